Background: an optimization exercise with open tools, aiming at small area, a short achievable clock period and few clock cycles. Do not read the settings as production practice. Only simulation tests tie the RTL to the original design; equivalence was not proved. The runs stand in the order in which they began. Some may have run side by side, so a run need not build on the results above it, and the first need not be the original design. Not every run is shown, and edits may drop behaviour that the tests do not exercise.

[flow/config.mk]
export PLATFORM = sky130hd
export DESIGN_NAME = core_top
export DESIGN_NICKNAME = core_top
export VERILOG_FILES = /design/flow/design.v
export SDC_FILE = /design/flow/constraint.sdc
export NUM_CORES = 4
export LEC_CHECK = 0
export CAP_MARGIN = 20
export CORE_MARGIN = 2
export CORE_UTILIZATION = 40
export SLEW_MARGIN = 20
[flow/constraint.sdc]
create_clock -name core_clock -period 22.0 [get_ports {clk}]
set_input_delay 4.4000 -clock core_clock [delete_from_list [all_inputs] [get_ports {clk}]]
set_output_delay 4.4000 -clock core_clock [all_outputs]
set_load 0.01 [all_outputs]
[flow/design.v]
typedef enum bit [3:0] {
  ALU_OP_SUM = 4'b0000,   
  ALU_OP_DIF = 4'b0001,   
  ALU_OP_AND = 4'b0010,   
  ALU_OP_ORR = 4'b0011,   
  ALU_OP_XOR = 4'b0100,   
  ALU_OP_SLL = 4'b0101,   
  ALU_OP_SLR = 4'b0110,   
  ALU_OP_SAR = 4'b0111,   
  ALU_OP_MUL = 4'b1000,   
  ALU_OP_DIV = 4'b1100    
} alu_op;
module alu #(
    parameter WIDTH = 32
) (
    input [WIDTH-1:0] op1,
    input [WIDTH-1:0] op2,
    input bit [3:0] alu_control,
    output logic [3:0] flags,
    output logic [WIDTH-1:0] result
);
  logic overflow, carry, negative, zero;
  wire carry_in;
  wire [WIDTH:0] sum_res;
  wire [WIDTH-1:0] sum_op2;
  assign carry_in = alu_control[0];
  assign sum_op2 = (alu_control[0] == 0) ? op2 : ~op2;
  assign sum_res = op1 + sum_op2 + carry_in;
  assign negative = (result[WIDTH-1] == 1);
  assign zero = (result == 0);
  always @(*) begin
    overflow = 0;
    carry = 0;
    case (alu_control)
      ALU_OP_SUM, ALU_OP_DIF: begin
        {carry, result} = sum_res;
        overflow = ~(alu_control[0]^op1[WIDTH-1]^op2[WIDTH-1]) & (op1[WIDTH-1]^result[WIDTH-1]);
      end
      ALU_OP_AND: result = op1 & op2;
      ALU_OP_ORR: result = op1 | op2;
      ALU_OP_XOR: result = op1 ^ op2;
      ALU_OP_SLL: result = op1 << op2;   
      ALU_OP_SLR: result = op1 >> op2;   
      ALU_OP_SAR: result = $signed(op1) >>> op2;
      ALU_OP_MUL: result = op1 * op2;
      default: result = 0;   
    endcase
  end
  assign flags = {negative, zero, carry, overflow};
endmodule
module control_unit (
    input [2:0] op,   
    input [2:0] func3,   
    input [10:0] func11,   
    output reg_write,   
    output mem_write,   
    output jump,   
    output jump_cond,   
    output [2:0] jump_cond_type,   
    output logic [3:0] alu_control,   
    output alu_src_op1,   
    output alu_src_op2,   
    output pc_target_src,   
    output logic [3:0] imm_src,
    output logic [1:0] result_src   
);
  typedef enum bit [2:0] {
    OP_A = 3'b000,   
    OP_B = 3'b001,   
    OP_C = 3'b010,   
    OP_D = 3'b011,   
    OP_E = 3'b100,   
    OP_F = 3'b101,   
    OP_G = 3'b110,   
    OP_H = 3'b111    
  } op_type;
  typedef enum bit [2:0] {
    CLIR = 3'b000,
    CUIR = 3'b001,
    JLL  = 3'b010
  } func3_d;
  typedef enum bit [2:0] {
    LDM  = 3'b000,
    JLRL = 3'b010
  } func3_f;
  typedef enum bit [1:0] {
    RESULT_SRC_ALURES = 2'b00,
    RESULT_SRC_MEMRD = 2'b01,
    RESULT_SRC_PCPLUS4 = 2'b10,
    RESULT_SRC_IMM = 2'b11   
  } result_src_t;
  assign reg_write = ~(op[1:0] == 2'b10);   
  assign mem_write = (op == OP_C);
  assign jump = (((op == OP_D) && (func3 == JLL)) || ((op == OP_F) && (func3 == JLRL)));
  assign jump_cond = (op == OP_G);
  assign jump_cond_type = func3;   
  assign alu_src_op1 = (op != OP_D);   
  assign alu_src_op2 = (op != OP_A) && (op != OP_G);   
  assign pc_target_src = (op == OP_F);  
  always @(*) begin
    case (op)
      OP_A: begin
        alu_control = {func11[0],func3};
        imm_src = 4'b0;   
        result_src = RESULT_SRC_ALURES;
      end
      OP_B: begin
        alu_control = {1'b0,func3};
        imm_src = ((func3 == 3'b101) || (func3 == 3'b110)) ? 4'b0001 : 4'b0000;   
        result_src = RESULT_SRC_ALURES;
      end
      OP_C: begin   
        alu_control = 4'b0;   
        imm_src = 4'b100;   
        result_src = RESULT_SRC_ALURES;   
      end
      OP_D: begin   
        alu_control = 4'b0;   
        case (func3)
          CLIR: begin
            imm_src = 4'b1100;
            result_src = RESULT_SRC_ALURES;
          end
          CUIR: begin
            imm_src = 4'b1110;
            result_src = RESULT_SRC_ALURES;
          end
          default: begin
            imm_src = 4'b1100;
            result_src = RESULT_SRC_PCPLUS4;
          end
        endcase
      end
      OP_F: begin
        alu_control = 4'b0;   
        imm_src = 4'b0000;   
        result_src = (func3 == LDM) ? RESULT_SRC_MEMRD : RESULT_SRC_ALURES;
      end
      OP_G: begin
        alu_control = 4'b1;   
        imm_src = 4'b1000;   
        result_src = RESULT_SRC_ALURES;   
      end
      default: begin
        alu_control = 4'b00;
        imm_src = 4'b000;
        result_src = RESULT_SRC_ALURES;
      end
    endcase
  end
endmodule
module hazard_unit (
    input reset,
    input [4:0] de_rs1,
    input [4:0] de_rs2,
    input [4:0] ex_rs1,
    input [4:0] ex_rs2,
    input [4:0] ex_rd,
    input ex_pc_src,
    input [1:0] ex_result_src,
    input [4:0] mem_rd,
    input mem_reg_write,
    input [4:0] wb_rd,
    input wb_reg_write,
    output if_stall,
    output de_stall,
    output de_flush,
    output ex_flush,
    output logic [1:0] ex_op1_forward,
    output logic [1:0] ex_op2_forward
);
  wire ldm_hazard_stall = (ex_result_src == 2'b01) & ((de_rs1 == ex_rd) | (de_rs2 == ex_rd));
  assign if_stall = ldm_hazard_stall | reset;
  assign de_stall = ldm_hazard_stall | reset;
  assign de_flush = ex_pc_src | reset;
  assign ex_flush = ldm_hazard_stall | ex_pc_src | reset;
  always @(*) begin
    if (((ex_rs1 == mem_rd) & mem_reg_write) & (ex_rs1 != 0)) begin
      ex_op1_forward = 2'b10;
    end else if (((ex_rs1 == wb_rd) & wb_reg_write) & (ex_rs1 != 0)) begin
      ex_op1_forward = 2'b01;
    end else begin
      ex_op1_forward = 2'b00;
    end
    if (((ex_rs2 == mem_rd) & mem_reg_write) & (ex_rs2 != 0)) begin
      ex_op2_forward = 2'b10;
    end else if (((ex_rs2 == wb_rd) & wb_reg_write) & (ex_rs2 != 0)) begin
      ex_op2_forward = 2'b01;
    end else begin
      ex_op2_forward = 2'b00;
    end
  end
endmodule
module imm_extend (
    input [25:0] imm_in,   
    input [3:0] imm_src,   
    output logic [31:0] imm_out   
);
  wire sign;   
  assign sign = (imm_src[0] == 1'b0) ? imm_in[25] : 1'b0;
  wire [15:0] imm_type_bf;
  wire [15:0] imm_type_c;
  wire [20:0] imm_type_d;
  wire [17:0] imm_type_g;
  assign imm_type_bf = imm_in[25-:16];
  assign imm_type_c  = {imm_in[25-:11], imm_in[4-:5]};
  assign imm_type_d  = imm_in[25-:21];
  assign imm_type_g  = {imm_type_c, 2'b00};   
  always @(*) begin
    case (imm_src)
      4'b0000, 4'b0001: imm_out = {{16{sign}}, imm_type_bf};   
      4'b0100, 4'b0101: imm_out = {{16{sign}}, imm_type_c};   
      4'b1000, 4'b1001: imm_out = {{14{sign}}, imm_type_g};   
      4'b1100, 4'b1101:
      imm_out = {{11{sign}}, imm_type_d};   
      default: imm_out = {imm_type_d, {11{1'b0}}};   
    endcase
  end
endmodule
module jump_cond_ctrl (
    input jump_cond,
    input [2:0] jump_cond_type,
    input [3:0] alu_flags,
    output logic jump_cond_true
);
  typedef enum bit [2:0] {
    COND_EQ = 3'b000,   
    COND_NE = 3'b001,   
    COND_GT = 3'b010,   
    COND_LT = 3'b011,   
    COND_GE = 3'b100,   
    COND_LE = 3'b101    
  } jump_cond_t;
  wire negative, zero, carry, overflow, ge, gt;
  assign {negative, zero, carry, overflow} = alu_flags;
  assign ge = (negative == overflow);
  assign gt = (~zero & ge);
  always @(*) begin
    if (jump_cond) begin
      case (jump_cond_type)
        COND_EQ: jump_cond_true = zero;
        COND_NE: jump_cond_true = ~zero;
        COND_GT: jump_cond_true = gt;
        COND_LT: jump_cond_true = ~ge;
        COND_GE: jump_cond_true = ge;
        COND_LE: jump_cond_true = ~gt;
        default: jump_cond_true = 1'b0;
      endcase
    end else begin
      jump_cond_true = 1'b0;
    end
  end
endmodule
module register_file #(
    parameter REGISTERS = 32,
    WIDTH = 32
) (
    input clk,
    we3,
    input [($clog2(REGISTERS))-1:0] a1,
    input [($clog2(REGISTERS))-1:0] a2,
    input [($clog2(REGISTERS))-1:0] a3,
    input [WIDTH-1:0] wd3,
    output [WIDTH-1:0] rd1,
    output [WIDTH-1:0] rd2
);
  reg [WIDTH-1:0] registers[REGISTERS-1:0];
  assign rd1 = (a1 == 0) ? 0 : (we3 && (a3 == a1)) ? wd3 : registers[a1];
  assign rd2 = (a2 == 0) ? 0 : (we3 && (a3 == a2)) ? wd3 : registers[a2];
  always @(posedge clk) begin
    if (we3) registers[a3] <= wd3;
  end
endmodule
module stage_instruction_fetch (
    input clk,
    input reset,
    input de_clear,
    input if_stall,
    input de_stall,
    input ex_pc_src,   
    input [31:0] ex_pc_target,
    input [31:0] if_instr_rd,   
    output [31:0] if_pc_next_instr_mem,   
    output reg [31:0] de_instr,   
    output reg [31:0] de_pc,
    output reg [31:0] de_pc_plus4
);
  logic [31:0] if_pc_plus4;
  logic [31:0] if_pc_next;
  logic [31:0] if_pc;
  assign if_pc_plus4 = if_pc + 4;
  assign if_pc_next = (ex_pc_src == 0) ? if_pc_plus4 : ex_pc_target;
  assign if_pc_next_instr_mem = (reset) ? 32'b0 : if_pc_next;
  always @(posedge clk) begin
    if (reset) if_pc <= -4;
    else if (~if_stall) if_pc <= if_pc_next;
  end
  always @(posedge clk) begin
    if (de_clear) begin
      de_instr <= 0;
      de_pc <= 0;
      de_pc_plus4 <= 0;
    end else if (~de_stall) begin
      de_instr <= if_instr_rd;
      de_pc <= if_pc;
      de_pc_plus4 <= if_pc_plus4;
    end
  end
endmodule
module stage_decode (
    input clk,
    input ex_clear,
    input [31:0] de_instr,
    input [31:0] de_pc,
    input [31:0] de_pc_plus4,
    input [31:0] wb_result,
    input wb_reg_write,
    input [4:0] wb_rd,
    output reg ex_reg_write,
    output reg ex_mem_write,
    output reg ex_jump,
    output reg ex_jump_cond,
    output reg [2:0] ex_jump_cond_type,
    output reg [3:0] ex_alu_control,
    output reg ex_alu_src_op1,
    output reg ex_alu_src_op2,
    output reg ex_pc_target_src,
    output reg [1:0] ex_result_src,
    output reg [31:0] ex_pc,
    output reg [31:0] ex_pc_plus_4,
    output reg [31:0] ex_imm_ext,
    output reg [31:0] ex_rd1,
    output reg [31:0] ex_rd2,
    output reg [4:0] ex_rd,
    output reg [4:0] ex_rs1,
    output reg [4:0] ex_rs2,
    output [4:0] de_rs1,
    output [4:0] de_rs2
);
  logic [3:0] imm_src;
  logic [31:0] rd1;
  logic [31:0] rd2;
  logic [31:0] imm_out;
  logic reg_write;
  logic mem_write;
  logic jump;
  logic jump_cond;
  logic alu_src_op1;
  logic alu_src_op2;
  logic pc_target_src;
  logic [1:0] result_src;
  logic [2:0] jump_cond_type;
  logic [3:0] alu_control;
  logic [4:0] rs1;
  logic [4:0] rs2;
  logic [4:0] rd;
  assign rs1 = de_instr[15:11];
  assign rs2 = de_instr[20:16];
  assign rd  = de_instr[10:6];
  register_file reg_file (
      .clk(clk),   
      .we3(wb_reg_write),
      .a1(rs1),
      .a2(rs2),
      .a3(wb_rd),
      .wd3(wb_result),
      .rd1(rd1),
      .rd2(rd2)
  );
  control_unit ctrl_unit (
      .op(de_instr[2:0]),
      .func3(de_instr[5:3]),
      .func11(de_instr[31:21]),
      .reg_write(reg_write),
      .mem_write(mem_write),
      .jump(jump),
      .jump_cond(jump_cond),
      .jump_cond_type(jump_cond_type),
      .alu_control(alu_control),
      .alu_src_op1(alu_src_op1),
      .alu_src_op2(alu_src_op2),
      .pc_target_src(pc_target_src),
      .imm_src(imm_src),
      .result_src(result_src)
  );
  imm_extend imm_ext (
      .imm_in (de_instr[31:6]),
      .imm_src(imm_src),
      .imm_out(imm_out)
  );
  assign de_rs1 = rs1;
  assign de_rs2 = rs2;
  always @(posedge clk) begin
    if (ex_clear) begin
      ex_reg_write      <= 0;
      ex_mem_write      <= 0;
      ex_jump           <= 0;
      ex_jump_cond      <= 0;
      ex_jump_cond_type <= 0;
      ex_alu_control    <= 0;
      ex_alu_src_op1    <= 0;
      ex_alu_src_op2    <= 0;
      ex_pc_target_src  <= 0;
      ex_result_src     <= 0;
      ex_pc             <= 0;
      ex_pc_plus_4      <= 0;
      ex_imm_ext        <= 0;
      ex_rd1            <= 0;
      ex_rd2            <= 0;
      ex_rd             <= 0;
      ex_rs1            <= 0;
      ex_rs2            <= 0;
    end else begin
      ex_reg_write      <= reg_write;
      ex_mem_write      <= mem_write;
      ex_jump           <= jump;
      ex_jump_cond      <= jump_cond;
      ex_jump_cond_type <= jump_cond_type;
      ex_alu_control    <= alu_control;
      ex_alu_src_op1    <= alu_src_op1;
      ex_alu_src_op2    <= alu_src_op2;
      ex_pc_target_src  <= pc_target_src;
      ex_result_src     <= result_src;
      ex_pc             <= de_pc;
      ex_pc_plus_4      <= de_pc_plus4;
      ex_imm_ext        <= imm_out;
      ex_rd1            <= rd1;
      ex_rd2            <= rd2;
      ex_rd             <= rd;
      ex_rs1            <= rs1;
      ex_rs2            <= rs2;
    end
  end
endmodule
module stage_execute (
    input clk,
    input reset, 
    input mem_clear,
    input ex_reg_write,
    input ex_mem_write,
    input ex_jump,
    input ex_jump_cond,
    input [2:0] ex_jump_cond_type,
    input [3:0] ex_alu_control,
    input ex_alu_src_op1,
    input ex_alu_src_op2,
    input ex_pc_target_src,
    input [1:0] ex_result_src,
    input [31:0] ex_pc,
    input [31:0] ex_pc_plus_4,
    input [31:0] ex_imm_ext,
    input [31:0] ex_rd1,
    input [31:0] ex_rd2,
    input [4:0] ex_rd,
    input [31:0] wb_result,
    input [1:0] ex_op1_forward,
    input [1:0] ex_op2_forward,
    output reg mem_reg_write,
    output reg mem_mem_write,
    output reg [1:0] mem_result_src,
    output reg [31:0] mem_alu_result,
    output reg [31:0] mem_write_data,
    output reg [31:0] mem_pc_plus_4,
    output reg [31:0] mem_imm_ext,
    output reg [ 4:0] mem_rd,
    output ex_pc_src,
    output [31:0] ex_pc_target
);
  logic [31:0] pre_op1;
  logic [31:0] op1;
  logic [31:0] write_data;
  logic [31:0] op2;
  logic [3:0] alu_flags;
  logic jump_cond_true;
  logic [31:0] alu_result;
  reg [31:0] mem_alu_result_proxy;
  always @(*) begin
    case (ex_op1_forward)
      2'b01:   pre_op1 = wb_result;
      2'b10:   pre_op1 = mem_alu_result_proxy;
      default: pre_op1 = ex_rd1;
    endcase
    case (ex_op2_forward)
      2'b01:   write_data = wb_result;
      2'b10:   write_data = mem_alu_result_proxy;
      default: write_data = ex_rd2;
    endcase
  end
  jump_cond_ctrl cond_unit (
      .jump_cond(ex_jump_cond),
      .jump_cond_type(ex_jump_cond_type),
      .alu_flags(alu_flags),
      .jump_cond_true(jump_cond_true)
  );
  alu alu0 (
      .op1(op1),
      .op2(op2),
      .alu_control(ex_alu_control),
      .flags(alu_flags),
      .result(alu_result)
  );
  assign op1 = (ex_alu_src_op1) ? pre_op1 : 32'b0;
  assign op2 = (ex_alu_src_op2) ? ex_imm_ext : write_data;
  assign mem_alu_result = mem_alu_result_proxy;
  assign ex_pc_target = (ex_pc_target_src)? alu_result : ex_pc + ex_imm_ext;
  assign ex_pc_src = ((ex_jump_cond & jump_cond_true) | (ex_jump)) & (~reset);
  always @(posedge clk) begin
    if (mem_clear) begin
      mem_reg_write        <= 0;
      mem_mem_write        <= 0;
      mem_result_src       <= 0;
      mem_alu_result_proxy <= 0;
      mem_write_data       <= 0;
      mem_pc_plus_4        <= 0;
      mem_imm_ext          <= 0;
      mem_rd               <= 0;
    end else begin
      mem_reg_write        <= ex_reg_write;
      mem_mem_write        <= ex_mem_write;
      mem_result_src       <= ex_result_src;
      mem_alu_result_proxy <= alu_result;
      mem_write_data       <= write_data;
      mem_pc_plus_4        <= ex_pc_plus_4;
      mem_imm_ext          <= ex_imm_ext;
      mem_rd               <= ex_rd;
    end
  end
endmodule
module stage_memory (
    input clk,
    input wb_clear,
    input mem_reg_write,
    input mem_mem_write,
    input [1:0] mem_result_src,
    input [31:0] mem_alu_result,
    input [31:0] mem_write_data,
    input [31:0] mem_pc_plus_4,
    input [31:0] mem_imm_ext,
    input [ 4:0] mem_rd,
    input [31:0] mem_read_result,
    output reg wb_reg_write,
    output reg [1:0] wb_result_src,
    output reg [31:0] wb_alu_result,
    output reg [31:0] wb_read_result,
    output reg [31:0] wb_pc_plus_4,
    output reg [31:0] wb_imm_ext,
    output reg [ 4:0] wb_rd
);
  assign wb_read_result = mem_read_result;
  always @(posedge clk) begin
    if (wb_clear) begin
      wb_reg_write <= 0;
      wb_result_src <= 0;
      wb_alu_result <= 0;
      wb_pc_plus_4 <= 0;
      wb_imm_ext <= 0;
      wb_rd <= 0;
    end else begin
      wb_reg_write <= mem_reg_write;
      wb_result_src <= mem_result_src;
      wb_alu_result <= mem_alu_result;
      wb_pc_plus_4 <= mem_pc_plus_4;
      wb_imm_ext <= mem_imm_ext;
      wb_rd <= mem_rd;
    end
  end
endmodule
module stage_writeback(
    input [1:0] wb_result_src,
    input [31:0] wb_alu_result,
    input [31:0] wb_read_result,
    input [31:0] wb_pc_plus_4,
    input [31:0] wb_imm_ext,
    output reg [31:0] wb_result
);
always @(*) begin
    case (wb_result_src)
        2'b01: wb_result =  wb_read_result;
        2'b10: wb_result =  wb_pc_plus_4;
        2'b11: wb_result = wb_imm_ext;
        default: wb_result = wb_alu_result;
    endcase
end
endmodule
module core_top (
    input clk,
    input reset,
    input [31:0] instr_memory_data,
    input [31:0] data_memory_data,
    output [31:0] instr_memory_addr,
    output [31:0] data_memory_addr,
    output [31:0] data_memory_wd,
    output data_memory_we,
    output instr_memory_enable
);
  wire if_stall;
  wire [31:0] if_instr_rd;   
  wire [31:0] if_pc_next_instr_mem;   
  wire de_clear;
  wire de_stall;
  wire [31:0] de_instr;   
  wire [31:0] de_pc;
  wire [31:0] de_pc_plus4;
  wire [4:0] de_rs1;
  wire [4:0] de_rs2;
  wire ex_clear;
  wire ex_reg_write;
  wire ex_mem_write;
  wire ex_jump;
  wire ex_jump_cond;
  wire [2:0] ex_jump_cond_type;
  wire [3:0] ex_alu_control;
  wire ex_alu_src_op1;
  wire ex_alu_src_op2;
  wire ex_pc_target_src;
  wire [1:0] ex_result_src;
  wire [31:0] ex_pc;
  wire [31:0] ex_pc_plus_4;
  wire [31:0] ex_imm_ext;
  wire [31:0] ex_rd1;
  wire [31:0] ex_rd2;
  wire [4:0] ex_rs1;
  wire [4:0] ex_rs2;
  wire [4:0] ex_rd;
  wire ex_pc_src;
  wire [31:0] ex_pc_target;
  wire mem_clear;
  wire mem_reg_write;
  wire mem_mem_write;
  wire [1:0] mem_result_src;
  wire [31:0] mem_alu_result;
  wire [31:0] mem_write_data;
  wire [31:0] mem_pc_plus_4;
  wire [31:0] mem_imm_ext;
  wire [4:0] mem_rd;
  wire [31:0] mem_read_result;
  wire wb_clear;
  wire wb_reg_write;
  wire [1:0] wb_result_src;
  wire [31:0] wb_alu_result;
  wire [31:0] wb_read_result;
  wire [31:0] wb_pc_plus_4;
  wire [31:0] wb_imm_ext;
  wire [4:0] wb_rd;
  wire [31:0] wb_result;
  wire [1:0] ex_op1_forward;
  wire [1:0] ex_op2_forward;
  assign instr_memory_addr = if_pc_next_instr_mem;
  assign if_instr_rd = instr_memory_data;
  assign instr_memory_enable = ~if_stall;
  assign mem_clear = reset;
  assign wb_clear = reset;
  stage_instruction_fetch instf (
      .clk(clk),
      .reset(reset),
      .de_clear(de_clear),
      .if_stall(if_stall),
      .de_stall(de_stall),
      .ex_pc_src(ex_pc_src),
      .ex_pc_target(ex_pc_target),
      .if_instr_rd(if_instr_rd),
      .if_pc_next_instr_mem(if_pc_next_instr_mem),   
      .de_instr(de_instr),
      .de_pc(de_pc),
      .de_pc_plus4(de_pc_plus4)
  );
  stage_decode de (
      .clk(clk),
      .ex_clear(ex_clear),
      .de_instr(de_instr),
      .de_pc(de_pc),
      .de_pc_plus4(de_pc_plus4),
      .wb_result(wb_result),
      .wb_reg_write(wb_reg_write),
      .wb_rd(wb_rd),
      .ex_reg_write(ex_reg_write),
      .ex_mem_write(ex_mem_write),
      .ex_jump(ex_jump),
      .ex_jump_cond(ex_jump_cond),
      .ex_jump_cond_type(ex_jump_cond_type),
      .ex_alu_control(ex_alu_control),
      .ex_alu_src_op1(ex_alu_src_op1),
      .ex_alu_src_op2(ex_alu_src_op2),
      .ex_pc_target_src(ex_pc_target_src),
      .ex_result_src(ex_result_src),
      .ex_pc(ex_pc),
      .ex_pc_plus_4(ex_pc_plus_4),
      .ex_imm_ext(ex_imm_ext),
      .ex_rd1(ex_rd1),
      .ex_rd2(ex_rd2),
      .ex_rd(ex_rd),
      .ex_rs1(ex_rs1),
      .ex_rs2(ex_rs2),
      .de_rs1(de_rs1),
      .de_rs2(de_rs2)
  );
  stage_execute ex (
      .clk(clk),
      .reset(reset),
      .mem_clear(mem_clear),
      .ex_reg_write(ex_reg_write),
      .ex_mem_write(ex_mem_write),
      .ex_jump(ex_jump),
      .ex_jump_cond(ex_jump_cond),
      .ex_jump_cond_type(ex_jump_cond_type),
      .ex_alu_control(ex_alu_control),
      .ex_alu_src_op1(ex_alu_src_op1),
      .ex_alu_src_op2(ex_alu_src_op2),
      .ex_pc_target_src(ex_pc_target_src),
      .ex_result_src(ex_result_src),
      .ex_pc(ex_pc),
      .ex_pc_plus_4(ex_pc_plus_4),
      .ex_imm_ext(ex_imm_ext),
      .ex_rd1(ex_rd1),
      .ex_rd2(ex_rd2),
      .ex_rd(ex_rd),
      .wb_result(wb_result),
      .ex_op1_forward(ex_op1_forward),
      .ex_op2_forward(ex_op2_forward),
      .mem_reg_write(mem_reg_write),
      .mem_mem_write(mem_mem_write),
      .mem_result_src(mem_result_src),
      .mem_alu_result(mem_alu_result),
      .mem_write_data(mem_write_data),
      .mem_pc_plus_4(mem_pc_plus_4),
      .mem_imm_ext(mem_imm_ext),
      .mem_rd(mem_rd),
      .ex_pc_src(ex_pc_src),
      .ex_pc_target(ex_pc_target)
  );
  assign data_memory_addr = mem_alu_result;
  assign data_memory_wd   = mem_write_data;
  assign data_memory_we   = mem_mem_write;
  assign mem_read_result  = data_memory_data;
  stage_memory mem (
      .clk(clk),
      .wb_clear(wb_clear),
      .mem_reg_write(mem_reg_write),
      .mem_mem_write(mem_mem_write),
      .mem_result_src(mem_result_src),
      .mem_alu_result(mem_alu_result),
      .mem_write_data(mem_write_data),
      .mem_pc_plus_4(mem_pc_plus_4),
      .mem_imm_ext(mem_imm_ext),
      .mem_rd(mem_rd),
      .mem_read_result(mem_read_result),
      .wb_reg_write(wb_reg_write),
      .wb_result_src(wb_result_src),
      .wb_alu_result(wb_alu_result),
      .wb_read_result(wb_read_result),
      .wb_pc_plus_4(wb_pc_plus_4),
      .wb_imm_ext(wb_imm_ext),
      .wb_rd(wb_rd)
  );
  stage_writeback wb (
      .wb_result_src(wb_result_src),
      .wb_alu_result(wb_alu_result),
      .wb_read_result(wb_read_result),
      .wb_pc_plus_4(wb_pc_plus_4),
      .wb_imm_ext(wb_imm_ext),
      .wb_result(wb_result)
  );
  hazard_unit hazard_u (
      .reset(reset),
      .de_rs1(de_rs1),
      .de_rs2(de_rs2),
      .ex_rs1(ex_rs1),
      .ex_rs2(ex_rs2),
      .ex_rd(ex_rd),
      .ex_pc_src(ex_pc_src),
      .ex_result_src(ex_result_src),
      .mem_rd(mem_rd),
      .mem_reg_write(mem_reg_write),
      .wb_rd(wb_rd),
      .wb_reg_write(wb_reg_write),
      .if_stall(if_stall),
      .de_stall(de_stall),
      .de_flush(de_clear),
      .ex_flush(ex_clear),
      .ex_op1_forward(ex_op1_forward),
      .ex_op2_forward(ex_op2_forward)
  );
endmodule
[flow/run.sh]
#!/bin/bash
# synth_recipe.tcl (not shown) runs the flow's synth.tcl, then flattens the netlist and writes it again
# the make line also repeats each setting of config.mk as NAME=value (left out here)
make -C /OpenROAD-flow-scripts/flow DESIGN_CONFIG=/design/flow/config.mk WORK_HOME=/design/flow/orfs CLKGATE_MAP_FILE= SYNTH_SCRIPT=/design/flow/synth_recipe.tcl finish
==> impl_metrics.tcl, run 1 <==
set metrics [dict create \
    outcome "finished clean" \
    fmax_ghz 0.04638 \
    first_global_vias 71100 \
    netlist_top_cells_area "edfxtp_1, dfxtp_1, mux4_2" \
    post-route-period-util 0.9801 \
    ys_seq_elements 1580 \
    wl_mm 383.6 \
    ios 164 \
    cts.sinks 1580 \
    fin_setup_tns_ns 0 \
    reg2regPathDepth 37 \
    area_growth_pct 12.52 \
    layout.cells.non_filler 11390 \
    clk_latency_ns 0.86 \
    largest_register "de.reg_file.registers" \
    crit_path_max_fanout 37 \
    grt_max_degree 103 \
    dr.first_iter.drc_count 9707 \
    r2r_end "instf.de_pc_plus4[21]$_SDFFE_PP0P_" \
    critPathBufInv 6 \
    cpMostUsedCell "fa_1" \
    grt_pass1_wl_mm 538.5 \
    chipHeight_um 489.3 \
    root_buffer "clkbuf_16" \
    ys_seq_area_frac 0.4446 \
    cts_made_buffers 166 \
    synth_area_per_cell_um2 11.68 \
    die-area_um2 239400 \
    core_area_um2 234700 \
    rsz0062_at_grt "false" \
    syn-cell-area_um2 94210 \
    syn_inst 8065 \
    wl_per_cell_um 33.67 \
    ys_types 100 \
    cts_max_path_buffers 3 \
    postCtsSetupRepairBufs 0 \
    initial_core_util 0.4013 \
    clock_skew_ns 0.06034 \
    seqCellArea_um2 41920 \
    gp_congestion 1.022 \
    synth-main-ff-cell "edfxtp_1" \
    drt-vias-per-instance 6.355 \
    startpoint_type "primary input" \
    port_buffers 163 \
    synth_edf_count 1024 \
    htree_levels 4 \
    die_x_um 489.3 \
    cp.required_ns 17.60 \
    timing.final.crit_period_ns 21.56 \
    dp.cells 11070 \
    hp-class "reg2reg" \
    cp-endpoint "instr_memory_addr[25]" \
    rr_startpoint "mem.wb_rd[3]$_SDFF_PP0_" \
    via_count 72410 \
    setup_viol 0 \
    synth_warnings 13 \
    nNetsFinal 8817 \
    r2r_slack_ns 8.43 \
    dr.pass1.iters 8 \
    startpoint "data_memory_data[11]" \
    slowest_stage "mux4_2" \
    track_usage 0.3161 \
    async_flop_share 0 \
    num_rows 178 \
    hold_viol_final 0 \
    endpoint_kind "output port" \
    drc 0 \
    drtAntennaViolNets 0 \
    cp.depth 34 \
    tightest_slew_ns 1.279 \
    largest_register_ff_count 1024 \
    worstPathArrival_ns 17.16 \
    cpPeakStageDelay_ns 0.90 \
    synth_top_cell_by_area "edfxtp_1" \
    hpwl_mm 266.8 \
    finalMaxSlewViolations 0 \
    drive_gt1_frac 0.1514 \
    slew_headroom 0.1368 \
    antenna_found_initial 22 \
    grt_overflow_total 0 \
    fillers 21520 \
    cap_violations 0 \
    synth_top_area_frac 0.3264 \
    clk_pin_slew_ns 0.06 \
    multi_input_area_um2 48520 \
    crit_family "adder cells" \
    cts_tree "built" \
    crit_type "in2out" \
]
==> through the flow <==
| step | util | hold slack [ns] | instance area [um2] | setup slack, ns |
|---|---|---|---|---|
| finish | 0.4516 | 0.4265 | 106000 | 0.4386 |
| CTS | 0.4513 | 0.4173 | 105900 | 0.4832 |
| global placement | 0.4268 | 0.4161 | 100200 | 0.7010 |
| floorplan | - | 0.4138 | 94210 | 2.116 |
| detailed placement | 0.4269 | 0.4204 | 100200 | 0.5237 |
| global route | 0.4515 | 0.4456 | 106000 | 0.01026 |
==> synthesized netlist by cell type (60+ instances only) <==
| cell | instances |
|---|---|
| and2_1 | 118 |
| nor2b_1 | 175 |
| dfxtp_1 | 556 |
| and3_1 | 85 |
| edfxtp_1 | 1024 |
| mux2i_1 | 256 |
| mux4_2 | 483 |
| xnor2_1 | 155 |
| o221ai_1 | 60 |
| mux2_2 | 76 |
| fa_1 | 410 |
| xor2_1 | 60 |
| a221oi_1 | 83 |
| nor3_1 | 171 |
| o22ai_1 | 81 |
| clkbuf_1 | 396 |
| nand2_1 | 572 |
| nor2_1 | 716 |
| inv_1 | 517 |
| buf_1 | 122 |
| ha_1 | 249 |
| o21ai_0 | 203 |
| a211oi_1 | 197 |
| o211ai_1 | 73 |
| a21oi_1 | 379 |
| nand3_1 | 104 |
==> final cells by class <==
cell class / instances / share of cell area
Multi-Input combinational cell: 5361 / 0.4577
Timing Repair Buffer: 440 / 0.03603
Clock buffer: 207 / 0.04256
Clock inverter: 103 / 0.01153
Inverter: 543 / 0.01925
Antenna cell: 10 / 0.0002361
Sequential cell: 1580 / 0.3955
Tap cell: 3150 / 0.03718
==> worst min-delay path by stage <==
stage                             startpoint                             to  slack (ns)  depth (start not counted)
2_1_floorplan     de.ex_mem_write$_SDFF_PP0_    ex.mem_mem_write$_SDFF_PP0_        0.41                          1
3_3_place_gp   ex.mem_imm_ext[18]$_SDFF_PP0_  mem.wb_imm_ext[18]$_SDFF_PP0_        0.42                          1
3_5_place_dp   ex.mem_imm_ext[24]$_SDFF_PP0_  mem.wb_imm_ext[24]$_SDFF_PP0_        0.42                          1
4_1_cts        ex.mem_imm_ext[24]$_SDFF_PP0_  mem.wb_imm_ext[24]$_SDFF_PP0_        0.42                          1
5_1_grt        ex.mem_imm_ext[24]$_SDFF_PP0_  mem.wb_imm_ext[24]$_SDFF_PP0_        0.45                          1
6_report       ex.mem_imm_ext[22]$_SDFF_PP0_  mem.wb_imm_ext[22]$_SDFF_PP0_        0.43                          1
==> metal layers <==
layer,track usage,part of all wire,vias to the layer above
met5,0,0.000089,-
met4,0.1831,0.070,4
met3,0.07230,0.11,1113
met2,0.4817,0.44,4685
met1,0.4135,0.38,36840
li1,-,-,29770
==> cell families after synthesis <==
family | after synthesis | share of synthesized area
simple gates | 2159 | 0.1071
flops | 1580 | 0.4446
compound gates | 1508 | 0.1094
buf+inv | 1124 | 0.04579
mux | 815 | 0.1518
fa+ha+maj | 659 | 0.1202
xor+xnor | 220 | 0.02118
==> layout by cell type, fill, tap and decap left out, types with 45 or more instances in the layout <==
cell,n
a211oi_1,188
nor3_1,168
inv_1,515
mux2_2,76
o22ai_1,81
mux2i_1,255
nor2_1,680
dfxtp_1,541
xnor2_1,155
clkinv_1,45
nand3_1,104
and2_1,116
ha_1,249
o211ai_1,73
o21ai_0,202
nand2b_1,58
a221oi_1,79
buf_4,268
mux4_2,483
nor2b_1,173
edfxtp_1,1024
o221ai_1,60
clkdlybuf4s50_1,162
xor2_1,60
and3_1,85
clkbuf_16,169
a21oi_1,378
nand2_1,568
o31a_1,47
fa_1,410
==> worst register-to-register path, delay by kind of cell (launching register included) <==
kind,cells,cell delay (ns)
AOI/OAI and AO/OA,8,2.73
xor gates and xnor gates,2,0.56
DFF,1,0.71
muxes,1,0.25
buffers and inverters,6,2.03
and+or+nand+nor,11,3.48
adders and majority gates,9,3.65
==> timing repair <==
action	in CTS	in global routing
endpoints found under the hold margin	0	0
gates resized for setup	0	1
endpoints found under the setup margin	0	4
hold buffers	0	0
Testbench counts, summed over its fixed seeds: cycles 46,491.
Power of run 1 is not shown: the default activity estimate is doubtful for this run.
==> run 2: changes to the inputs <==
==> flow/design.v (replaced) <==
module ks_add #(
    parameter N = 32
) (
    input [N-1:0] a,
    input [N-1:0] b,
    input cin,
    output [N-1:0] s
);
  localparam L = $clog2(N);
  wire [N-1:0] g[0:L];
  wire [N-1:0] p[0:L];
  wire [N-1:0] p0 = a ^ b;
  assign g[0] = (a & b) | {{(N-1){1'b0}}, p0[0] & cin};
  assign p[0] = p0;
  genvar l, i;
  generate
    for (l = 0; l < L; l = l + 1) begin : g_lvl
      for (i = 0; i < N; i = i + 1) begin : g_bit
        if (i >= (1 << l)) begin : g_m
          assign g[l+1][i] = g[l][i] | (p[l][i] & g[l][i-(1<<l)]);
          assign p[l+1][i] = p[l][i] & p[l][i-(1<<l)];
        end else begin : g_p
          assign g[l+1][i] = g[l][i];
          assign p[l+1][i] = p[l][i];
        end
      end
    end
  endgenerate
  assign s = p0 ^ {g[L][N-2:0], cin};
endmodule
module core_top (
    input clk,
    input reset,
    input [31:0] instr_memory_data,
    input [31:0] data_memory_data,
    output [31:0] instr_memory_addr,
    output [31:0] data_memory_addr,
    output [31:0] data_memory_wd,
    output data_memory_we,
    output instr_memory_enable
);
  reg [29:0] f_pc;         
  wire [29:0] f2_pc = f_pc - 30'd1;
  reg        f2_v;
  reg        sq_flag;      
  reg        st_q;         
  reg        en_q;         
  reg [31:0] d_instr;
  reg [29:0] d_pc;
  reg        d_v;
  reg        e_v;
  reg [31:0] e_a, e_b, e_aux;
  reg [2:0]  e_op;
  reg        e_mul, e_load, e_store, e_branch, e_jlrl, e_pred, e_rw;
  reg [2:0]  e_cond;
  reg [1:0]  e_skip;
  reg [4:0]  e_rd;
  reg [31:0] e_addr;       
  reg        e_we;
  reg [9:0]  e_pcn;        
  reg        e_dpcu;       
  reg        m_v, m_rw, m_load, m_mul;
  reg [4:0]  m_rd;
  reg [31:0] m_res;
  reg [31:0] m_mc;         
  assign instr_memory_addr   = {f_pc, 2'b00};
  assign instr_memory_enable = en_q;
  assign data_memory_addr    = e_addr;
  assign data_memory_wd      = e_aux;
  assign data_memory_we      = e_we;
  wire [31:0] m_mulres = m_res + m_mc;
  wire [31:0] m_alures = m_mul ? m_mulres : m_res;
  wire [31:0] m_result = m_load ? data_memory_data : m_alures;
  wire m_fw = m_v & m_rw;               
  wire e_sub = (e_op == 3'd1);
  wire [31:0] e_sum = e_a + (e_sub ? ~e_b : e_b) + {31'd0, e_sub};
  wire [31:0] e_x = e_a ^ e_b;
  wire e_eq = (e_x == 32'd0);
  wire e_lt = (e_a[31] ^ e_b[31]) ? e_a[31] : e_sum[31];
  wire e_left = (e_op == 3'd5);
  wire e_big = |e_b[31:5];
  wire e_fill = (e_op == 3'd7) & e_a[31];
  wire [31:0] e_a_rev, e_sh_rev;
  wire [31:0] e_sh_in = e_left ? e_a_rev : e_a;
  wire [63:0] e_sh_full = {{32{e_fill}}, e_sh_in} >> e_b[4:0];
  wire [31:0] e_sh_r = e_big ? {32{e_fill}} : e_sh_full[31:0];
  genvar ri;
  generate
    for (ri = 0; ri < 32; ri = ri + 1) begin : g_rev
      assign e_a_rev[ri] = e_a[31-ri];
      assign e_sh_rev[ri] = e_sh_r[31-ri];
    end
  endgenerate
  reg [31:0] e_alu;
  always @(*) begin
    case (e_op)
      3'd0, 3'd1: e_alu = e_sum;
      3'd2: e_alu = e_a & e_b;
      3'd3: e_alu = e_a | e_b;
      3'd4: e_alu = e_x;
      3'd5: e_alu = e_sh_rev;
      default: e_alu = e_sh_r;
    endcase
  end
  reg e_cond_true;
  always @(*) begin
    case (e_cond)
      3'd0: e_cond_true = e_eq;
      3'd1: e_cond_true = ~e_eq;
      3'd2: e_cond_true = ~e_lt & ~e_eq;
      3'd3: e_cond_true = e_lt;
      3'd4: e_cond_true = ~e_lt;
      3'd5: e_cond_true = e_lt | e_eq;
      default: e_cond_true = 1'b0;
    endcase
  end
  wire e_taken    = e_v & e_branch & e_cond_true;
  wire e_mispred  = e_v & e_branch & (e_cond_true ^ e_pred);
  wire e_bshort   = e_taken & ~e_pred & (e_skip != 2'd0);
  wire [9:0] e_tw = e_alu[11:2];
  wire j_k0 = (e_tw == e_pcn);
  wire j_k1 = (e_tw == e_pcn + 10'd1);
  wire j_k2 = (e_tw == e_pcn + 10'd2);
  wire j_safe = (e_tw <= 10'd1018) & ((j_k0 & ~e_dpcu) | j_k1 | j_k2);
  wire jfix = e_v & e_jlrl & j_safe;
  wire [19:0] t_page = e_alu[31:12];
  wire e_short    = e_bshort | (jfix & ~j_k0);
  wire [1:0] e_nskip = e_jlrl ? (j_k1 ? 2'd1 : 2'd2) : e_skip;
  wire e_redirect = (e_mispred & ~e_bshort) | (e_v & e_jlrl & ~j_safe);
  wire [29:0] e_target = e_jlrl ? e_alu[31:2] : e_aux[31:2];
  function automatic [63:0] mul_rows(input [31:0] a, input [31:0] b);
    reg one0, two0, neg0, pp0_0, pp0_1, pp0_2, pp0_3, pp0_4, pp0_5, pp0_6, pp0_7, pp0_8;
    reg pp0_9, pp0_10, pp0_11, pp0_12, pp0_13, pp0_14, pp0_15, pp0_16, pp0_17, pp0_18, pp0_19, pp0_20;
    reg pp0_21, pp0_22, pp0_23, pp0_24, pp0_25, pp0_26, pp0_27, pp0_28, pp0_29, pp0_30, pp0_31, one1;
    reg two1, neg1, pp1_2, pp1_3, pp1_4, pp1_5, pp1_6, pp1_7, pp1_8, pp1_9, pp1_10, pp1_11;
    reg pp1_12, pp1_13, pp1_14, pp1_15, pp1_16, pp1_17, pp1_18, pp1_19, pp1_20, pp1_21, pp1_22, pp1_23;
    reg pp1_24, pp1_25, pp1_26, pp1_27, pp1_28, pp1_29, pp1_30, pp1_31, one2, two2, neg2, pp2_4;
    reg pp2_5, pp2_6, pp2_7, pp2_8, pp2_9, pp2_10, pp2_11, pp2_12, pp2_13, pp2_14, pp2_15, pp2_16;
    reg pp2_17, pp2_18, pp2_19, pp2_20, pp2_21, pp2_22, pp2_23, pp2_24, pp2_25, pp2_26, pp2_27, pp2_28;
    reg pp2_29, pp2_30, pp2_31, one3, two3, neg3, pp3_6, pp3_7, pp3_8, pp3_9, pp3_10, pp3_11;
    reg pp3_12, pp3_13, pp3_14, pp3_15, pp3_16, pp3_17, pp3_18, pp3_19, pp3_20, pp3_21, pp3_22, pp3_23;
    reg pp3_24, pp3_25, pp3_26, pp3_27, pp3_28, pp3_29, pp3_30, pp3_31, one4, two4, neg4, pp4_8;
    reg pp4_9, pp4_10, pp4_11, pp4_12, pp4_13, pp4_14, pp4_15, pp4_16, pp4_17, pp4_18, pp4_19, pp4_20;
    reg pp4_21, pp4_22, pp4_23, pp4_24, pp4_25, pp4_26, pp4_27, pp4_28, pp4_29, pp4_30, pp4_31, one5;
    reg two5, neg5, pp5_10, pp5_11, pp5_12, pp5_13, pp5_14, pp5_15, pp5_16, pp5_17, pp5_18, pp5_19;
    reg pp5_20, pp5_21, pp5_22, pp5_23, pp5_24, pp5_25, pp5_26, pp5_27, pp5_28, pp5_29, pp5_30, pp5_31;
    reg one6, two6, neg6, pp6_12, pp6_13, pp6_14, pp6_15, pp6_16, pp6_17, pp6_18, pp6_19, pp6_20;
    reg pp6_21, pp6_22, pp6_23, pp6_24, pp6_25, pp6_26, pp6_27, pp6_28, pp6_29, pp6_30, pp6_31, one7;
    reg two7, neg7, pp7_14, pp7_15, pp7_16, pp7_17, pp7_18, pp7_19, pp7_20, pp7_21, pp7_22, pp7_23;
    reg pp7_24, pp7_25, pp7_26, pp7_27, pp7_28, pp7_29, pp7_30, pp7_31, one8, two8, neg8, pp8_16;
    reg pp8_17, pp8_18, pp8_19, pp8_20, pp8_21, pp8_22, pp8_23, pp8_24, pp8_25, pp8_26, pp8_27, pp8_28;
    reg pp8_29, pp8_30, pp8_31, one9, two9, neg9, pp9_18, pp9_19, pp9_20, pp9_21, pp9_22, pp9_23;
    reg pp9_24, pp9_25, pp9_26, pp9_27, pp9_28, pp9_29, pp9_30, pp9_31, one10, two10, neg10, pp10_20;
    reg pp10_21, pp10_22, pp10_23, pp10_24, pp10_25, pp10_26, pp10_27, pp10_28, pp10_29, pp10_30, pp10_31, one11;
    reg two11, neg11, pp11_22, pp11_23, pp11_24, pp11_25, pp11_26, pp11_27, pp11_28, pp11_29, pp11_30, pp11_31;
    reg one12, two12, neg12, pp12_24, pp12_25, pp12_26, pp12_27, pp12_28, pp12_29, pp12_30, pp12_31, one13;
    reg two13, neg13, pp13_26, pp13_27, pp13_28, pp13_29, pp13_30, pp13_31, one14, two14, neg14, pp14_28;
    reg pp14_29, pp14_30, pp14_31, one15, two15, neg15, pp15_30, pp15_31, hs1, hc2, hs3, hc4;
    reg fs5, fc6, hs7, hc8, fs9, fc10, hs11, hc12, fs13, fc14, fs15, fc16;
    reg hs17, hc18, fs19, fc20, fs21, fc22, hs23, hc24, fs25, fc26, fs27, fc28;
    reg fs29, fc30, hs31, hc32, fs33, fc34, fs35, fc36, fs37, fc38, hs39, hc40;
    reg hs41, hc42, hs43, hc44, fs45, fc46, hs47, hc48, fs49, fc50, hs51, hc52;
    reg fs53, fc54, fs55, fc56, hs57, hc58, fs59, fc60, fs61, fc62, hs63, hc64;
    reg fs65, fc66, fs67, fc68, fs69, fc70, hs71, hc72, fs73, fc74, fs75, fc76;
    reg fs77, fc78, hs79, hc80, fs81, fc82, fs83, fc84, fs85, fc86, fs87, fc88;
    reg fs89, fc90, fs91, fc92, fs93, fc94, fs95, fc96, fs97, fc98, fs99, fc100;
    reg fs101, fc102, fs103, fc104, fs105, fc106, fs107, fc108, fs109, fc110, fs111, fc112;
    reg fs113, fc114, fs115, fc116, fs117, fc118, fs119, fc120, fs121, fc122, fs123, fc124;
    reg fs125, fc126, fs127, fc128, fs129, fc130, fs131, fc132, fs133, fc134, fs135, fc136;
    reg fs137, fc138, fs139, fc140, fs141, fc142, fs143, fc144, hs145, hc146, hs147, hc148;
    reg fs149, fc150, hs151, hc152, fs153, fc154, hs155, hc156, fs157, fc158, fs159, fc160;
    reg hs161, hc162, fs163, fc164, fs165, fc166, hs167, hc168, fs169, fc170, fs171, fc172;
    reg fs173, fc174, fs175, fc176, fs177, fc178, fs179, fc180, fs181, fc182, fs183, fc184;
    reg fs185, fc186, fs187, fc188, fs189, fc190, fs191, fc192, fs193, fc194, fs195, fc196;
    reg fs197, fc198, fs199, fc200, fs201, fc202, fs203, fc204, fs205, fc206, fs207, fc208;
    reg fs209, fc210, fs211, fc212, fs213, fc214, fs215, fc216, fs217, fc218, fs219, fc220;
    reg fs221, fc222, fs223, fc224, fs225, fc226, fs227, fc228, fs229, fc230, fs231, fc232;
    reg fs233, fc234, fs235, fc236, fs237, fc238, fs239, fc240, fs241, fc242, fs243, fc244;
    reg fs245, fc246, fs247, fc248, fs249, fc250, fs251, fc252, fs253, fc254, fs255, fc256;
    reg fs257, fc258, fs259, fc260, fs261, fc262, fs263, fc264, hs265, hc266, hs267, hc268;
    reg fs269, fc270, hs271, hc272, fs273, fc274, hs275, hc276, fs277, fc278, fs279, fc280;
    reg fs281, fc282, fs283, fc284, fs285, fc286, fs287, fc288, fs289, fc290, fs291, fc292;
    reg fs293, fc294, fs295, fc296, fs297, fc298, fs299, fc300, fs301, fc302, fs303, fc304;
    reg fs305, fc306, fs307, fc308, fs309, fc310, fs311, fc312, fs313, fc314, fs315, fc316;
    reg fs317, fc318, fs319, fc320, fs321, fc322, fs323, fc324, fs325, fc326, fs327, fc328;
    reg fs329, fc330, fs331, fc332, fs333, fc334, fs335, fc336, fs337, fc338, fs339, fc340;
    reg fs341, fc342, fs343, fc344, fs345, fc346, fs347, fc348, fs349, fc350, fs351, fc352;
    reg fs353, fc354, fs355, fc356, fs357, fc358, fs359, fc360, fs361, fc362, fs363, fc364;
    reg hs365, hc366, hs367, hc368, fs369, fc370, fs371, fc372, fs373, fc374, fs375, fc376;
    reg fs377, fc378, fs379, fc380, fs381, fc382, fs383, fc384, fs385, fc386, fs387, fc388;
    reg fs389, fc390, fs391, fc392, fs393, fc394, fs395, fc396, fs397, fc398, fs399, fc400;
    reg fs401, fc402, fs403, fc404, fs405, fc406, fs407, fc408, fs409, fc410, fs411, fc412;
    reg fs413, fc414, fs415, fc416, fs417, fc418, fs419, fc420, hs421, hc422, hs423, hc424;
    reg fs425, fc426, fs427, fc428, fs429, fc430, fs431, fc432, fs433, fc434, fs435, fc436;
    reg fs437, fc438, fs439, fc440, fs441, fc442, fs443, fc444, fs445, fc446, fs447, fc448;
    reg fs449, fc450, fs451, fc452, fs453, fc454, fs455, fc456, fs457, fc458, fs459, fc460;
    reg fs461, fc462, fs463, fc464, fs465, fc466, fs467, fc468, fs469, fc470, fs471, fc472;
    reg fs473, fc474, fs475, fc476, fs477, fc478, fs479, fc480;
    begin
      one0 = b[0] ^ 1'b0;
      two0 = (b[1] & ~b[0] & ~1'b0) | (~b[1] & b[0] & 1'b0);
      neg0 = b[1];
      pp0_0 = ((one0 & a[0]) | (two0 & 1'b0)) ^ neg0;
      pp0_1 = ((one0 & a[1]) | (two0 & a[0])) ^ neg0;
      pp0_2 = ((one0 & a[2]) | (two0 & a[1])) ^ neg0;
      pp0_3 = ((one0 & a[3]) | (two0 & a[2])) ^ neg0;
      pp0_4 = ((one0 & a[4]) | (two0 & a[3])) ^ neg0;
      pp0_5 = ((one0 & a[5]) | (two0 & a[4])) ^ neg0;
      pp0_6 = ((one0 & a[6]) | (two0 & a[5])) ^ neg0;
      pp0_7 = ((one0 & a[7]) | (two0 & a[6])) ^ neg0;
      pp0_8 = ((one0 & a[8]) | (two0 & a[7])) ^ neg0;
      pp0_9 = ((one0 & a[9]) | (two0 & a[8])) ^ neg0;
      pp0_10 = ((one0 & a[10]) | (two0 & a[9])) ^ neg0;
      pp0_11 = ((one0 & a[11]) | (two0 & a[10])) ^ neg0;
      pp0_12 = ((one0 & a[12]) | (two0 & a[11])) ^ neg0;
      pp0_13 = ((one0 & a[13]) | (two0 & a[12])) ^ neg0;
      pp0_14 = ((one0 & a[14]) | (two0 & a[13])) ^ neg0;
      pp0_15 = ((one0 & a[15]) | (two0 & a[14])) ^ neg0;
      pp0_16 = ((one0 & a[16]) | (two0 & a[15])) ^ neg0;
      pp0_17 = ((one0 & a[17]) | (two0 & a[16])) ^ neg0;
      pp0_18 = ((one0 & a[18]) | (two0 & a[17])) ^ neg0;
      pp0_19 = ((one0 & a[19]) | (two0 & a[18])) ^ neg0;
      pp0_20 = ((one0 & a[20]) | (two0 & a[19])) ^ neg0;
      pp0_21 = ((one0 & a[21]) | (two0 & a[20])) ^ neg0;
      pp0_22 = ((one0 & a[22]) | (two0 & a[21])) ^ neg0;
      pp0_23 = ((one0 & a[23]) | (two0 & a[22])) ^ neg0;
      pp0_24 = ((one0 & a[24]) | (two0 & a[23])) ^ neg0;
      pp0_25 = ((one0 & a[25]) | (two0 & a[24])) ^ neg0;
      pp0_26 = ((one0 & a[26]) | (two0 & a[25])) ^ neg0;
      pp0_27 = ((one0 & a[27]) | (two0 & a[26])) ^ neg0;
      pp0_28 = ((one0 & a[28]) | (two0 & a[27])) ^ neg0;
      pp0_29 = ((one0 & a[29]) | (two0 & a[28])) ^ neg0;
      pp0_30 = ((one0 & a[30]) | (two0 & a[29])) ^ neg0;
      pp0_31 = ((one0 & a[31]) | (two0 & a[30])) ^ neg0;
      one1 = b[2] ^ b[1];
      two1 = (b[3] & ~b[2] & ~b[1]) | (~b[3] & b[2] & b[1]);
      neg1 = b[3];
      pp1_2 = ((one1 & a[0]) | (two1 & 1'b0)) ^ neg1;
      pp1_3 = ((one1 & a[1]) | (two1 & a[0])) ^ neg1;
      pp1_4 = ((one1 & a[2]) | (two1 & a[1])) ^ neg1;
      pp1_5 = ((one1 & a[3]) | (two1 & a[2])) ^ neg1;
      pp1_6 = ((one1 & a[4]) | (two1 & a[3])) ^ neg1;
      pp1_7 = ((one1 & a[5]) | (two1 & a[4])) ^ neg1;
      pp1_8 = ((one1 & a[6]) | (two1 & a[5])) ^ neg1;
      pp1_9 = ((one1 & a[7]) | (two1 & a[6])) ^ neg1;
      pp1_10 = ((one1 & a[8]) | (two1 & a[7])) ^ neg1;
      pp1_11 = ((one1 & a[9]) | (two1 & a[8])) ^ neg1;
      pp1_12 = ((one1 & a[10]) | (two1 & a[9])) ^ neg1;
      pp1_13 = ((one1 & a[11]) | (two1 & a[10])) ^ neg1;
      pp1_14 = ((one1 & a[12]) | (two1 & a[11])) ^ neg1;
      pp1_15 = ((one1 & a[13]) | (two1 & a[12])) ^ neg1;
      pp1_16 = ((one1 & a[14]) | (two1 & a[13])) ^ neg1;
      pp1_17 = ((one1 & a[15]) | (two1 & a[14])) ^ neg1;
      pp1_18 = ((one1 & a[16]) | (two1 & a[15])) ^ neg1;
      pp1_19 = ((one1 & a[17]) | (two1 & a[16])) ^ neg1;
      pp1_20 = ((one1 & a[18]) | (two1 & a[17])) ^ neg1;
      pp1_21 = ((one1 & a[19]) | (two1 & a[18])) ^ neg1;
      pp1_22 = ((one1 & a[20]) | (two1 & a[19])) ^ neg1;
      pp1_23 = ((one1 & a[21]) | (two1 & a[20])) ^ neg1;
      pp1_24 = ((one1 & a[22]) | (two1 & a[21])) ^ neg1;
      pp1_25 = ((one1 & a[23]) | (two1 & a[22])) ^ neg1;
      pp1_26 = ((one1 & a[24]) | (two1 & a[23])) ^ neg1;
      pp1_27 = ((one1 & a[25]) | (two1 & a[24])) ^ neg1;
      pp1_28 = ((one1 & a[26]) | (two1 & a[25])) ^ neg1;
      pp1_29 = ((one1 & a[27]) | (two1 & a[26])) ^ neg1;
      pp1_30 = ((one1 & a[28]) | (two1 & a[27])) ^ neg1;
      pp1_31 = ((one1 & a[29]) | (two1 & a[28])) ^ neg1;
      one2 = b[4] ^ b[3];
      two2 = (b[5] & ~b[4] & ~b[3]) | (~b[5] & b[4] & b[3]);
      neg2 = b[5];
      pp2_4 = ((one2 & a[0]) | (two2 & 1'b0)) ^ neg2;
      pp2_5 = ((one2 & a[1]) | (two2 & a[0])) ^ neg2;
      pp2_6 = ((one2 & a[2]) | (two2 & a[1])) ^ neg2;
      pp2_7 = ((one2 & a[3]) | (two2 & a[2])) ^ neg2;
      pp2_8 = ((one2 & a[4]) | (two2 & a[3])) ^ neg2;
      pp2_9 = ((one2 & a[5]) | (two2 & a[4])) ^ neg2;
      pp2_10 = ((one2 & a[6]) | (two2 & a[5])) ^ neg2;
      pp2_11 = ((one2 & a[7]) | (two2 & a[6])) ^ neg2;
      pp2_12 = ((one2 & a[8]) | (two2 & a[7])) ^ neg2;
      pp2_13 = ((one2 & a[9]) | (two2 & a[8])) ^ neg2;
      pp2_14 = ((one2 & a[10]) | (two2 & a[9])) ^ neg2;
      pp2_15 = ((one2 & a[11]) | (two2 & a[10])) ^ neg2;
      pp2_16 = ((one2 & a[12]) | (two2 & a[11])) ^ neg2;
      pp2_17 = ((one2 & a[13]) | (two2 & a[12])) ^ neg2;
      pp2_18 = ((one2 & a[14]) | (two2 & a[13])) ^ neg2;
      pp2_19 = ((one2 & a[15]) | (two2 & a[14])) ^ neg2;
      pp2_20 = ((one2 & a[16]) | (two2 & a[15])) ^ neg2;
      pp2_21 = ((one2 & a[17]) | (two2 & a[16])) ^ neg2;
      pp2_22 = ((one2 & a[18]) | (two2 & a[17])) ^ neg2;
      pp2_23 = ((one2 & a[19]) | (two2 & a[18])) ^ neg2;
      pp2_24 = ((one2 & a[20]) | (two2 & a[19])) ^ neg2;
      pp2_25 = ((one2 & a[21]) | (two2 & a[20])) ^ neg2;
      pp2_26 = ((one2 & a[22]) | (two2 & a[21])) ^ neg2;
      pp2_27 = ((one2 & a[23]) | (two2 & a[22])) ^ neg2;
      pp2_28 = ((one2 & a[24]) | (two2 & a[23])) ^ neg2;
      pp2_29 = ((one2 & a[25]) | (two2 & a[24])) ^ neg2;
      pp2_30 = ((one2 & a[26]) | (two2 & a[25])) ^ neg2;
      pp2_31 = ((one2 & a[27]) | (two2 & a[26])) ^ neg2;
      one3 = b[6] ^ b[5];
      two3 = (b[7] & ~b[6] & ~b[5]) | (~b[7] & b[6] & b[5]);
      neg3 = b[7];
      pp3_6 = ((one3 & a[0]) | (two3 & 1'b0)) ^ neg3;
      pp3_7 = ((one3 & a[1]) | (two3 & a[0])) ^ neg3;
      pp3_8 = ((one3 & a[2]) | (two3 & a[1])) ^ neg3;
      pp3_9 = ((one3 & a[3]) | (two3 & a[2])) ^ neg3;
      pp3_10 = ((one3 & a[4]) | (two3 & a[3])) ^ neg3;
      pp3_11 = ((one3 & a[5]) | (two3 & a[4])) ^ neg3;
      pp3_12 = ((one3 & a[6]) | (two3 & a[5])) ^ neg3;
      pp3_13 = ((one3 & a[7]) | (two3 & a[6])) ^ neg3;
      pp3_14 = ((one3 & a[8]) | (two3 & a[7])) ^ neg3;
      pp3_15 = ((one3 & a[9]) | (two3 & a[8])) ^ neg3;
      pp3_16 = ((one3 & a[10]) | (two3 & a[9])) ^ neg3;
      pp3_17 = ((one3 & a[11]) | (two3 & a[10])) ^ neg3;
      pp3_18 = ((one3 & a[12]) | (two3 & a[11])) ^ neg3;
      pp3_19 = ((one3 & a[13]) | (two3 & a[12])) ^ neg3;
      pp3_20 = ((one3 & a[14]) | (two3 & a[13])) ^ neg3;
      pp3_21 = ((one3 & a[15]) | (two3 & a[14])) ^ neg3;
      pp3_22 = ((one3 & a[16]) | (two3 & a[15])) ^ neg3;
      pp3_23 = ((one3 & a[17]) | (two3 & a[16])) ^ neg3;
      pp3_24 = ((one3 & a[18]) | (two3 & a[17])) ^ neg3;
      pp3_25 = ((one3 & a[19]) | (two3 & a[18])) ^ neg3;
      pp3_26 = ((one3 & a[20]) | (two3 & a[19])) ^ neg3;
      pp3_27 = ((one3 & a[21]) | (two3 & a[20])) ^ neg3;
      pp3_28 = ((one3 & a[22]) | (two3 & a[21])) ^ neg3;
      pp3_29 = ((one3 & a[23]) | (two3 & a[22])) ^ neg3;
      pp3_30 = ((one3 & a[24]) | (two3 & a[23])) ^ neg3;
      pp3_31 = ((one3 & a[25]) | (two3 & a[24])) ^ neg3;
      one4 = b[8] ^ b[7];
      two4 = (b[9] & ~b[8] & ~b[7]) | (~b[9] & b[8] & b[7]);
      neg4 = b[9];
      pp4_8 = ((one4 & a[0]) | (two4 & 1'b0)) ^ neg4;
      pp4_9 = ((one4 & a[1]) | (two4 & a[0])) ^ neg4;
      pp4_10 = ((one4 & a[2]) | (two4 & a[1])) ^ neg4;
      pp4_11 = ((one4 & a[3]) | (two4 & a[2])) ^ neg4;
      pp4_12 = ((one4 & a[4]) | (two4 & a[3])) ^ neg4;
      pp4_13 = ((one4 & a[5]) | (two4 & a[4])) ^ neg4;
      pp4_14 = ((one4 & a[6]) | (two4 & a[5])) ^ neg4;
      pp4_15 = ((one4 & a[7]) | (two4 & a[6])) ^ neg4;
      pp4_16 = ((one4 & a[8]) | (two4 & a[7])) ^ neg4;
      pp4_17 = ((one4 & a[9]) | (two4 & a[8])) ^ neg4;
      pp4_18 = ((one4 & a[10]) | (two4 & a[9])) ^ neg4;
      pp4_19 = ((one4 & a[11]) | (two4 & a[10])) ^ neg4;
      pp4_20 = ((one4 & a[12]) | (two4 & a[11])) ^ neg4;
      pp4_21 = ((one4 & a[13]) | (two4 & a[12])) ^ neg4;
      pp4_22 = ((one4 & a[14]) | (two4 & a[13])) ^ neg4;
      pp4_23 = ((one4 & a[15]) | (two4 & a[14])) ^ neg4;
      pp4_24 = ((one4 & a[16]) | (two4 & a[15])) ^ neg4;
      pp4_25 = ((one4 & a[17]) | (two4 & a[16])) ^ neg4;
      pp4_26 = ((one4 & a[18]) | (two4 & a[17])) ^ neg4;
      pp4_27 = ((one4 & a[19]) | (two4 & a[18])) ^ neg4;
      pp4_28 = ((one4 & a[20]) | (two4 & a[19])) ^ neg4;
      pp4_29 = ((one4 & a[21]) | (two4 & a[20])) ^ neg4;
      pp4_30 = ((one4 & a[22]) | (two4 & a[21])) ^ neg4;
      pp4_31 = ((one4 & a[23]) | (two4 & a[22])) ^ neg4;
      one5 = b[10] ^ b[9];
      two5 = (b[11] & ~b[10] & ~b[9]) | (~b[11] & b[10] & b[9]);
      neg5 = b[11];
      pp5_10 = ((one5 & a[0]) | (two5 & 1'b0)) ^ neg5;
      pp5_11 = ((one5 & a[1]) | (two5 & a[0])) ^ neg5;
      pp5_12 = ((one5 & a[2]) | (two5 & a[1])) ^ neg5;
      pp5_13 = ((one5 & a[3]) | (two5 & a[2])) ^ neg5;
      pp5_14 = ((one5 & a[4]) | (two5 & a[3])) ^ neg5;
      pp5_15 = ((one5 & a[5]) | (two5 & a[4])) ^ neg5;
      pp5_16 = ((one5 & a[6]) | (two5 & a[5])) ^ neg5;
      pp5_17 = ((one5 & a[7]) | (two5 & a[6])) ^ neg5;
      pp5_18 = ((one5 & a[8]) | (two5 & a[7])) ^ neg5;
      pp5_19 = ((one5 & a[9]) | (two5 & a[8])) ^ neg5;
      pp5_20 = ((one5 & a[10]) | (two5 & a[9])) ^ neg5;
      pp5_21 = ((one5 & a[11]) | (two5 & a[10])) ^ neg5;
      pp5_22 = ((one5 & a[12]) | (two5 & a[11])) ^ neg5;
      pp5_23 = ((one5 & a[13]) | (two5 & a[12])) ^ neg5;
      pp5_24 = ((one5 & a[14]) | (two5 & a[13])) ^ neg5;
      pp5_25 = ((one5 & a[15]) | (two5 & a[14])) ^ neg5;
      pp5_26 = ((one5 & a[16]) | (two5 & a[15])) ^ neg5;
      pp5_27 = ((one5 & a[17]) | (two5 & a[16])) ^ neg5;
      pp5_28 = ((one5 & a[18]) | (two5 & a[17])) ^ neg5;
      pp5_29 = ((one5 & a[19]) | (two5 & a[18])) ^ neg5;
      pp5_30 = ((one5 & a[20]) | (two5 & a[19])) ^ neg5;
      pp5_31 = ((one5 & a[21]) | (two5 & a[20])) ^ neg5;
      one6 = b[12] ^ b[11];
      two6 = (b[13] & ~b[12] & ~b[11]) | (~b[13] & b[12] & b[11]);
      neg6 = b[13];
      pp6_12 = ((one6 & a[0]) | (two6 & 1'b0)) ^ neg6;
      pp6_13 = ((one6 & a[1]) | (two6 & a[0])) ^ neg6;
      pp6_14 = ((one6 & a[2]) | (two6 & a[1])) ^ neg6;
      pp6_15 = ((one6 & a[3]) | (two6 & a[2])) ^ neg6;
      pp6_16 = ((one6 & a[4]) | (two6 & a[3])) ^ neg6;
      pp6_17 = ((one6 & a[5]) | (two6 & a[4])) ^ neg6;
      pp6_18 = ((one6 & a[6]) | (two6 & a[5])) ^ neg6;
      pp6_19 = ((one6 & a[7]) | (two6 & a[6])) ^ neg6;
      pp6_20 = ((one6 & a[8]) | (two6 & a[7])) ^ neg6;
      pp6_21 = ((one6 & a[9]) | (two6 & a[8])) ^ neg6;
      pp6_22 = ((one6 & a[10]) | (two6 & a[9])) ^ neg6;
      pp6_23 = ((one6 & a[11]) | (two6 & a[10])) ^ neg6;
      pp6_24 = ((one6 & a[12]) | (two6 & a[11])) ^ neg6;
      pp6_25 = ((one6 & a[13]) | (two6 & a[12])) ^ neg6;
      pp6_26 = ((one6 & a[14]) | (two6 & a[13])) ^ neg6;
      pp6_27 = ((one6 & a[15]) | (two6 & a[14])) ^ neg6;
      pp6_28 = ((one6 & a[16]) | (two6 & a[15])) ^ neg6;
      pp6_29 = ((one6 & a[17]) | (two6 & a[16])) ^ neg6;
      pp6_30 = ((one6 & a[18]) | (two6 & a[17])) ^ neg6;
      pp6_31 = ((one6 & a[19]) | (two6 & a[18])) ^ neg6;
      one7 = b[14] ^ b[13];
      two7 = (b[15] & ~b[14] & ~b[13]) | (~b[15] & b[14] & b[13]);
      neg7 = b[15];
      pp7_14 = ((one7 & a[0]) | (two7 & 1'b0)) ^ neg7;
      pp7_15 = ((one7 & a[1]) | (two7 & a[0])) ^ neg7;
      pp7_16 = ((one7 & a[2]) | (two7 & a[1])) ^ neg7;
      pp7_17 = ((one7 & a[3]) | (two7 & a[2])) ^ neg7;
      pp7_18 = ((one7 & a[4]) | (two7 & a[3])) ^ neg7;
      pp7_19 = ((one7 & a[5]) | (two7 & a[4])) ^ neg7;
      pp7_20 = ((one7 & a[6]) | (two7 & a[5])) ^ neg7;
      pp7_21 = ((one7 & a[7]) | (two7 & a[6])) ^ neg7;
      pp7_22 = ((one7 & a[8]) | (two7 & a[7])) ^ neg7;
      pp7_23 = ((one7 & a[9]) | (two7 & a[8])) ^ neg7;
      pp7_24 = ((one7 & a[10]) | (two7 & a[9])) ^ neg7;
      pp7_25 = ((one7 & a[11]) | (two7 & a[10])) ^ neg7;
      pp7_26 = ((one7 & a[12]) | (two7 & a[11])) ^ neg7;
      pp7_27 = ((one7 & a[13]) | (two7 & a[12])) ^ neg7;
      pp7_28 = ((one7 & a[14]) | (two7 & a[13])) ^ neg7;
      pp7_29 = ((one7 & a[15]) | (two7 & a[14])) ^ neg7;
      pp7_30 = ((one7 & a[16]) | (two7 & a[15])) ^ neg7;
      pp7_31 = ((one7 & a[17]) | (two7 & a[16])) ^ neg7;
      one8 = b[16] ^ b[15];
      two8 = (b[17] & ~b[16] & ~b[15]) | (~b[17] & b[16] & b[15]);
      neg8 = b[17];
      pp8_16 = ((one8 & a[0]) | (two8 & 1'b0)) ^ neg8;
      pp8_17 = ((one8 & a[1]) | (two8 & a[0])) ^ neg8;
      pp8_18 = ((one8 & a[2]) | (two8 & a[1])) ^ neg8;
      pp8_19 = ((one8 & a[3]) | (two8 & a[2])) ^ neg8;
      pp8_20 = ((one8 & a[4]) | (two8 & a[3])) ^ neg8;
      pp8_21 = ((one8 & a[5]) | (two8 & a[4])) ^ neg8;
      pp8_22 = ((one8 & a[6]) | (two8 & a[5])) ^ neg8;
      pp8_23 = ((one8 & a[7]) | (two8 & a[6])) ^ neg8;
      pp8_24 = ((one8 & a[8]) | (two8 & a[7])) ^ neg8;
      pp8_25 = ((one8 & a[9]) | (two8 & a[8])) ^ neg8;
      pp8_26 = ((one8 & a[10]) | (two8 & a[9])) ^ neg8;
      pp8_27 = ((one8 & a[11]) | (two8 & a[10])) ^ neg8;
      pp8_28 = ((one8 & a[12]) | (two8 & a[11])) ^ neg8;
      pp8_29 = ((one8 & a[13]) | (two8 & a[12])) ^ neg8;
      pp8_30 = ((one8 & a[14]) | (two8 & a[13])) ^ neg8;
      pp8_31 = ((one8 & a[15]) | (two8 & a[14])) ^ neg8;
      one9 = b[18] ^ b[17];
      two9 = (b[19] & ~b[18] & ~b[17]) | (~b[19] & b[18] & b[17]);
      neg9 = b[19];
      pp9_18 = ((one9 & a[0]) | (two9 & 1'b0)) ^ neg9;
      pp9_19 = ((one9 & a[1]) | (two9 & a[0])) ^ neg9;
      pp9_20 = ((one9 & a[2]) | (two9 & a[1])) ^ neg9;
      pp9_21 = ((one9 & a[3]) | (two9 & a[2])) ^ neg9;
      pp9_22 = ((one9 & a[4]) | (two9 & a[3])) ^ neg9;
      pp9_23 = ((one9 & a[5]) | (two9 & a[4])) ^ neg9;
      pp9_24 = ((one9 & a[6]) | (two9 & a[5])) ^ neg9;
      pp9_25 = ((one9 & a[7]) | (two9 & a[6])) ^ neg9;
      pp9_26 = ((one9 & a[8]) | (two9 & a[7])) ^ neg9;
      pp9_27 = ((one9 & a[9]) | (two9 & a[8])) ^ neg9;
      pp9_28 = ((one9 & a[10]) | (two9 & a[9])) ^ neg9;
      pp9_29 = ((one9 & a[11]) | (two9 & a[10])) ^ neg9;
      pp9_30 = ((one9 & a[12]) | (two9 & a[11])) ^ neg9;
      pp9_31 = ((one9 & a[13]) | (two9 & a[12])) ^ neg9;
      one10 = b[20] ^ b[19];
      two10 = (b[21] & ~b[20] & ~b[19]) | (~b[21] & b[20] & b[19]);
      neg10 = b[21];
      pp10_20 = ((one10 & a[0]) | (two10 & 1'b0)) ^ neg10;
      pp10_21 = ((one10 & a[1]) | (two10 & a[0])) ^ neg10;
      pp10_22 = ((one10 & a[2]) | (two10 & a[1])) ^ neg10;
      pp10_23 = ((one10 & a[3]) | (two10 & a[2])) ^ neg10;
      pp10_24 = ((one10 & a[4]) | (two10 & a[3])) ^ neg10;
      pp10_25 = ((one10 & a[5]) | (two10 & a[4])) ^ neg10;
      pp10_26 = ((one10 & a[6]) | (two10 & a[5])) ^ neg10;
      pp10_27 = ((one10 & a[7]) | (two10 & a[6])) ^ neg10;
      pp10_28 = ((one10 & a[8]) | (two10 & a[7])) ^ neg10;
      pp10_29 = ((one10 & a[9]) | (two10 & a[8])) ^ neg10;
      pp10_30 = ((one10 & a[10]) | (two10 & a[9])) ^ neg10;
      pp10_31 = ((one10 & a[11]) | (two10 & a[10])) ^ neg10;
      one11 = b[22] ^ b[21];
      two11 = (b[23] & ~b[22] & ~b[21]) | (~b[23] & b[22] & b[21]);
      neg11 = b[23];
      pp11_22 = ((one11 & a[0]) | (two11 & 1'b0)) ^ neg11;
      pp11_23 = ((one11 & a[1]) | (two11 & a[0])) ^ neg11;
      pp11_24 = ((one11 & a[2]) | (two11 & a[1])) ^ neg11;
      pp11_25 = ((one11 & a[3]) | (two11 & a[2])) ^ neg11;
      pp11_26 = ((one11 & a[4]) | (two11 & a[3])) ^ neg11;
      pp11_27 = ((one11 & a[5]) | (two11 & a[4])) ^ neg11;
      pp11_28 = ((one11 & a[6]) | (two11 & a[5])) ^ neg11;
      pp11_29 = ((one11 & a[7]) | (two11 & a[6])) ^ neg11;
      pp11_30 = ((one11 & a[8]) | (two11 & a[7])) ^ neg11;
      pp11_31 = ((one11 & a[9]) | (two11 & a[8])) ^ neg11;
      one12 = b[24] ^ b[23];
      two12 = (b[25] & ~b[24] & ~b[23]) | (~b[25] & b[24] & b[23]);
      neg12 = b[25];
      pp12_24 = ((one12 & a[0]) | (two12 & 1'b0)) ^ neg12;
      pp12_25 = ((one12 & a[1]) | (two12 & a[0])) ^ neg12;
      pp12_26 = ((one12 & a[2]) | (two12 & a[1])) ^ neg12;
      pp12_27 = ((one12 & a[3]) | (two12 & a[2])) ^ neg12;
      pp12_28 = ((one12 & a[4]) | (two12 & a[3])) ^ neg12;
      pp12_29 = ((one12 & a[5]) | (two12 & a[4])) ^ neg12;
      pp12_30 = ((one12 & a[6]) | (two12 & a[5])) ^ neg12;
      pp12_31 = ((one12 & a[7]) | (two12 & a[6])) ^ neg12;
      one13 = b[26] ^ b[25];
      two13 = (b[27] & ~b[26] & ~b[25]) | (~b[27] & b[26] & b[25]);
      neg13 = b[27];
      pp13_26 = ((one13 & a[0]) | (two13 & 1'b0)) ^ neg13;
      pp13_27 = ((one13 & a[1]) | (two13 & a[0])) ^ neg13;
      pp13_28 = ((one13 & a[2]) | (two13 & a[1])) ^ neg13;
      pp13_29 = ((one13 & a[3]) | (two13 & a[2])) ^ neg13;
      pp13_30 = ((one13 & a[4]) | (two13 & a[3])) ^ neg13;
      pp13_31 = ((one13 & a[5]) | (two13 & a[4])) ^ neg13;
      one14 = b[28] ^ b[27];
      two14 = (b[29] & ~b[28] & ~b[27]) | (~b[29] & b[28] & b[27]);
      neg14 = b[29];
      pp14_28 = ((one14 & a[0]) | (two14 & 1'b0)) ^ neg14;
      pp14_29 = ((one14 & a[1]) | (two14 & a[0])) ^ neg14;
      pp14_30 = ((one14 & a[2]) | (two14 & a[1])) ^ neg14;
      pp14_31 = ((one14 & a[3]) | (two14 & a[2])) ^ neg14;
      one15 = b[30] ^ b[29];
      two15 = (b[31] & ~b[30] & ~b[29]) | (~b[31] & b[30] & b[29]);
      neg15 = b[31];
      pp15_30 = ((one15 & a[0]) | (two15 & 1'b0)) ^ neg15;
      pp15_31 = ((one15 & a[1]) | (two15 & a[0])) ^ neg15;
      hs1 = pp0_24 ^ pp1_24;
      hc2 = pp0_24 & pp1_24;
      hs3 = pp0_25 ^ pp1_25;
      hc4 = pp0_25 & pp1_25;
      fs5 = pp0_26 ^ pp1_26 ^ pp2_26;
      fc6 = (pp0_26 & pp1_26) | (pp0_26 & pp2_26) | (pp1_26 & pp2_26);
      hs7 = pp3_26 ^ pp4_26;
      hc8 = pp3_26 & pp4_26;
      fs9 = pp0_27 ^ pp1_27 ^ pp2_27;
      fc10 = (pp0_27 & pp1_27) | (pp0_27 & pp2_27) | (pp1_27 & pp2_27);
      hs11 = pp3_27 ^ pp4_27;
      hc12 = pp3_27 & pp4_27;
      fs13 = pp0_28 ^ pp1_28 ^ pp2_28;
      fc14 = (pp0_28 & pp1_28) | (pp0_28 & pp2_28) | (pp1_28 & pp2_28);
      fs15 = pp3_28 ^ pp4_28 ^ pp5_28;
      fc16 = (pp3_28 & pp4_28) | (pp3_28 & pp5_28) | (pp4_28 & pp5_28);
      hs17 = pp6_28 ^ pp7_28;
      hc18 = pp6_28 & pp7_28;
      fs19 = pp0_29 ^ pp1_29 ^ pp2_29;
      fc20 = (pp0_29 & pp1_29) | (pp0_29 & pp2_29) | (pp1_29 & pp2_29);
      fs21 = pp3_29 ^ pp4_29 ^ pp5_29;
      fc22 = (pp3_29 & pp4_29) | (pp3_29 & pp5_29) | (pp4_29 & pp5_29);
      hs23 = pp6_29 ^ pp7_29;
      hc24 = pp6_29 & pp7_29;
      fs25 = pp0_30 ^ pp1_30 ^ pp2_30;
      fc26 = (pp0_30 & pp1_30) | (pp0_30 & pp2_30) | (pp1_30 & pp2_30);
      fs27 = pp3_30 ^ pp4_30 ^ pp5_30;
      fc28 = (pp3_30 & pp4_30) | (pp3_30 & pp5_30) | (pp4_30 & pp5_30);
      fs29 = pp6_30 ^ pp7_30 ^ pp8_30;
      fc30 = (pp6_30 & pp7_30) | (pp6_30 & pp8_30) | (pp7_30 & pp8_30);
      hs31 = pp9_30 ^ pp10_30;
      hc32 = pp9_30 & pp10_30;
      fs33 = pp0_31 ^ pp1_31 ^ pp2_31;
      fc34 = (pp0_31 & pp1_31) | (pp0_31 & pp2_31) | (pp1_31 & pp2_31);
      fs35 = pp3_31 ^ pp4_31 ^ pp5_31;
      fc36 = (pp3_31 & pp4_31) | (pp3_31 & pp5_31) | (pp4_31 & pp5_31);
      fs37 = pp6_31 ^ pp7_31 ^ pp8_31;
      fc38 = (pp6_31 & pp7_31) | (pp6_31 & pp8_31) | (pp7_31 & pp8_31);
      hs39 = pp9_31 ^ pp10_31;
      hc40 = pp9_31 & pp10_31;
      hs41 = pp0_16 ^ pp1_16;
      hc42 = pp0_16 & pp1_16;
      hs43 = pp0_17 ^ pp1_17;
      hc44 = pp0_17 & pp1_17;
      fs45 = pp0_18 ^ pp1_18 ^ pp2_18;
      fc46 = (pp0_18 & pp1_18) | (pp0_18 & pp2_18) | (pp1_18 & pp2_18);
      hs47 = pp3_18 ^ pp4_18;
      hc48 = pp3_18 & pp4_18;
      fs49 = pp0_19 ^ pp1_19 ^ pp2_19;
      fc50 = (pp0_19 & pp1_19) | (pp0_19 & pp2_19) | (pp1_19 & pp2_19);
      hs51 = pp3_19 ^ pp4_19;
      hc52 = pp3_19 & pp4_19;
      fs53 = pp0_20 ^ pp1_20 ^ pp2_20;
      fc54 = (pp0_20 & pp1_20) | (pp0_20 & pp2_20) | (pp1_20 & pp2_20);
      fs55 = pp3_20 ^ pp4_20 ^ pp5_20;
      fc56 = (pp3_20 & pp4_20) | (pp3_20 & pp5_20) | (pp4_20 & pp5_20);
      hs57 = pp6_20 ^ pp7_20;
      hc58 = pp6_20 & pp7_20;
      fs59 = pp0_21 ^ pp1_21 ^ pp2_21;
      fc60 = (pp0_21 & pp1_21) | (pp0_21 & pp2_21) | (pp1_21 & pp2_21);
      fs61 = pp3_21 ^ pp4_21 ^ pp5_21;
      fc62 = (pp3_21 & pp4_21) | (pp3_21 & pp5_21) | (pp4_21 & pp5_21);
      hs63 = pp6_21 ^ pp7_21;
      hc64 = pp6_21 & pp7_21;
      fs65 = pp0_22 ^ pp1_22 ^ pp2_22;
      fc66 = (pp0_22 & pp1_22) | (pp0_22 & pp2_22) | (pp1_22 & pp2_22);
      fs67 = pp3_22 ^ pp4_22 ^ pp5_22;
      fc68 = (pp3_22 & pp4_22) | (pp3_22 & pp5_22) | (pp4_22 & pp5_22);
      fs69 = pp6_22 ^ pp7_22 ^ pp8_22;
      fc70 = (pp6_22 & pp7_22) | (pp6_22 & pp8_22) | (pp7_22 & pp8_22);
      hs71 = pp9_22 ^ pp10_22;
      hc72 = pp9_22 & pp10_22;
      fs73 = pp0_23 ^ pp1_23 ^ pp2_23;
      fc74 = (pp0_23 & pp1_23) | (pp0_23 & pp2_23) | (pp1_23 & pp2_23);
      fs75 = pp3_23 ^ pp4_23 ^ pp5_23;
      fc76 = (pp3_23 & pp4_23) | (pp3_23 & pp5_23) | (pp4_23 & pp5_23);
      fs77 = pp6_23 ^ pp7_23 ^ pp8_23;
      fc78 = (pp6_23 & pp7_23) | (pp6_23 & pp8_23) | (pp7_23 & pp8_23);
      hs79 = pp9_23 ^ pp10_23;
      hc80 = pp9_23 & pp10_23;
      fs81 = pp2_24 ^ pp3_24 ^ pp4_24;
      fc82 = (pp2_24 & pp3_24) | (pp2_24 & pp4_24) | (pp3_24 & pp4_24);
      fs83 = pp5_24 ^ pp6_24 ^ pp7_24;
      fc84 = (pp5_24 & pp6_24) | (pp5_24 & pp7_24) | (pp6_24 & pp7_24);
      fs85 = pp8_24 ^ pp9_24 ^ pp10_24;
      fc86 = (pp8_24 & pp9_24) | (pp8_24 & pp10_24) | (pp9_24 & pp10_24);
      fs87 = pp11_24 ^ pp12_24 ^ neg12;
      fc88 = (pp11_24 & pp12_24) | (pp11_24 & neg12) | (pp12_24 & neg12);
      fs89 = pp2_25 ^ pp3_25 ^ pp4_25;
      fc90 = (pp2_25 & pp3_25) | (pp2_25 & pp4_25) | (pp3_25 & pp4_25);
      fs91 = pp5_25 ^ pp6_25 ^ pp7_25;
      fc92 = (pp5_25 & pp6_25) | (pp5_25 & pp7_25) | (pp6_25 & pp7_25);
      fs93 = pp8_25 ^ pp9_25 ^ pp10_25;
      fc94 = (pp8_25 & pp9_25) | (pp8_25 & pp10_25) | (pp9_25 & pp10_25);
      fs95 = pp11_25 ^ pp12_25 ^ hs3;
      fc96 = (pp11_25 & pp12_25) | (pp11_25 & hs3) | (pp12_25 & hs3);
      fs97 = pp5_26 ^ pp6_26 ^ pp7_26;
      fc98 = (pp5_26 & pp6_26) | (pp5_26 & pp7_26) | (pp6_26 & pp7_26);
      fs99 = pp8_26 ^ pp9_26 ^ pp10_26;
      fc100 = (pp8_26 & pp9_26) | (pp8_26 & pp10_26) | (pp9_26 & pp10_26);
      fs101 = pp11_26 ^ pp12_26 ^ pp13_26;
      fc102 = (pp11_26 & pp12_26) | (pp11_26 & pp13_26) | (pp12_26 & pp13_26);
      fs103 = neg13 ^ fs5 ^ hs7;
      fc104 = (neg13 & fs5) | (neg13 & hs7) | (fs5 & hs7);
      fs105 = pp5_27 ^ pp6_27 ^ pp7_27;
      fc106 = (pp5_27 & pp6_27) | (pp5_27 & pp7_27) | (pp6_27 & pp7_27);
      fs107 = pp8_27 ^ pp9_27 ^ pp10_27;
      fc108 = (pp8_27 & pp9_27) | (pp8_27 & pp10_27) | (pp9_27 & pp10_27);
      fs109 = pp11_27 ^ pp12_27 ^ pp13_27;
      fc110 = (pp11_27 & pp12_27) | (pp11_27 & pp13_27) | (pp12_27 & pp13_27);
      fs111 = fs9 ^ hs11 ^ fc6;
      fc112 = (fs9 & hs11) | (fs9 & fc6) | (hs11 & fc6);
      fs113 = pp8_28 ^ pp9_28 ^ pp10_28;
      fc114 = (pp8_28 & pp9_28) | (pp8_28 & pp10_28) | (pp9_28 & pp10_28);
      fs115 = pp11_28 ^ pp12_28 ^ pp13_28;
      fc116 = (pp11_28 & pp12_28) | (pp11_28 & pp13_28) | (pp12_28 & pp13_28);
      fs117 = pp14_28 ^ neg14 ^ fs13;
      fc118 = (pp14_28 & neg14) | (pp14_28 & fs13) | (neg14 & fs13);
      fs119 = fs15 ^ hs17 ^ fc10;
      fc120 = (fs15 & hs17) | (fs15 & fc10) | (hs17 & fc10);
      fs121 = pp8_29 ^ pp9_29 ^ pp10_29;
      fc122 = (pp8_29 & pp9_29) | (pp8_29 & pp10_29) | (pp9_29 & pp10_29);
      fs123 = pp11_29 ^ pp12_29 ^ pp13_29;
      fc124 = (pp11_29 & pp12_29) | (pp11_29 & pp13_29) | (pp12_29 & pp13_29);
      fs125 = pp14_29 ^ fs19 ^ fs21;
      fc126 = (pp14_29 & fs19) | (pp14_29 & fs21) | (fs19 & fs21);
      fs127 = hs23 ^ fc14 ^ fc16;
      fc128 = (hs23 & fc14) | (hs23 & fc16) | (fc14 & fc16);
      fs129 = pp11_30 ^ pp12_30 ^ pp13_30;
      fc130 = (pp11_30 & pp12_30) | (pp11_30 & pp13_30) | (pp12_30 & pp13_30);
      fs131 = pp14_30 ^ pp15_30 ^ neg15;
      fc132 = (pp14_30 & pp15_30) | (pp14_30 & neg15) | (pp15_30 & neg15);
      fs133 = fs25 ^ fs27 ^ fs29;
      fc134 = (fs25 & fs27) | (fs25 & fs29) | (fs27 & fs29);
      fs135 = hs31 ^ fc20 ^ fc22;
      fc136 = (hs31 & fc20) | (hs31 & fc22) | (fc20 & fc22);
      fs137 = pp11_31 ^ pp12_31 ^ pp13_31;
      fc138 = (pp11_31 & pp12_31) | (pp11_31 & pp13_31) | (pp12_31 & pp13_31);
      fs139 = pp14_31 ^ pp15_31 ^ fs33;
      fc140 = (pp14_31 & pp15_31) | (pp14_31 & fs33) | (pp15_31 & fs33);
      fs141 = fs35 ^ fs37 ^ hs39;
      fc142 = (fs35 & fs37) | (fs35 & hs39) | (fs37 & hs39);
      fs143 = fc26 ^ fc28 ^ fc30;
      fc144 = (fc26 & fc28) | (fc26 & fc30) | (fc28 & fc30);
      hs145 = pp0_10 ^ pp1_10;
      hc146 = pp0_10 & pp1_10;
      hs147 = pp0_11 ^ pp1_11;
      hc148 = pp0_11 & pp1_11;
      fs149 = pp0_12 ^ pp1_12 ^ pp2_12;
      fc150 = (pp0_12 & pp1_12) | (pp0_12 & pp2_12) | (pp1_12 & pp2_12);
      hs151 = pp3_12 ^ pp4_12;
      hc152 = pp3_12 & pp4_12;
      fs153 = pp0_13 ^ pp1_13 ^ pp2_13;
      fc154 = (pp0_13 & pp1_13) | (pp0_13 & pp2_13) | (pp1_13 & pp2_13);
      hs155 = pp3_13 ^ pp4_13;
      hc156 = pp3_13 & pp4_13;
      fs157 = pp0_14 ^ pp1_14 ^ pp2_14;
      fc158 = (pp0_14 & pp1_14) | (pp0_14 & pp2_14) | (pp1_14 & pp2_14);
      fs159 = pp3_14 ^ pp4_14 ^ pp5_14;
      fc160 = (pp3_14 & pp4_14) | (pp3_14 & pp5_14) | (pp4_14 & pp5_14);
      hs161 = pp6_14 ^ pp7_14;
      hc162 = pp6_14 & pp7_14;
      fs163 = pp0_15 ^ pp1_15 ^ pp2_15;
      fc164 = (pp0_15 & pp1_15) | (pp0_15 & pp2_15) | (pp1_15 & pp2_15);
      fs165 = pp3_15 ^ pp4_15 ^ pp5_15;
      fc166 = (pp3_15 & pp4_15) | (pp3_15 & pp5_15) | (pp4_15 & pp5_15);
      hs167 = pp6_15 ^ pp7_15;
      hc168 = pp6_15 & pp7_15;
      fs169 = pp2_16 ^ pp3_16 ^ pp4_16;
      fc170 = (pp2_16 & pp3_16) | (pp2_16 & pp4_16) | (pp3_16 & pp4_16);
      fs171 = pp5_16 ^ pp6_16 ^ pp7_16;
      fc172 = (pp5_16 & pp6_16) | (pp5_16 & pp7_16) | (pp6_16 & pp7_16);
      fs173 = pp8_16 ^ neg8 ^ hs41;
      fc174 = (pp8_16 & neg8) | (pp8_16 & hs41) | (neg8 & hs41);
      fs175 = pp2_17 ^ pp3_17 ^ pp4_17;
      fc176 = (pp2_17 & pp3_17) | (pp2_17 & pp4_17) | (pp3_17 & pp4_17);
      fs177 = pp5_17 ^ pp6_17 ^ pp7_17;
      fc178 = (pp5_17 & pp6_17) | (pp5_17 & pp7_17) | (pp6_17 & pp7_17);
      fs179 = pp8_17 ^ hs43 ^ hc42;
      fc180 = (pp8_17 & hs43) | (pp8_17 & hc42) | (hs43 & hc42);
      fs181 = pp5_18 ^ pp6_18 ^ pp7_18;
      fc182 = (pp5_18 & pp6_18) | (pp5_18 & pp7_18) | (pp6_18 & pp7_18);
      fs183 = pp8_18 ^ pp9_18 ^ neg9;
      fc184 = (pp8_18 & pp9_18) | (pp8_18 & neg9) | (pp9_18 & neg9);
      fs185 = fs45 ^ hs47 ^ hc44;
      fc186 = (fs45 & hs47) | (fs45 & hc44) | (hs47 & hc44);
      fs187 = pp5_19 ^ pp6_19 ^ pp7_19;
      fc188 = (pp5_19 & pp6_19) | (pp5_19 & pp7_19) | (pp6_19 & pp7_19);
      fs189 = pp8_19 ^ pp9_19 ^ fs49;
      fc190 = (pp8_19 & pp9_19) | (pp8_19 & fs49) | (pp9_19 & fs49);
      fs191 = hs51 ^ fc46 ^ hc48;
      fc192 = (hs51 & fc46) | (hs51 & hc48) | (fc46 & hc48);
      fs193 = pp8_20 ^ pp9_20 ^ pp10_20;
      fc194 = (pp8_20 & pp9_20) | (pp8_20 & pp10_20) | (pp9_20 & pp10_20);
      fs195 = neg10 ^ fs53 ^ fs55;
      fc196 = (neg10 & fs53) | (neg10 & fs55) | (fs53 & fs55);
      fs197 = hs57 ^ fc50 ^ hc52;
      fc198 = (hs57 & fc50) | (hs57 & hc52) | (fc50 & hc52);
      fs199 = pp8_21 ^ pp9_21 ^ pp10_21;
      fc200 = (pp8_21 & pp9_21) | (pp8_21 & pp10_21) | (pp9_21 & pp10_21);
      fs201 = fs59 ^ fs61 ^ hs63;
      fc202 = (fs59 & fs61) | (fs59 & hs63) | (fs61 & hs63);
      fs203 = fc54 ^ fc56 ^ hc58;
      fc204 = (fc54 & fc56) | (fc54 & hc58) | (fc56 & hc58);
      fs205 = pp11_22 ^ neg11 ^ fs65;
      fc206 = (pp11_22 & neg11) | (pp11_22 & fs65) | (neg11 & fs65);
      fs207 = fs67 ^ fs69 ^ hs71;
      fc208 = (fs67 & fs69) | (fs67 & hs71) | (fs69 & hs71);
      fs209 = fc60 ^ fc62 ^ hc64;
      fc210 = (fc60 & fc62) | (fc60 & hc64) | (fc62 & hc64);
      fs211 = pp11_23 ^ fs73 ^ fs75;
      fc212 = (pp11_23 & fs73) | (pp11_23 & fs75) | (fs73 & fs75);
      fs213 = fs77 ^ hs79 ^ fc66;
      fc214 = (fs77 & hs79) | (fs77 & fc66) | (hs79 & fc66);
      fs215 = fc68 ^ fc70 ^ hc72;
      fc216 = (fc68 & fc70) | (fc68 & hc72) | (fc70 & hc72);
      fs217 = hs1 ^ fs81 ^ fs83;
      fc218 = (hs1 & fs81) | (hs1 & fs83) | (fs81 & fs83);
      fs219 = fs85 ^ fs87 ^ fc74;
      fc220 = (fs85 & fs87) | (fs85 & fc74) | (fs87 & fc74);
      fs221 = fc76 ^ fc78 ^ hc80;
      fc222 = (fc76 & fc78) | (fc76 & hc80) | (fc78 & hc80);
      fs223 = hc2 ^ fs89 ^ fs91;
      fc224 = (hc2 & fs89) | (hc2 & fs91) | (fs89 & fs91);
      fs225 = fs93 ^ fs95 ^ fc82;
      fc226 = (fs93 & fs95) | (fs93 & fc82) | (fs95 & fc82);
      fs227 = fc84 ^ fc86 ^ fc88;
      fc228 = (fc84 & fc86) | (fc84 & fc88) | (fc86 & fc88);
      fs229 = hc4 ^ fs97 ^ fs99;
      fc230 = (hc4 & fs97) | (hc4 & fs99) | (fs97 & fs99);
      fs231 = fs101 ^ fs103 ^ fc90;
      fc232 = (fs101 & fs103) | (fs101 & fc90) | (fs103 & fc90);
      fs233 = fc92 ^ fc94 ^ fc96;
      fc234 = (fc92 & fc94) | (fc92 & fc96) | (fc94 & fc96);
      fs235 = hc8 ^ fs105 ^ fs107;
      fc236 = (hc8 & fs105) | (hc8 & fs107) | (fs105 & fs107);
      fs237 = fs109 ^ fs111 ^ fc98;
      fc238 = (fs109 & fs111) | (fs109 & fc98) | (fs111 & fc98);
      fs239 = fc100 ^ fc102 ^ fc104;
      fc240 = (fc100 & fc102) | (fc100 & fc104) | (fc102 & fc104);
      fs241 = hc12 ^ fs113 ^ fs115;
      fc242 = (hc12 & fs113) | (hc12 & fs115) | (fs113 & fs115);
      fs243 = fs117 ^ fs119 ^ fc106;
      fc244 = (fs117 & fs119) | (fs117 & fc106) | (fs119 & fc106);
      fs245 = fc108 ^ fc110 ^ fc112;
      fc246 = (fc108 & fc110) | (fc108 & fc112) | (fc110 & fc112);
      fs247 = hc18 ^ fs121 ^ fs123;
      fc248 = (hc18 & fs121) | (hc18 & fs123) | (fs121 & fs123);
      fs249 = fs125 ^ fs127 ^ fc114;
      fc250 = (fs125 & fs127) | (fs125 & fc114) | (fs127 & fc114);
      fs251 = fc116 ^ fc118 ^ fc120;
      fc252 = (fc116 & fc118) | (fc116 & fc120) | (fc118 & fc120);
      fs253 = hc24 ^ fs129 ^ fs131;
      fc254 = (hc24 & fs129) | (hc24 & fs131) | (fs129 & fs131);
      fs255 = fs133 ^ fs135 ^ fc122;
      fc256 = (fs133 & fs135) | (fs133 & fc122) | (fs135 & fc122);
      fs257 = fc124 ^ fc126 ^ fc128;
      fc258 = (fc124 & fc126) | (fc124 & fc128) | (fc126 & fc128);
      fs259 = hc32 ^ fs137 ^ fs139;
      fc260 = (hc32 & fs137) | (hc32 & fs139) | (fs137 & fs139);
      fs261 = fs141 ^ fs143 ^ fc130;
      fc262 = (fs141 & fs143) | (fs141 & fc130) | (fs143 & fc130);
      fs263 = fc132 ^ fc134 ^ fc136;
      fc264 = (fc132 & fc134) | (fc132 & fc136) | (fc134 & fc136);
      hs265 = pp0_6 ^ pp1_6;
      hc266 = pp0_6 & pp1_6;
      hs267 = pp0_7 ^ pp1_7;
      hc268 = pp0_7 & pp1_7;
      fs269 = pp0_8 ^ pp1_8 ^ pp2_8;
      fc270 = (pp0_8 & pp1_8) | (pp0_8 & pp2_8) | (pp1_8 & pp2_8);
      hs271 = pp3_8 ^ pp4_8;
      hc272 = pp3_8 & pp4_8;
      fs273 = pp0_9 ^ pp1_9 ^ pp2_9;
      fc274 = (pp0_9 & pp1_9) | (pp0_9 & pp2_9) | (pp1_9 & pp2_9);
      hs275 = pp3_9 ^ pp4_9;
      hc276 = pp3_9 & pp4_9;
      fs277 = pp2_10 ^ pp3_10 ^ pp4_10;
      fc278 = (pp2_10 & pp3_10) | (pp2_10 & pp4_10) | (pp3_10 & pp4_10);
      fs279 = pp5_10 ^ neg5 ^ hs145;
      fc280 = (pp5_10 & neg5) | (pp5_10 & hs145) | (neg5 & hs145);
      fs281 = pp2_11 ^ pp3_11 ^ pp4_11;
      fc282 = (pp2_11 & pp3_11) | (pp2_11 & pp4_11) | (pp3_11 & pp4_11);
      fs283 = pp5_11 ^ hs147 ^ hc146;
      fc284 = (pp5_11 & hs147) | (pp5_11 & hc146) | (hs147 & hc146);
      fs285 = pp5_12 ^ pp6_12 ^ neg6;
      fc286 = (pp5_12 & pp6_12) | (pp5_12 & neg6) | (pp6_12 & neg6);
      fs287 = fs149 ^ hs151 ^ hc148;
      fc288 = (fs149 & hs151) | (fs149 & hc148) | (hs151 & hc148);
      fs289 = pp5_13 ^ pp6_13 ^ fs153;
      fc290 = (pp5_13 & pp6_13) | (pp5_13 & fs153) | (pp6_13 & fs153);
      fs291 = hs155 ^ fc150 ^ hc152;
      fc292 = (hs155 & fc150) | (hs155 & hc152) | (fc150 & hc152);
      fs293 = neg7 ^ fs157 ^ fs159;
      fc294 = (neg7 & fs157) | (neg7 & fs159) | (fs157 & fs159);
      fs295 = hs161 ^ fc154 ^ hc156;
      fc296 = (hs161 & fc154) | (hs161 & hc156) | (fc154 & hc156);
      fs297 = fs163 ^ fs165 ^ hs167;
      fc298 = (fs163 & fs165) | (fs163 & hs167) | (fs165 & hs167);
      fs299 = fc158 ^ fc160 ^ hc162;
      fc300 = (fc158 & fc160) | (fc158 & hc162) | (fc160 & hc162);
      fs301 = fs169 ^ fs171 ^ fs173;
      fc302 = (fs169 & fs171) | (fs169 & fs173) | (fs171 & fs173);
      fs303 = fc164 ^ fc166 ^ hc168;
      fc304 = (fc164 & fc166) | (fc164 & hc168) | (fc166 & hc168);
      fs305 = fs175 ^ fs177 ^ fs179;
      fc306 = (fs175 & fs177) | (fs175 & fs179) | (fs177 & fs179);
      fs307 = fc170 ^ fc172 ^ fc174;
      fc308 = (fc170 & fc172) | (fc170 & fc174) | (fc172 & fc174);
      fs309 = fs181 ^ fs183 ^ fs185;
      fc310 = (fs181 & fs183) | (fs181 & fs185) | (fs183 & fs185);
      fs311 = fc176 ^ fc178 ^ fc180;
      fc312 = (fc176 & fc178) | (fc176 & fc180) | (fc178 & fc180);
      fs313 = fs187 ^ fs189 ^ fs191;
      fc314 = (fs187 & fs189) | (fs187 & fs191) | (fs189 & fs191);
      fs315 = fc182 ^ fc184 ^ fc186;
      fc316 = (fc182 & fc184) | (fc182 & fc186) | (fc184 & fc186);
      fs317 = fs193 ^ fs195 ^ fs197;
      fc318 = (fs193 & fs195) | (fs193 & fs197) | (fs195 & fs197);
      fs319 = fc188 ^ fc190 ^ fc192;
      fc320 = (fc188 & fc190) | (fc188 & fc192) | (fc190 & fc192);
      fs321 = fs199 ^ fs201 ^ fs203;
      fc322 = (fs199 & fs201) | (fs199 & fs203) | (fs201 & fs203);
      fs323 = fc194 ^ fc196 ^ fc198;
      fc324 = (fc194 & fc196) | (fc194 & fc198) | (fc196 & fc198);
      fs325 = fs205 ^ fs207 ^ fs209;
      fc326 = (fs205 & fs207) | (fs205 & fs209) | (fs207 & fs209);
      fs327 = fc200 ^ fc202 ^ fc204;
      fc328 = (fc200 & fc202) | (fc200 & fc204) | (fc202 & fc204);
      fs329 = fs211 ^ fs213 ^ fs215;
      fc330 = (fs211 & fs213) | (fs211 & fs215) | (fs213 & fs215);
      fs331 = fc206 ^ fc208 ^ fc210;
      fc332 = (fc206 & fc208) | (fc206 & fc210) | (fc208 & fc210);
      fs333 = fs217 ^ fs219 ^ fs221;
      fc334 = (fs217 & fs219) | (fs217 & fs221) | (fs219 & fs221);
      fs335 = fc212 ^ fc214 ^ fc216;
      fc336 = (fc212 & fc214) | (fc212 & fc216) | (fc214 & fc216);
      fs337 = fs223 ^ fs225 ^ fs227;
      fc338 = (fs223 & fs225) | (fs223 & fs227) | (fs225 & fs227);
      fs339 = fc218 ^ fc220 ^ fc222;
      fc340 = (fc218 & fc220) | (fc218 & fc222) | (fc220 & fc222);
      fs341 = fs229 ^ fs231 ^ fs233;
      fc342 = (fs229 & fs231) | (fs229 & fs233) | (fs231 & fs233);
      fs343 = fc224 ^ fc226 ^ fc228;
      fc344 = (fc224 & fc226) | (fc224 & fc228) | (fc226 & fc228);
      fs345 = fs235 ^ fs237 ^ fs239;
      fc346 = (fs235 & fs237) | (fs235 & fs239) | (fs237 & fs239);
      fs347 = fc230 ^ fc232 ^ fc234;
      fc348 = (fc230 & fc232) | (fc230 & fc234) | (fc232 & fc234);
      fs349 = fs241 ^ fs243 ^ fs245;
      fc350 = (fs241 & fs243) | (fs241 & fs245) | (fs243 & fs245);
      fs351 = fc236 ^ fc238 ^ fc240;
      fc352 = (fc236 & fc238) | (fc236 & fc240) | (fc238 & fc240);
      fs353 = fs247 ^ fs249 ^ fs251;
      fc354 = (fs247 & fs249) | (fs247 & fs251) | (fs249 & fs251);
      fs355 = fc242 ^ fc244 ^ fc246;
      fc356 = (fc242 & fc244) | (fc242 & fc246) | (fc244 & fc246);
      fs357 = fs253 ^ fs255 ^ fs257;
      fc358 = (fs253 & fs255) | (fs253 & fs257) | (fs255 & fs257);
      fs359 = fc248 ^ fc250 ^ fc252;
      fc360 = (fc248 & fc250) | (fc248 & fc252) | (fc250 & fc252);
      fs361 = fs259 ^ fs261 ^ fs263;
      fc362 = (fs259 & fs261) | (fs259 & fs263) | (fs261 & fs263);
      fs363 = fc254 ^ fc256 ^ fc258;
      fc364 = (fc254 & fc256) | (fc254 & fc258) | (fc256 & fc258);
      hs365 = pp0_4 ^ pp1_4;
      hc366 = pp0_4 & pp1_4;
      hs367 = pp0_5 ^ pp1_5;
      hc368 = pp0_5 & pp1_5;
      fs369 = pp2_6 ^ pp3_6 ^ neg3;
      fc370 = (pp2_6 & pp3_6) | (pp2_6 & neg3) | (pp3_6 & neg3);
      fs371 = pp2_7 ^ pp3_7 ^ hs267;
      fc372 = (pp2_7 & pp3_7) | (pp2_7 & hs267) | (pp3_7 & hs267);
      fs373 = neg4 ^ fs269 ^ hs271;
      fc374 = (neg4 & fs269) | (neg4 & hs271) | (fs269 & hs271);
      fs375 = fs273 ^ hs275 ^ fc270;
      fc376 = (fs273 & hs275) | (fs273 & fc270) | (hs275 & fc270);
      fs377 = fs277 ^ fs279 ^ fc274;
      fc378 = (fs277 & fs279) | (fs277 & fc274) | (fs279 & fc274);
      fs379 = fs281 ^ fs283 ^ fc278;
      fc380 = (fs281 & fs283) | (fs281 & fc278) | (fs283 & fc278);
      fs381 = fs285 ^ fs287 ^ fc282;
      fc382 = (fs285 & fs287) | (fs285 & fc282) | (fs287 & fc282);
      fs383 = fs289 ^ fs291 ^ fc286;
      fc384 = (fs289 & fs291) | (fs289 & fc286) | (fs291 & fc286);
      fs385 = fs293 ^ fs295 ^ fc290;
      fc386 = (fs293 & fs295) | (fs293 & fc290) | (fs295 & fc290);
      fs387 = fs297 ^ fs299 ^ fc294;
      fc388 = (fs297 & fs299) | (fs297 & fc294) | (fs299 & fc294);
      fs389 = fs301 ^ fs303 ^ fc298;
      fc390 = (fs301 & fs303) | (fs301 & fc298) | (fs303 & fc298);
      fs391 = fs305 ^ fs307 ^ fc302;
      fc392 = (fs305 & fs307) | (fs305 & fc302) | (fs307 & fc302);
      fs393 = fs309 ^ fs311 ^ fc306;
      fc394 = (fs309 & fs311) | (fs309 & fc306) | (fs311 & fc306);
      fs395 = fs313 ^ fs315 ^ fc310;
      fc396 = (fs313 & fs315) | (fs313 & fc310) | (fs315 & fc310);
      fs397 = fs317 ^ fs319 ^ fc314;
      fc398 = (fs317 & fs319) | (fs317 & fc314) | (fs319 & fc314);
      fs399 = fs321 ^ fs323 ^ fc318;
      fc400 = (fs321 & fs323) | (fs321 & fc318) | (fs323 & fc318);
      fs401 = fs325 ^ fs327 ^ fc322;
      fc402 = (fs325 & fs327) | (fs325 & fc322) | (fs327 & fc322);
      fs403 = fs329 ^ fs331 ^ fc326;
      fc404 = (fs329 & fs331) | (fs329 & fc326) | (fs331 & fc326);
      fs405 = fs333 ^ fs335 ^ fc330;
      fc406 = (fs333 & fs335) | (fs333 & fc330) | (fs335 & fc330);
      fs407 = fs337 ^ fs339 ^ fc334;
      fc408 = (fs337 & fs339) | (fs337 & fc334) | (fs339 & fc334);
      fs409 = fs341 ^ fs343 ^ fc338;
      fc410 = (fs341 & fs343) | (fs341 & fc338) | (fs343 & fc338);
      fs411 = fs345 ^ fs347 ^ fc342;
      fc412 = (fs345 & fs347) | (fs345 & fc342) | (fs347 & fc342);
      fs413 = fs349 ^ fs351 ^ fc346;
      fc414 = (fs349 & fs351) | (fs349 & fc346) | (fs351 & fc346);
      fs415 = fs353 ^ fs355 ^ fc350;
      fc416 = (fs353 & fs355) | (fs353 & fc350) | (fs355 & fc350);
      fs417 = fs357 ^ fs359 ^ fc354;
      fc418 = (fs357 & fs359) | (fs357 & fc354) | (fs359 & fc354);
      fs419 = fs361 ^ fs363 ^ fc358;
      fc420 = (fs361 & fs363) | (fs361 & fc358) | (fs363 & fc358);
      hs421 = pp0_2 ^ pp1_2;
      hc422 = pp0_2 & pp1_2;
      hs423 = pp0_3 ^ pp1_3;
      hc424 = pp0_3 & pp1_3;
      fs425 = pp2_4 ^ neg2 ^ hs365;
      fc426 = (pp2_4 & neg2) | (pp2_4 & hs365) | (neg2 & hs365);
      fs427 = pp2_5 ^ hs367 ^ hc366;
      fc428 = (pp2_5 & hs367) | (pp2_5 & hc366) | (hs367 & hc366);
      fs429 = hs265 ^ fs369 ^ hc368;
      fc430 = (hs265 & fs369) | (hs265 & hc368) | (fs369 & hc368);
      fs431 = hc266 ^ fs371 ^ fc370;
      fc432 = (hc266 & fs371) | (hc266 & fc370) | (fs371 & fc370);
      fs433 = hc268 ^ fs373 ^ fc372;
      fc434 = (hc268 & fs373) | (hc268 & fc372) | (fs373 & fc372);
      fs435 = hc272 ^ fs375 ^ fc374;
      fc436 = (hc272 & fs375) | (hc272 & fc374) | (fs375 & fc374);
      fs437 = hc276 ^ fs377 ^ fc376;
      fc438 = (hc276 & fs377) | (hc276 & fc376) | (fs377 & fc376);
      fs439 = fc280 ^ fs379 ^ fc378;
      fc440 = (fc280 & fs379) | (fc280 & fc378) | (fs379 & fc378);
      fs441 = fc284 ^ fs381 ^ fc380;
      fc442 = (fc284 & fs381) | (fc284 & fc380) | (fs381 & fc380);
      fs443 = fc288 ^ fs383 ^ fc382;
      fc444 = (fc288 & fs383) | (fc288 & fc382) | (fs383 & fc382);
      fs445 = fc292 ^ fs385 ^ fc384;
      fc446 = (fc292 & fs385) | (fc292 & fc384) | (fs385 & fc384);
      fs447 = fc296 ^ fs387 ^ fc386;
      fc448 = (fc296 & fs387) | (fc296 & fc386) | (fs387 & fc386);
      fs449 = fc300 ^ fs389 ^ fc388;
      fc450 = (fc300 & fs389) | (fc300 & fc388) | (fs389 & fc388);
      fs451 = fc304 ^ fs391 ^ fc390;
      fc452 = (fc304 & fs391) | (fc304 & fc390) | (fs391 & fc390);
      fs453 = fc308 ^ fs393 ^ fc392;
      fc454 = (fc308 & fs393) | (fc308 & fc392) | (fs393 & fc392);
      fs455 = fc312 ^ fs395 ^ fc394;
      fc456 = (fc312 & fs395) | (fc312 & fc394) | (fs395 & fc394);
      fs457 = fc316 ^ fs397 ^ fc396;
      fc458 = (fc316 & fs397) | (fc316 & fc396) | (fs397 & fc396);
      fs459 = fc320 ^ fs399 ^ fc398;
      fc460 = (fc320 & fs399) | (fc320 & fc398) | (fs399 & fc398);
      fs461 = fc324 ^ fs401 ^ fc400;
      fc462 = (fc324 & fs401) | (fc324 & fc400) | (fs401 & fc400);
      fs463 = fc328 ^ fs403 ^ fc402;
      fc464 = (fc328 & fs403) | (fc328 & fc402) | (fs403 & fc402);
      fs465 = fc332 ^ fs405 ^ fc404;
      fc466 = (fc332 & fs405) | (fc332 & fc404) | (fs405 & fc404);
      fs467 = fc336 ^ fs407 ^ fc406;
      fc468 = (fc336 & fs407) | (fc336 & fc406) | (fs407 & fc406);
      fs469 = fc340 ^ fs409 ^ fc408;
      fc470 = (fc340 & fs409) | (fc340 & fc408) | (fs409 & fc408);
      fs471 = fc344 ^ fs411 ^ fc410;
      fc472 = (fc344 & fs411) | (fc344 & fc410) | (fs411 & fc410);
      fs473 = fc348 ^ fs413 ^ fc412;
      fc474 = (fc348 & fs413) | (fc348 & fc412) | (fs413 & fc412);
      fs475 = fc352 ^ fs415 ^ fc414;
      fc476 = (fc352 & fs415) | (fc352 & fc414) | (fs415 & fc414);
      fs477 = fc356 ^ fs417 ^ fc416;
      fc478 = (fc356 & fs417) | (fc356 & fc416) | (fs417 & fc416);
      fs479 = fc360 ^ fs419 ^ fc418;
      fc480 = (fc360 & fs419) | (fc360 & fc418) | (fs419 & fc418);
      mul_rows[0] = pp0_0;
      mul_rows[32] = neg0;
      mul_rows[1] = pp0_1;
      mul_rows[33] = 1'b0;
      mul_rows[2] = neg1;
      mul_rows[34] = hs421;
      mul_rows[3] = hs423;
      mul_rows[35] = hc422;
      mul_rows[4] = fs425;
      mul_rows[36] = hc424;
      mul_rows[5] = fs427;
      mul_rows[37] = fc426;
      mul_rows[6] = fs429;
      mul_rows[38] = fc428;
      mul_rows[7] = fs431;
      mul_rows[39] = fc430;
      mul_rows[8] = fs433;
      mul_rows[40] = fc432;
      mul_rows[9] = fs435;
      mul_rows[41] = fc434;
      mul_rows[10] = fs437;
      mul_rows[42] = fc436;
      mul_rows[11] = fs439;
      mul_rows[43] = fc438;
      mul_rows[12] = fs441;
      mul_rows[44] = fc440;
      mul_rows[13] = fs443;
      mul_rows[45] = fc442;
      mul_rows[14] = fs445;
      mul_rows[46] = fc444;
      mul_rows[15] = fs447;
      mul_rows[47] = fc446;
      mul_rows[16] = fs449;
      mul_rows[48] = fc448;
      mul_rows[17] = fs451;
      mul_rows[49] = fc450;
      mul_rows[18] = fs453;
      mul_rows[50] = fc452;
      mul_rows[19] = fs455;
      mul_rows[51] = fc454;
      mul_rows[20] = fs457;
      mul_rows[52] = fc456;
      mul_rows[21] = fs459;
      mul_rows[53] = fc458;
      mul_rows[22] = fs461;
      mul_rows[54] = fc460;
      mul_rows[23] = fs463;
      mul_rows[55] = fc462;
      mul_rows[24] = fs465;
      mul_rows[56] = fc464;
      mul_rows[25] = fs467;
      mul_rows[57] = fc466;
      mul_rows[26] = fs469;
      mul_rows[58] = fc468;
      mul_rows[27] = fs471;
      mul_rows[59] = fc470;
      mul_rows[28] = fs473;
      mul_rows[60] = fc472;
      mul_rows[29] = fs475;
      mul_rows[61] = fc474;
      mul_rows[30] = fs477;
      mul_rows[62] = fc476;
      mul_rows[31] = fs479;
      mul_rows[63] = fc478;
    end
  endfunction
  wire [31:0] mul_s, mul_c;
  assign {mul_c, mul_s} = mul_rows(e_a, e_b);
  wire [2:0] d_opc = d_instr[2:0];
  wire [2:0] d_f3 = d_instr[5:3];
  wire [4:0] d_rd = d_instr[10:6];
  wire [4:0] d_rs1 = d_instr[15:11];
  wire [4:0] d_rs2 = d_instr[20:16];
  wire d_isA = (d_opc == 3'b000);
  wire d_isB = (d_opc == 3'b001);
  wire d_isC = (d_opc == 3'b010);
  wire d_isD = (d_opc == 3'b011);
  wire d_isF = (d_opc == 3'b101);
  wire d_isG = (d_opc == 3'b110);
  wire d_jll = d_isD & (d_f3 == 3'd2);
  wire d_jlrl = d_isF & (d_f3 == 3'd2);
  wire d_load = d_isF & (d_f3 != 3'd2);
  wire d_mul = d_isA & d_instr[21];
  wire d_rw = (d_isA | d_isB | d_isD | d_isF) & (d_rd != 5'd0);
  wire d_mem = d_load | d_isC;
  wire d_use1 = d_isA | d_isB | d_jlrl | d_isG;      
  wire d_use1m = d_mem;                               
  wire d_use2 = d_isA | d_isC | d_isG;
  wire [31:0] rf_r1, rf_r2;
  reg [31:0] rf[1:31];
  reg [31:0] rf_a, rf_b;
  integer k;
  always @(*) begin
    rf_a = 32'd0;
    rf_b = 32'd0;
    for (k = 1; k < 32; k = k + 1) begin
      rf_a = rf_a | ({32{d_rs1 == k}} & rf[k]);
      rf_b = rf_b | ({32{d_rs2 == k}} & rf[k]);
    end
  end
  assign rf_r1 = rf_a;
  assign rf_r2 = rf_b;
  always @(posedge clk) begin
    if (m_fw) rf[m_rd] <= m_result;    
  end
  wire e_fw = e_v & e_rw;
  wire e_hit1 = e_fw & (e_rd == d_rs1);
  wire e_hit2 = e_fw & (e_rd == d_rs2);
  wire m_hit1 = m_fw & (m_rd == d_rs1);
  wire m_hit2 = m_fw & (m_rd == d_rs2);
  wire [31:0] v1 = e_hit1 ? e_alu : m_hit1 ? m_result : rf_r1;
  wire [31:0] v2 = e_hit2 ? e_alu : m_hit2 ? m_result : rf_r2;
  function automatic hazard(input use1, input use1m, input use2, input [4:0] rs1, input [4:0] rs2,
                            input ev, input [4:0] erd, input elate,
                            input mv, input [4:0] mrd, input mload);
    reg eh1, eh2;
    begin
      eh1 = ev & (erd == rs1);
      eh2 = ev & (erd == rs2);
      hazard = (use1 & eh1 & elate) | (use2 & eh2 & elate)
             | (use1m & (eh1 | (mv & mload & (mrd == rs1))));
    end
  endfunction
  wire d_hazard = hazard(d_use1, d_use1m, d_use2, d_rs1, d_rs2, e_fw, e_rd, e_load | e_mul, m_fw, m_rd, m_load);
  wire [31:0] vb = m_hit1 ? m_alures : rf_r1;
  wire [31:0] d_addr;
  ks_add #(32) u_aadd (.a(vb), .b(d_isC ? immSs : imm16s), .cin(1'b0), .s(d_addr));
  wire [31:0] imm16s = {{16{d_instr[31]}}, d_instr[31:16]};
  wire [31:0] imm16z = {16'd0, d_instr[31:16]};
  wire [31:0] immSs = {{16{d_instr[31]}}, d_instr[31:21], d_instr[10:6]};
  wire [31:0] imm21s = {{11{d_instr[31]}}, d_instr[31:11]};
  wire [31:0] imm21u = {d_instr[31:11], 11'd0};
  wire [29:0] d_pc4 = d_pc + 30'd1;
  wire [29:0] d_target = d_pc + (d_isG ? {{14{d_instr[31]}}, immSs[15:0]} : imm21s[31:2]);
  wire d_backward = d_instr[31];
  wire d_jll_seq = (imm21s == 32'd4);
  wire d_jll_skip = (imm21s == 32'd8);
  wire [1:0] d_bskip = (immSs == 32'd2) ? 2'd1 : (immSs == 32'd3) ? 2'd2 : 2'd0;
  reg [31:0] d_b;
  reg [2:0] d_aluop;
  always @(*) begin
    d_aluop = 3'd0;
    case (d_opc)
      3'b000: begin
        d_b = v2;
        d_aluop = d_f3;
      end
      3'b001: begin
        d_b = (d_f3 == 3'd5 || d_f3 == 3'd6) ? imm16z : imm16s;
        d_aluop = d_f3;
      end
      3'b010: d_b = immSs;
      3'b011: d_b = (d_f3 == 3'd0) ? imm21s : (d_f3 == 3'd1) ? imm21u : {d_pc4, 2'b00};
      3'b110: begin
        d_b = v2;
        d_aluop = 3'd1;
      end
      default: d_b = imm16s;
    endcase
  end
  wire [31:0] d_a = d_isD ? 32'd0 : v1;
  wire [31:0] d_aux = d_isG ? {(d_backward ? d_pc4 : d_target), 2'b00} : v2;
  wire kill_d = e_short;                      
  wire d_go = d_v & ~st_q & ~kill_d & ~e_redirect;    
  wire d_pcuser = d_jll | d_isG;
  wire d_redirect = d_go & ((d_jll & ~d_jll_seq & ~d_jll_skip) | (d_isG & d_backward));
  wire redirect = e_redirect | d_redirect;
  wire d_free = ~d_v | ~st_q;
  wire sq_req = (e_short & (e_nskip == 2'd2)) | (d_go & d_jll & d_jll_skip);
  wire sq_pend = sq_flag | sq_req;
  wire [31:0] fi = instr_memory_data;
  wire [2:0] fi_op = fi[2:0];
  wire fi_jlrl = (fi_op == 3'b101) & (fi[5:3] == 3'd2);
  wire fi_use1 = (fi_op == 3'b000) | (fi_op == 3'b001) | fi_jlrl | (fi_op == 3'b110);
  wire fi_use1m = ((fi_op == 3'b101) & ~(fi[5:3] == 3'd2)) | (fi_op == 3'b010);
  wire fi_use2 = (fi_op == 3'b000) | (fi_op == 3'b010) | (fi_op == 3'b110);
  wire h_free = hazard(fi_use1, fi_use1m, fi_use2, fi[15:11], fi[20:16],
                       d_v & ~kill_d & d_rw, d_rd, d_load | d_mul,
                       e_fw, e_rd, e_load);
  wire h_stay = hazard(d_use1, d_use1m, d_use2, d_rs1, d_rs2, 1'b0, 5'd0, 1'b0, e_fw, e_rd, e_load);
  function automatic [29:0] fixpg(input [29:0] x);
    fixpg = jfix ? {t_page, x[9:0]} : x;
  endfunction
  wire [29:0] f_pc1 = f_pc + 30'd1;
  always @(posedge clk) begin
    if (reset) f_pc <= 30'd0;
    else if (e_redirect) f_pc <= e_target;
    else if (d_redirect) f_pc <= d_target;
    else if (st_q) f_pc <= fixpg(f_pc);
    else f_pc <= fixpg(f_pc1);
    f2_v  <= ~reset & ~redirect & (~st_q | f2_v);
    if (reset | redirect) begin
      d_v <= 1'b0;
      sq_flag <= 1'b0;
      st_q <= 1'b0;
      en_q <= 1'b1;
    end else if (d_free) begin
      d_v <= f2_v & ~sq_pend;
      sq_flag <= sq_pend & ~f2_v;
      st_q <= f2_v & ~sq_pend & h_free;
      en_q <= ~(f2_v & ~sq_pend & h_free);
    end else begin
      d_v <= d_v & ~kill_d;
      sq_flag <= sq_pend;
      st_q <= d_v & ~kill_d & h_stay;
      en_q <= ~(d_v & ~kill_d & h_stay);
    end
    if (d_free) begin
      d_instr <= instr_memory_data;
      d_pc <= fixpg(f2_pc);
    end else begin
      d_pc <= fixpg(d_pc);
    end
    e_v <= ~reset & d_go;
    e_a <= d_a;
    e_b <= d_b;
    e_aux <= d_aux;
    e_op <= d_aluop;
    e_mul <= d_mul;
    e_load <= d_load;
    e_store <= d_isC;
    e_branch <= d_isG;
    e_jlrl <= d_jlrl;
    e_pred <= d_backward;
    e_rw <= d_rw;
    e_cond <= d_f3;
    e_skip <= d_bskip;
    e_rd <= d_rd;
    e_addr <= d_addr;
    e_we <= ~reset & d_go & d_isC;
    e_pcn <= d_pc4[9:0];
    e_dpcu <= f2_v & (fi[2:0] == 3'b110 || fi[5:0] == 6'b010011);
    m_v <= ~reset & e_v;
    m_rw <= e_rw;
    m_load <= e_load;
    m_mul <= e_mul;
    m_rd <= e_rd;
    m_res <= e_mul ? mul_s : e_alu;
    m_mc <= mul_c;
  end
endmodule
==> flow/flow/run.sh (new file) <==
#!/bin/bash
# Standard ORFS layout (standard.sh, unchanged synthesis) with two layout knobs:
#  - timing repair aims for 16.3 ns more setup slack than the constraint requires, so that the
#    resizer works on the design's real critical paths instead of stopping at 22 ns;
#  - port buffers use buf_4 instead of the default pick.
# The clock, the constraints and the flow scripts are unchanged.
set -euo pipefail
export SETUP_SLACK_MARGIN=16.3
export BUFFER_PORTS_ARGS="-buffer_cell sky130_fd_sc_hd__buf_4"
bash standard.sh > standard_flow.log 2>&1
==> flow/standard.sh (new file) <==
#!/bin/bash
# synth_recipe.tcl (not shown) runs the flow's synth.tcl, then flattens the netlist and writes it again
# the make line also repeats each setting of config.mk as NAME=value (left out here)
make -C /OpenROAD-flow-scripts/flow DESIGN_CONFIG=/design/flow/config.mk WORK_HOME=/design/flow/orfs CLKGATE_MAP_FILE= SYNTH_SCRIPT=/design/flow/synth_recipe.tcl "${@:-finish}"
--- a/flow/config.mk
+++ b/flow/config.mk
@@ -7,5 +7,8 @@
 export LEC_CHECK = 0
 export CAP_MARGIN = 20
 export CORE_MARGIN = 2
-export CORE_UTILIZATION = 40
+export CORE_UTILIZATION = 50
+export CTS_CLUSTER_DIAMETER = 60
+export CTS_CLUSTER_SIZE = 25
 export SLEW_MARGIN = 20
+export SYNTH_HIERARCHICAL = 1
removed: flow/run.sh
==> run 2 against run 1 <==
Compared with the run above:
- core utilization increased by 13 points
- still clean on timing, DRC and antenna
- largest cell class unchanged
- sequential share of layout area increased by 0.12 points
- synthesized area decreased by 13%
- worst setup slack better by 16 ns
- fmax increased to 3.7 times the previous value
- first-iteration DRC count up 65%
- clock skew grew 0.030 ns
- highest routed layer unchanged
- die area shrank 30%
==> impl_metrics.tcl, run 2 <==
set metrics [dict create \
    syn-cell-area_um2 82210 \
    clk_pin_slew_ns 0.09 \
    synth_top_cell_by_area "edfxtp_1" \
    drive_gt1_frac 0.1715 \
    hpwl_mm 277.7 \
    cpPeakStageDelay_ns 0.44 \
    root_buffer "clkbuf_16" \
    nNetsFinal 8391 \
    cp_cell_sequence "buf_6" \
    synthTopCellsByCount "edfxtp_1, a22oi_1, nand2_1" \
    crit_type "reg2out" \
    grt_pass1_wl_mm 594.1 \
    wl_mm 440.7 \
    outcome "finished clean" \
    fmax_ghz 0.1728 \
    cts-hold-fix-buffers 0 \
    synth_most_common_cell "edfxtp_1" \
    worstPathArrival_ns 1.39 \
    startpoint_type "flop" \
    synth_top_area_frac 0.3850 \
    final_area_um2 93980 \
    ys_types 122 \
    post-route-period-util 0.2630 \
    die-area_um2 167700 \
    fillers 13850 \
    crit_family "flip-flops" \
    gp_congestion 1.051 \
    cts_made_buffers 109 \
    fin_setup_tns_ns 0 \
    syn_inst 7818 \
    synth_edf_count 1054 \
    final_common_cell "edfxtp_1" \
    num_rows 148 \
    initial_core_util 0.5045 \
    postPlaceCellArea_um2 86680 \
    cts_tree "built" \
    port_buffers 161 \
    critPathBufInv 1 \
    hp-class "reg2reg" \
    drtAntennaViolNets 0 \
    grt_overflow_total 0 \
    core_area_um2 163000 \
    track_usage 0.5065 \
    wl_per_cell_um 43.24 \
    timing.final.crit_period_ns 5.787 \
    synth_area_per_cell_um2 10.52 \
    endpoint_kind "output port" \
    drt-vias-per-instance 7.758 \
    first_global_vias 73680 \
    area_growth_pct 14.31 \
    slowest_stage "dfxtp_4" \
    clk_latency_ns 0.83 \
    clock_skew_ns 0.09051 \
    chipHeight_um 409.5 \
    slew_headroom 0.1382 \
    drc 0 \
    grt_max_degree 81 \
    cts.sinks 1321 \
    via_count 79090 \
    ys_seq_area_frac 0.4500 \
    cp.required_ns 17.60 \
    utilization 0.5767 \
    final_cell_mix "edfxtp_1, a22oi_1, nand2_1" \
    ys_seq_elements 1321 \
    cts_max_path_buffers 3 \
    rsz0062_at_grt "true" \
    synth_warnings 8 \
    cap_violations 0 \
    hold_viol_final 0 \
    setup_viol 0 \
    netlist_top_cells_area "edfxtp_1, dfxtp_1, a22oi_1" \
    htree_levels 3 \
    die_x_um 409.5 \
    antenna_found_initial 24 \
    finalMaxSlewViolations 0 \
    largest_register "rf" \
    largest_register_ff_count 992 \
    crit_path_max_fanout 1 \
    async_flop_share 0 \
    dr.first_iter.drc_count 15980 \
    tightest_slew_ns 1.257 \
    ios 164 \
    synth-main-ff-cell "edfxtp_1" \
    dr.pass1.iters 12 \
]
## run 2: cell types whose count changed in the layout (fill, tap and decap cells not counted), sizes merged, moves of 195 or more
cell,delta
xnor2,+211
buf,+325
inv,-217
dfxtp,-289
a22oi,+529
mux4,-442
nor2,-239
a221oi,+195
fa,-220
a22o,+255
## run 2: final cells by class
class / instances / area [um2] / share of cell area
diodes: 18 / 45.04 / 0.0004793
clock buffers: 117 / 2874 / 0.03058
clock inverters: 91 / 1144 / 0.01217
inverters: 286 / 1132 / 0.01205
multi-input cells: 5574 / 43330 / 0.4611
flip-flops and latches: 1321 / 37280 / 0.3967
well taps: 2175 / 2721 / 0.02896
repair buffers: 611 / 5440 / 0.05789
repair inverters: 1 / 5.005 / 0.00005325
## run 2: metrics by stage
stage	cells	setup WS [ns]	hold slack, ns
after CTS	10090	16.25	0.3738
after global placement	9797	14.34	0.3628
after floorplan	7820	16.28	0.3291
after detailed placement	9798	14.21	0.3661
final	10190	16.21	0.3568
after global routing	10180	16.09	0.3801
## run 2: per-layer routing
metal	track usage	wire, um
met5	0.01667	425
met4	0.3881	44720
met3	0.2066	69920
met2	0.7296	181000
met1	0.6004	144700
## run 2: worst paths after layout
check	startpoint	to	slack, ns	cells after the start
max reg2reg	d_instr[14]$_DFFE_PN_	e_addr[20]$_DFF_P_	16.23	19
max	e_addr[8]$_DFF_P_	data_memory_addr[8]	16.21	1
min	e_load$_DFF_P_	m_load$_DFF_P_	0.36	0
min reg2reg	e_load$_DFF_P_	m_load$_DFF_P_	0.36	0
## run 2: logic make-up (layout without fill, tap and decap cells)
logic type      Yosys count  after routing  synth area share
buf+inv                 925           1106           0.04400
simple gates           1822           1822            0.1062
other cells               1             21        0.00004561
compound gates         2610           2610            0.2300
mux                     251            251           0.03791
flops                  1321           1321            0.4500
xor+xnor                466            466           0.05025
fa+ha+maj               422            422           0.08155
## run 2: what timing repair did
action                     4_1_cts  5_1_grt
gates resized for setup        320      162
setup endpoints to repair      271      143
cloned                           5        5
setup buffers                   82       76
pin swaps                       21       44
Testbench counts for the RTL of run 2, summed over its fixed seeds: cycles 45,573.
Power of run 2 is not shown: the default activity estimate is doubtful for this run.
==> run 3: changes to the inputs <==
--- a/flow/config.mk
+++ b/flow/config.mk
@@ -5,6 +5,7 @@
 export SDC_FILE = /design/flow/constraint.sdc
 export NUM_CORES = 4
 export LEC_CHECK = 0
+export ABC_AREA = 1
 export CAP_MARGIN = 20
 export CORE_MARGIN = 2
 export CORE_UTILIZATION = 50
==> run 3 against run 2 <==
Compared with the run above:
- still clean
- register-to-register slack worse by 0.15 ns
- synthesized area shrank 0.88%
- hold slack improved by 0.041 ns
- via count grew 1.6%
- final area decreased by 1.4%
- critical path depth is 20 higher
- final cell count rose by 15%
- clock-buffer cell count shrank 3
- clock skew shrank 0.0079 ns
- flip-flop and latch count did not move
==> impl_metrics.tcl, run 3 <==
set metrics [dict create \
    endpoint_kind "flop" \
    synth_edf_count 1054 \
    synth-main-ff-cell "edfxtp_1" \
    slew_headroom 0.07208 \
    crit_path_max_fanout 21 \
    ios 164 \
    synth_warnings 8 \
    finalMaxSlewViolations 0 \
    r2r_slack_ns 16.08 \
    startpoint_type "flop" \
    setup_viol 0 \
    area_growth_pct 13.66 \
    drive_gt1_frac 0.1284 \
    die-area_um2 166200 \
    r2r_end "e_addr[24]$_DFF_P_" \
    fillers 14660 \
    clock_skew_ns 0.08266 \
    tightest_slew_ns 1.377 \
    root_buffer "clkbuf_16" \
    startpoint "d_instr[13]$_DFFE_PN_" \
    syn-cell-area_um2 81490 \
    cts.sinks 1321 \
    drtAntennaViolNets 0 \
    clk_pin_slew_ns 0.08 \
    synthTopCellsByCount "nand2_1, inv_1, edfxtp_1" \
    ys_types 76 \
    drt-vias-per-instance 6.843 \
    utilization 0.5710 \
    drc 0 \
    rsz0062_at_grt "true" \
    fin_setup_tns_ns 0 \
    worstPathArrival_ns 6.62 \
    dr.first_iter.drc_count 14160 \
    cap_violations 0 \
    fmax_ghz 0.1689 \
    synth_most_common_cell "nand2_1" \
    syn_inst 9205 \
    ys_seq_elements 1321 \
    post-route-period-util 0.2692 \
    synth_mux_area_frac 0.0009520 \
    rr_startpoint "d_instr[13]$_DFFE_PN_" \
    synth_top_cell_by_area "edfxtp_1" \
    synth_xor_area_frac 0.05138 \
    cts_tree "built" \
    ys_seq_area_frac 0.4540 \
    htree_levels 3 \
    timing.final.crit_period_ns 5.922 \
    grt_overflow_total 0 \
    cts-hold-fix-buffers 0 \
    cp-endpoint "e_addr[24]$_DFF_P_" \
    via_count 80390 \
    grt_pass1_wl_mm 578.6 \
    hold_viol_final 0 \
    cts_made_buffers 109 \
    cts_max_path_buffers 3 \
    crit_type "reg2reg" \
    wl_per_cell_um 35.97 \
    num_rows 148 \
    die_x_um 407.7 \
    outcome "finished clean" \
    wl_mm 422.6 \
    synth_area_per_cell_um2 8.852 \
    synth_compound_area_frac 0.1594 \
    initial_core_util 0.5023 \
    synth_top_area_frac 0.3884 \
    grt_max_degree 70 \
    async_flop_share 0 \
    netlist_top_cells_area "edfxtp_1, nand2_1, dfxtp_1" \
    first_global_vias 75510 \
    final_common_cell "nand2_1" \
    track_usage 0.4932 \
    final_cell_mix "nand2_1, inv_1, edfxtp_1" \
    synth_fa_ha_area_frac 0.08215 \
    largest_register_ff_count 992 \
    clk_latency_ns 0.86 \
    reg2regPathDepth 21 \
    synth_top_family_by_area "simple AND/OR/NAND/NOR gates" \
    synth-simple-area-share 0.1760 \
    hp-class "reg2reg" \
    chipHeight_um 407.7 \
    cp.required_ns 22.69 \
    dr.pass1.iters 8 \
    gp_congestion 1.060 \
    hpwl_mm 290.3 \
    core_area_um2 162200 \
    antenna_found_initial 45 \
    largest_register "rf" \
    port_buffers 161 \
    nNetsFinal 9932 \
]
==> run 3: changes by cell type in the layout (fill, tap and decap cells not counted), moves of 243 or more <==
cell     delta
xnor2_1   -300
o22ai_1   +364
nand2_1  +1524
o21ai_0   +247
nand3_1   +243
inv_1     +816
xor2_1    +320
a22oi_1   -479
==> run 3: cells by family after synthesis <==
logic type | count (synthesis)
flip-flops | 1321
multiplexers | 7
other | 1
adder cells (fa/ha/maj) | 421
AND/OR/NAND/NOR | 3365
AO/OA/AOI/OAI | 2005
buffers and inverters | 1607
XOR/XNOR | 478
==> run 3: critical path, cell delays in order, from the launching register on <==
cell	delay (ns)
edfxtp_1	0.55
inv_1	0.22
nor2_1	0.07
inv_1	0.18
nor2_1	0.11
nand2_1	0.40
inv_1	0.17
buf_4	0.30
nand2_1	0.14
o2111ai_1	0.23
nor4_1	0.72
nand4_1	0.61
nand2_1	0.29
nand2_1	0.26
ha_1	0.50
nand2_1	0.10
inv_1	0.08
nand2_1	0.09
nor3_1	0.34
nand3_1	0.17
nand4_1	0.11
nand2_1	0.06
==> run 3: cell type report <==
cell class,instances,area [um2],share of cell area
Clock inverter,94,1323,0.01428
Timing Repair inverter,5,27.53,0.0002972
Clock buffer,114,2756,0.02976
Tap cell,2175,2721,0.02938
Sequential cell,1321,37240,0.4021
Timing Repair Buffer,565,4701,0.05075
Inverter,1159,4493,0.04851
Multi-Input combinational cell,6284,39280,0.4241
Antenna cell,31,77.57,0.0008376
==> run 3: stage by stage <==
| stage | cell area, um2 | instances | hold slack, ns | worst slack, ns |
|---|---|---|---|---|
| after floorplan | 81500 | 9207 | 0.3290 | 16.13 |
| after detailed placement | 86400 | 11400 | 0.3780 | 14.63 |
| after global placement | 86350 | 11390 | 0.3811 | 14.64 |
| final | 92620 | 11750 | 0.3983 | 16.08 |
| after global routing | 92560 | 11720 | 0.3886 | 16.05 |
| after CTS | 91730 | 11680 | 0.3913 | 16.21 |
==> run 3: timing repair <==
action | 4_1_cts | 5_1_grt
gates resized for setup | 256 | 118
gates cloned | 8 | 5
pin swaps | 8 | 14
endpoints found under the setup margin | 212 | 153
setup buffers | 66 | 34
==> run 3: worst min-delay path by stage <==
stage	slack, ns	start	cells past startpoint	end
final	0.40	e_load$_DFF_P_	0	m_load$_DFF_P_
after global routing	0.39	e_load$_DFF_P_	0	m_load$_DFF_P_
after floorplan	0.33	e_mul$_DFF_P_	0	m_mul$_DFF_P_
after global placement	0.38	e_load$_DFF_P_	0	m_load$_DFF_P_
after detailed placement	0.38	e_load$_DFF_P_	0	m_load$_DFF_P_
after CTS	0.39	e_load$_DFF_P_	0	m_load$_DFF_P_
==> run 3: per-layer routing <==
metal / global-route usage / vias to the layer above / wire, um
li1: - / 32690 / -
met1: 0.5742 / 37920 / 139600
met2: 0.7042 / 7446 / 171100
met3: 0.1977 / 2286 / 65000
met4: 0.4255 / 38 / 46510
met5: 0.01264 / - / 423
Power of run 3 is not shown: the default activity estimate is doubtful for this run.
==> run 4: changes to the inputs <==
--- a/flow/design.v
+++ b/flow/design.v
@@ -1122,8 +1122,13 @@
   endfunction
   wire d_hazard = hazard(d_use1, d_use1m, d_use2, d_rs1, d_rs2, e_fw, e_rd, e_load | e_mul, m_fw, m_rd, m_load);
   wire [31:0] vb = m_hit1 ? m_alures : rf_r1;
-  wire [31:0] d_addr;
-  ks_add #(32) u_aadd (.a(vb), .b(d_isC ? immSs : imm16s), .cin(1'b0), .s(d_addr));
+  wire [15:0] d_off = d_isC ? immSs[15:0] : imm16s[15:0];
+  wire [16:0] d_alo;
+  ks_add #(17) u_aadd (.a({1'b0, vb[15:0]}), .b({1'b0, d_off}), .cin(1'b0), .s(d_alo));
+  wire [15:0] vb_hp1 = vb[31:16] + 16'd1;
+  wire [15:0] vb_hm1 = vb[31:16] - 16'd1;
+  wire [15:0] d_ahi = d_off[15] ? (d_alo[16] ? vb[31:16] : vb_hm1) : (d_alo[16] ? vb_hp1 : vb[31:16]);
+  wire [31:0] d_addr = {d_ahi, d_alo[15:0]};
   wire [31:0] imm16s = {{16{d_instr[31]}}, d_instr[31:16]};
   wire [31:0] imm16z = {16'd0, d_instr[31:16]};
   wire [31:0] immSs = {{16{d_instr[31]}}, d_instr[31:21], d_instr[10:6]};
--- a/flow/config.mk
+++ b/flow/config.mk
@@ -5,7 +5,6 @@
 export SDC_FILE = /design/flow/constraint.sdc
 export NUM_CORES = 4
 export LEC_CHECK = 0
-export ABC_AREA = 1
 export CAP_MARGIN = 20
 export CORE_MARGIN = 2
 export CORE_UTILIZATION = 50
==> run 4 against run 3 <==
Compared with the run above:
- the layout now fails its checks (max-capacitance violations, max-slew violations)
- critical path type unchanged
- global-route usage up 1.6 points
- sequential share of layout area shrank 1.5 points
- first-iteration DRC count grew 16%
- synthesized area grew 1.0%
- core utilization increased by 1.9 points
- hold slack worse by 0.050 ns
- flip-flop and latch count stayed put
==> impl_metrics.tcl, run 4 <==
set metrics [dict create \
    outcome "complete, but fails checks" \
    violatedChecks "max-capacitance violations, max-slew violations" \
    initial_core_util 0.5046 \
    cts.sinks 1321 \
    htree_levels 3 \
    cap_violations 1 \
    dr.pass1.iters 13 \
    via_count 81250 \
    timing.final.crit_period_ns 5.950 \
    track_usage 0.5095 \
    core_area_um2 163100 \
    largest_register_ff_count 992 \
    syn-cell-area_um2 82320 \
    ys_types 115 \
    ios 164 \
    holdPathStages 0 \
    area_growth_pct 16.88 \
    cts_max_path_buffers 3 \
    synthTopCellsByCount "edfxtp_1, a22oi_1, nor2_1" \
    syn_inst 7983 \
    drt-vias-per-instance 7.754 \
    crit_path_max_fanout 28 \
    async_flop_share 0 \
    startpoint "d_instr[13]$_DFFE_PN_" \
    fin_setup_tns_ns 0 \
    grt_max_degree 73 \
    grt_overflow_total 0 \
    hpwl_mm 282.2 \
    drive_gt1_frac 0.1845 \
    num_rows 148 \
    r2r_end "e_addr[30]$_DFF_P_" \
    startpoint_type "flop" \
    clock_skew_ns 0.1156 \
    dr.first_iter.drc_count 16460 \
    synth_area_per_cell_um2 10.31 \
    reg2regPathDepth 24 \
    worstHoldStart "e_load$_DFF_P_" \
    synth_warnings 8 \
    multi_input_area_um2 43890 \
    final_cell_mix "edfxtp_1, a22oi_1, buf_4" \
    largest_register "rf" \
    dp.cells 9987 \
    chipHeight_um 409.8 \
    endpoint_kind "flop" \
    rr_startpoint "d_instr[13]$_DFFE_PN_" \
    ys_seq_elements 1321 \
    synth_top_cell_by_area "edfxtp_1" \
    cts_made_buffers 105 \
    first_global_vias 73960 \
    wl_mm 446.8 \
    synth_edf_count 1054 \
    grt_pass1_wl_mm 597.7 \
    fmax_ghz 0.1681 \
    cp-endpoint "e_addr[30]$_DFF_P_" \
    cts-hold-fix-buffers 0 \
    drtAntennaViolNets 0 \
    seqCellArea_um2 37270 \
    finalMaxSlewViolations 4 \
    clk_latency_ns 0.85 \
    synth_top_area_frac 0.3845 \
    antenna_found_initial 39 \
    final_common_cell "edfxtp_1" \
    hold_viol_final 0 \
    post-route-period-util 0.2705 \
    crit_type "reg2reg" \
    slew_headroom -0.8000 \
    root_buffer "clkbuf_16" \
    rsz0062_at_grt "true" \
    netlist_top_cells_area "edfxtp_1, a22oi_1, dfxtp_1" \
    nNetsFinal 8668 \
    ys_seq_area_frac 0.4494 \
    worstPathArrival_ns 6.67 \
    die_x_um 409.8 \
    layout.cells.non_filler 10480 \
    setup_viol 0 \
    port_buffers 161 \
    gp_congestion 1.096 \
    synth_most_common_cell "edfxtp_1" \
    wl_per_cell_um 42.64 \
    hp-class "reg2reg" \
    die-area_um2 167900 \
    synth-main-ff-cell "edfxtp_1" \
    clk_pin_slew_ns 0.10 \
    cp.required_ns 22.72 \
    drc 0 \
    fillers 13740 \
    tightest_slew_ns 2.679 \
    cts_tree "built" \
    r2r_slack_ns 16.05 \
]
run 4: cell types whose count changed in the layout (fill, tap and decap cells not counted), moves of 134 or more:
cell / delta
nand2_1: -1482
a22oi_1: +697
o22ai_1: -368
a22o_1: +134
inv_1: -812
xor2_1: -306
mux2i_1: +154
a21oi_1: +185
nand3_1: -203
xnor2_1: +267
o21ai_0: -252
run 4: stage by stage:
stage	setup WS, ns	utilization	hold slack (ns)	instance area (um2)
finish	16.05	0.5897	0.3484	96210
global route	16.11	0.5895	0.3562	96170
CTS	16.06	0.5743	0.3479	93700
detailed placement	14.52	0.5334	0.3342	87020
global placement	14.54	0.5333	0.3333	87000
floorplan	16.16	-	0.3291	82450
run 4: cell families after synthesis:
logic type	synth area share
AOI/OAI and AO/OA	0.2259
and+or+nand+nor	0.1169
DFF	0.4494
buffers and inverters	0.04446
xor gates and xnor gates	0.04823
adders and majority gates	0.07947
muxes	0.03557
other	0.00004556
run 4: cell type report:
| type | count | share of cell area |
|---|---|---|
| multi-input cells | 5728 | 0.4562 |
| flip-flops and latches | 1321 | 0.3874 |
| repair buffers | 737 | 0.07328 |
| well taps | 2175 | 0.02829 |
| clock buffers | 108 | 0.02743 |
| clock inverters | 89 | 0.01428 |
| inverters | 300 | 0.01260 |
| diodes | 19 | 0.0004942 |
| repair inverters | 1 | 0.00007803 |
run 4: worst min path at each step:
stage,to,slack (ns)
finish,m_load$_DFF_P_,0.35
CTS,m_load$_DFF_P_,0.35
floorplan,m_mul$_DFF_P_,0.33
detailed placement,m_load$_DFF_P_,0.33
global placement,m_load$_DFF_P_,0.33
global route,m_load$_DFF_P_,0.36
run 4: worst max-delay path: stages, from the launching register on:
cell	delay, ns
edfxtp_1	0.43
buf_12	0.19
nand3b_1	0.20
buf_4	0.17
nor2_4	0.44
buf_8	0.46
a22oi_1	0.18
nand4_1	0.15
nor3_2	0.06
nand2_2	0.19
a21boi_4	0.32
ha_1	0.35
a21oi_1	0.27
o21ai_0	0.16
a21oi_1	0.18
o21ai_2	0.10
xnor2_2	0.18
a211oi_2	0.23
o211ai_1	0.14
nor4_2	0.27
nand3_2	0.20
nor2_2	0.18
or4b_1	0.44
o21ai_0	0.11
xor2_1	0.18
run 4: per-layer routing:
metal  global-route usage  part of all wire
met5              0.01724            0.0013
met3               0.2013              0.16
met1               0.6004              0.32
met2               0.7333              0.41
met4               0.4111              0.11
run 4: timing repair:
action,in CTS,in global routing
pin swaps,43,75
buffers inserted,122,131
cloned,7,15
setup endpoints to repair,237,166
resized for setup,441,264
Testbench counts for the RTL of run 4, summed over its fixed seeds: cycles 45,573.
Power of run 4 is not shown: the default activity estimate is doubtful for this run.

## port drivers added, routing unchanged
How much do the figures lean on ideal ports? The routed layouts below were timed once more, with nothing changed but the port constraints.
Step 1 assumes that a clkbuf_16 drives the clock port and a buf_2 every other input.
Step 2 adds t to the input delays and takes it off the output delays; t is the mean of the earliest and latest rising clock arrival at the registers after step 1. Input paths then give back, and output paths get back, about the clock's delay inside the block.
Three values: no drivers, after step 1, after step 2; two values: the first two.
run | t (ns) | setup slack, ns | worst setup path after step 2 | worst register clock-pin slew, ns | worst slew at a driven data input, ns
run 1 | 0.931 | 0.439 / 0.416 / 0.416 | input to output | 0.08 / 0.08 | 0.11
run 2 | 0.871 | 16.213 / 16.128 / 15.437 | input to register | 0.10 / 0.10 | 0.27
run 3 | 0.907 | 16.078 / 16.078 / 15.266 | input to register | 0.10 / 0.10 | 0.09
run 4 | 0.886 | 16.050 / 16.050 / 15.362 | input to register | 0.10 / 0.10 | 0.12
The setup slack of run 3, which loses most, moves by 0.000 ns with the drivers and by -0.812 ns with both steps.
